This design comes from an exercise in tuning for small area on the open sky130 flow, not from production work.
RTL that was checked went through simulation tests only; none was proved equivalent to the original.
The runs stand in the order in which they began. Some may have run side by side, so a run need not build on the results above it, and the first need not be the original design.
The series may have gaps, and a smaller design here may also do less where the tests do not look.
No functional check of the RTL was part of run 7.
No driver is modelled on the clock port, so clocking that relies on it looks cheaper here than on a real chip.

<file path="flow/run.sh">
#!/bin/bash
# synth_recipe.tcl (not shown) runs the flow's synth.tcl, then flattens the netlist and writes it again
# the make line also repeats each setting of config.mk as NAME=value (left out here)
make -C /OpenROAD-flow-scripts/flow DESIGN_CONFIG=/design/flow/config.mk WORK_HOME=/design/flow/orfs CLKGATE_MAP_FILE= SYNTH_SCRIPT=/design/flow/synth_recipe.tcl finish
</file>
<file path="flow/config.mk">
export PLATFORM = sky130hd
export DESIGN_NAME = Top_Module
export DESIGN_NICKNAME = Top_Module
export VERILOG_FILES = /design/flow/design.v
export SDC_FILE = /design/flow/constraint.sdc
export NUM_CORES = 4
export LEC_CHECK = 0
export CAP_MARGIN = 20
export CORE_MARGIN = 2
export CORE_UTILIZATION = 40
export PLACE_DENSITY = 0.6
export SLEW_MARGIN = 20
</file>
<file path="flow/constraint.sdc">
create_clock -name core_clock -period 20.0 [get_ports {clk}]
set_input_delay 4.0000 -clock core_clock [delete_from_list [all_inputs] [get_ports {clk}]]
set_output_delay 4.0000 -clock core_clock [all_outputs]
set_load 0.01 [all_outputs]
</file>
<file path="flow/design.v">
`timescale 1ns / 1ps
module D_FF(
    input clk,  
    input rst,  
    input en,  
    input D,  
    output reg Q
    );
    always @(posedge clk)
    begin
    if (rst) Q <= 1'b0;
    else if (en) Q <= D;
    end
endmodule
`timescale 1ns / 1ps
module Slow_Clock(
    input clk_in,
    input reset,
    output slow_clk_en
    );
    reg [7:0] counter;
    always @(posedge clk_in)
    begin
    if (reset)
    counter <= 0;
    else
    counter <= (counter >= 255) ? 8'd0 : counter + 8'd1;
    end
    assign slow_clk_en = (counter == 255) ? 1'b1 : 1'b0;
endmodule
`timescale 1ns / 1ps
module debounce(
    input clk_in,
    input reset,
    input pb,
    output led
    );
    wire clk_out;
    wire Q1, Q2, Q2_bar;
  Slow_Clock u1(clk_in, reset, clk_out);
  D_FF d1(clk_in, reset, clk_out, pb, Q1); 
  D_FF D2(clk_in, reset, clk_out, Q1, Q2); 
  assign Q2_bar = ~Q2;
  assign led = Q2_bar & Q1;
endmodule
`timescale 1ns / 1ps
module Decoder_7_segment(
    input [3:0] in,  
    output reg [6:0] seg  
    );
    always @(*)
    begin
    case (in)
    0: seg=7'b0000001;  
    1: seg=7'b1001111;  
    2: seg=7'b0010010;  
    3: seg=7'b0000110;  
    4: seg=7'b1001100;  
    5: seg=7'b0100100;  
    6: seg=7'b0100000;  
    7: seg=7'b0001111;  
    8: seg=7'b0000000;  
    9: seg=7'b0000100;  
    default: seg=7'b1111111;  
    endcase
    end
endmodule
`timescale 1ns / 1ps
module Sevenseg_driver(
    input clk,
    input rst,
    input clr,
    input [3:0] in1,
    input [3:0] in2,
    input [3:0] in3,
    input [3:0] in4,
    output reg [6:0] seg,
    output reg [3:0] an
    );
    wire [6:0] seg1, seg2, seg3, seg4;
    reg [5:0] segclk;
    localparam LEFT = 2'b00, MIDLEFT = 2'b01, MIDRIGHT = 2'b10, RIGHT = 2'b11;
    reg [1:0] state;
    Decoder_7_segment disp1(in1, seg1);
    Decoder_7_segment disp2(in2, seg2);
    Decoder_7_segment disp3(in3, seg3);
    Decoder_7_segment disp4(in4, seg4);
    always @(posedge clk)
    begin
    if (rst)
    segclk <= 0;
    else if (segclk == 63)
    segclk <= 0;
    else
    segclk <= segclk + 1'b1;
    end
    always @(posedge clk)
    begin
    if (rst || clr)
    begin
    seg <= 7'b1111111;
    an <= 4'b1111;
    state <= LEFT;
    end
    else if (segclk == 63)
    begin
    case (state)
    LEFT:
    begin
    seg <= seg1;
    an <= 4'b0111;
    state <= MIDLEFT;
    end
    MIDLEFT:
    begin
    seg <= seg2;
    an <= 4'b1011;
    state <= MIDRIGHT;
    end
    MIDRIGHT:
    begin
    seg <= seg3;
    an <= 4'b1101;
    state <= RIGHT;
    end
    RIGHT:
    begin
    seg <= seg4;
    an <= 4'b1110;
    state <= LEFT;
    end
    endcase
    end
    end
endmodule
`timescale 1ns / 1ps
module binarytoBCD(
    input [11:0] binary,
    output reg [3:0] thos,
    output reg [3:0] huns,
    output reg [3:0] tens,
    output reg [3:0] ones
    );
    reg [11:0] bcd_data, bcd_data2, bcd_data3;
    always @(*)  
    begin
    bcd_data = binary;  
    thos = bcd_data/1000;  
    bcd_data2 = bcd_data%1000;  
    huns = bcd_data2/100;  
    bcd_data3 = bcd_data2%100;  
    tens = bcd_data3/10;  
    ones = bcd_data3%10;  
    end
endmodule
`timescale 1ns / 1ps
module digital_clock(  
    input clk,
    input en,
    input rst,
    input hrup,
    input minup,
    output [3:0] s1,
    output [3:0] s2,
    output [3:0] m1,
    output [3:0] m2,
    output [3:0] h1,
    output [3:0] h2
    );
   reg [5:0] hour, min, sec;  
   reg [14:0] clkc;
   always @(posedge clk)
   begin 
   if (rst == 1'b1)
   begin
   {hour,min,sec} <= 0;
   clkc <= 0;
   end
   else if (minup == 1'b1)  
   if (min == 6'd59)
   min <=0;
   else 
   min <=min+1'd1;
   else if (hrup == 1'b1)
   if (hour ==23)
   hour <= 0;
   else
   hour <= hour +1;
   else if (en == 1'b1)
   if (clkc == 32_767)
   begin
   clkc <=0;
   if (sec == 6'd59)
   begin
   sec<=0;
   if(min== 6'd59)
   begin 
   min<=0;
   if (hour == 6'd23)
   hour<=0;
   else
   hour<= hour +1'd1;
   end
   else
   min <= min + 1'd1;
   end
   else
   sec<= sec+1'd1;
   end
   else
   clkc<=clkc + 1;
   end
   binarytoBCD secs(.binary(sec), .thos(), .huns(), .tens(s2), .ones(s1));
   binarytoBCD mins(.binary(min), .thos(), .huns(), .tens(m2), .ones(m1));
   binarytoBCD hours(.binary(hour), .thos(), .huns(), .tens(h2), .ones(h1));
endmodule
`timescale 1ns / 1ps
module Top_Module(
    input clk,  
    input rst,  
    input sw,  
    input btnC,  
    input btnU,   
    input btnR,   
    output  [3:0] an, 
    output  [6:0] seg,
    output [7:0] led  
    );
    wire [3:0] s1,s2,m1,m2,h1,h2;
    reg hrup, minup, reset;
    wire btnCclr, btnUclr, btnRclr;
    reg btnCclr_prev, btnUclr_prev, btnRclr_prev;
   debounce dbC(clk, rst, btnC, btnCclr);
   debounce dbU(clk, rst, btnU, btnUclr);
   debounce dbR(clk, rst, btnR, btnRclr);
   Sevenseg_driver seg7(clk, rst, 1'b0, h2, h1, m2, m1, seg, an);  
   digital_clock clock(clk, sw, rst | btnCclr, hrup, minup, s1, s2, m1, m2, h1, h2);
   always @(posedge clk)
   begin
   if (rst == 1'b1)
   begin
   btnUclr_prev <= 1'b0;
   btnRclr_prev <= 1'b0;
   hrup <= 1'b0;
   minup <= 1'b0;
   end
   else
   begin
   btnUclr_prev <= btnUclr; 
   btnRclr_prev <= btnRclr;
   if (btnUclr_prev == 1'b0 &&  btnUclr == 1'b1) hrup <= 1'b1; else hrup <=1'b0;
   if (btnRclr_prev == 1'b0 &&  btnRclr == 1'b1) minup <= 1'b1; else minup <=1'b0;
   end
  end
  assign led[7:0] ={s2,s1};
endmodule
</file>
==> results.sh, run 1 <==
export IMPL_grt_pass1_wl_um=20800
export IMPL_worstMarginPinSlew_ps=919
export IMPL_numCtsBuffers=9
export IMPL_dpl_cell_count=880
export IMPL_rsz0062_at_grt="false"
export IMPL_syn_area_sq_um=5840
export IMPL_cts_tree="built"
export IMPL_min_to="hrup"
export IMPL_reg2reg_depth=18
export IMPL_setup_viol=0
export IMPL_arrival_ps=3380
export IMPL_finalHoldViolCount=0
export IMPL_synth_fp_nets=773
export IMPL_grt_pass1_vias=4468
export IMPL_synth_compound_area_share_pct=18.4
export IMPL_start_kind="register"
export IMPL_final_setup_tns_ps=0
export IMPL_endpoint_kind="output port"
export IMPL_routabilityCongestion=0.863
export IMPL_post_cts_buffers=0
export IMPL_seq_area_frac_synth_pct=29.5
export IMPL_clock_path_buffers=2
export IMPL_cts_hold_buffers=0
export IMPL_diodes=0
export IMPL_ios=25
export IMPL_slew_viol_final=0
export IMPL_drv_cap=0
export IMPL_grt_usage_pct=15.6
export IMPL_whs_path_depth=1
export IMPL_yosysWarnings=10
export IMPL_vias=4818
export IMPL_r2r_end="seg7.seg[2]"
export IMPL_fin_skew_ps=10.3
export IMPL_critPathMaxFanout=12
export IMPL_port_buffer_count=23
export IMPL_async_flop_share_pct=0
export IMPL_finalNetCount=768
export IMPL_use_met1_pct=21.0
export IMPL_drt_iter0_drc=265
export IMPL_n_fill_cell=1419
export IMPL_fin_crit_ps=7380
export IMPL_synth_edf_count=0
export IMPL_grt_overflow_total=0
export IMPL_viasPerCell=5.38
export IMPL_worst_hold_slack_ps=379
export IMPL_busiest_layer="met2"
export IMPL_coreArea_sq_um=14400
export IMPL_grt_met3_usage_pct=2.28
export IMPL_grtUsageMet2_pct=25.4
export IMPL_cts_max_level=3
export IMPL_synth_top_family_by_area="simple AND/OR/NAND/NOR gates"
export IMPL_synth_avg_cell_area_sq_um=8.21
export IMPL_dpl_hpwl_um=8880
export IMPL_wire_per_inst_um=13.5
export IMPL_min_period_over_period_pct=36.9
export IMPL_routed_wl_um=12100
export IMPL_antenna_found_initial=0
export IMPL_rrSetupSlack_ps=15460
export IMPL_drive_gt1_share_pct=6.18
export IMPL_synthAdderAreaFrac_pct=11.9
export IMPL_cts_sinks=86
export IMPL_area_growth_pct=8.67
export IMPL_status="finished clean"
export IMPL_cts_resized=0
export IMPL_fp_dieH_um=125
export IMPL_critical_path_class="register to output port"
export IMPL_synthSimpleGateAreaFrac_pct=22.7
export IMPL_min_path_type="register to register"
export IMPL_clock_root_buffer="clkbuf_16"
export IMPL_fp_dieArea_sq_um=15600
export IMPL_synthFlopType="dfxtp_1"
export IMPL_ys_ff_latch=86
export IMPL_fin_util_pct=44.0
export IMPL_drc=0
export IMPL_muxShareOfSynthArea_pct=2.96
export IMPL_ys_types=82
export IMPL_synth_xor_area_share_pct=8.24
export IMPL_die_x_um=125
export IMPL_reg2reg_from="clock.min[4]"
export IMPL_start_util_pct=40.5
export IMPL_rows=44
export IMPL_clock_latency_ps=340
export IMPL_path_clk_slew_ps=70
export IMPL_grt_max_degree=41
export IMPL_hold_start="btnUclr_prev"
export IMPL_max_freq_ghz=0.135
export IMPL_relSlewSlack_pct=38.6
export IMPL_ant_nets=0
export IMPL_synthCells=712
export IMPL_cp_required_ps=16000
export IMPL_detail_route_first_pass_iterations=5
export IMPL_fin_cells=896
## critical path: stages (launching register included)
cell	delay (ps)
dfxtp_1	420
or2_2	370
ha_1	280
nor2b_1	310
a21oi_1	140
a21oi_1	210
xor2_1	250
nand2_1	70
nand2_1	60
o21ai_1	120
nand2b_1	120
xnor2_1	120
clkdlybuf4s50_1	560
## per-layer routing
metal  up-vias  wire length, um
met5         -                0
met4         0              216
met3        17              380
met2        70             5620
met1      2243             5860
li1       2488                -
## worst max path at each step
stage / startpoint / to / slack [ps] / depth (start not counted)
after floorplan: clock.sec[4] / led[3] / 13610 / 12
after global placement: clock.sec[3] / led[3] / 13130 / 12
after detailed placement: clock.sec[3] / led[3] / 12970 / 12
final: clock.sec[3] / led[3] / 12620 / 12
after global routing: clock.sec[3] / led[3] / 12320 / 12
after CTS: clock.sec[3] / led[3] / 12600 / 12
## sequential cells by signal (all words and copies together), names as in the netlist, 2 cells and up
name / flops
clock.clkc: 15
seg7.state: 2
seg7.an: 4
dbR.u1.counter: 8
dbC.u1.counter: 8
seg7.segclk: 6
dbU.u1.counter: 8
clock.hour: 6
seg7.seg: 7
clock.sec: 6
clock.min: 6
## cells by family (layout without fill, tap and decap cells)
kind of cell | after synthesis | count (layout)
fa+ha+maj | 56 | 56
simple gates | 270 | 270
flops | 86 | 86
other cells | 1 | 1
buf+inv | 75 | 75
mux | 17 | 17
compound gates | 152 | 152
xor+xnor | 55 | 55
## synth_stat cells, types with 4 or more instances
cell / count / area [sq um]
nor2_1: 92 / 345
dfxtp_1: 86 / 1720
ha_1: 55 / 688
nand2_1: 51 / 191
inv_1: 31 / 116
xor2_1: 29 / 254
a21oi_1: 28 / 140
nand3_1: 26 / 130
xnor2_1: 26 / 228
o21ai_0: 22 / 110
a31oi_1: 18 / 113
nor2b_1: 17 / 106
clkbuf_1: 16 / 60.1
mux2i_1: 15 / 150
nand4_1: 14 / 87.6
and2_1: 11 / 68.8
and3_1: 11 / 68.8
nor3_1: 10 / 50.1
buf_2: 9 / 45.0
o21ai_1: 9 / 45.0
or2_2: 8 / 50.1
buf_6: 7 / 78.8
o31ai_1: 6 / 45.0
a211o_1: 5 / 43.8
a21o_1: 5 / 37.5
nor3b_1: 5 / 37.5
a211oi_1: 4 / 30.0
buf_1: 4 / 15.0
buf_4: 4 / 30.0
nor4_1: 4 / 25.0
o211ai_1: 4 / 30.0
o22a_1: 4 / 35.0
## final cells by class
| cell class | instances | area (sq um) | share of cell area (%) |
|---|---|---|---|
| Clock buffer | 11 | 233 | 3.67 |
| Clock inverter | 5 | 35.0 | 0.552 |
| Timing Repair Buffer | 24 | 238 | 3.74 |
| Multi-Input combinational cell | 551 | 3760 | 59.2 |
| Tap cell | 184 | 230 | 3.63 |
| Sequential cell | 86 | 1720 | 27.1 |
| Inverter | 35 | 136 | 2.15 |
## layout by cell type (no fill, tap or decap), types with 5 or more instances in the layout
| master | count |
|---|---|
| nor2_1 | 92 |
| dfxtp_1 | 86 |
| ha_1 | 55 |
| nand2_1 | 51 |
| inv_1 | 31 |
| xor2_1 | 29 |
| a21oi_1 | 28 |
| xnor2_1 | 26 |
| nand3_1 | 26 |
| clkdlybuf4s50_1 | 23 |
| o21ai_0 | 22 |
| a31oi_1 | 18 |
| nor2b_1 | 17 |
| mux2i_1 | 15 |
| nand4_1 | 14 |
| and2_1 | 11 |
| and3_1 | 11 |
| nor3_1 | 10 |
| o21ai_1 | 9 |
| clkbuf_16 | 9 |
| or2_2 | 8 |
| o31ai_1 | 6 |
| a21o_1 | 5 |
| nor3b_1 | 5 |
| a211o_1 | 5 |
## per-stage QoR
stage,area (sq um),worst slack (ps)
2_1_floorplan,5840,13610
3_3_place_gp,6080,13130
3_5_place_dp,6080,12970
4_1_cts,6350,12600
5_1_grt,6350,12320
6_report,6350,12620
Power of run 1 is not shown: the default activity estimate is doubtful for this run.
==> inputs of run 2 (changes only) <==
--- a/flow/design.v
+++ b/flow/design.v
@@ -223,34 +223,124 @@
     input btnU,   
     input btnR,   
-    output  [3:0] an, 
-    output  [6:0] seg,
+    output [3:0] an,
+    output [6:0] seg,
     output [7:0] led  
     );
-    wire [3:0] s1,s2,m1,m2,h1,h2;
-    reg hrup, minup, reset;
-    wire btnCclr, btnUclr, btnRclr;
-    reg btnCclr_prev, btnUclr_prev, btnRclr_prev;
-   debounce dbC(clk, rst, btnC, btnCclr);
-   debounce dbU(clk, rst, btnU, btnUclr);
-   debounce dbR(clk, rst, btnR, btnRclr);
-   Sevenseg_driver seg7(clk, rst, 1'b0, h2, h1, m2, m1, seg, an);  
-   digital_clock clock(clk, sw, rst | btnCclr, hrup, minup, s1, s2, m1, m2, h1, h2);
-   always @(posedge clk)
-   begin
-   if (rst == 1'b1)
-   begin
-   btnUclr_prev <= 1'b0;
-   btnRclr_prev <= 1'b0;
-   hrup <= 1'b0;
-   minup <= 1'b0;
-   end
-   else
-   begin
-   btnUclr_prev <= btnUclr; 
-   btnRclr_prev <= btnRclr;
-   if (btnUclr_prev == 1'b0 &&  btnUclr == 1'b1) hrup <= 1'b1; else hrup <=1'b0;
-   if (btnRclr_prev == 1'b0 &&  btnRclr == 1'b1) minup <= 1'b1; else minup <=1'b0;
-   end
-  end
-  assign led[7:0] ={s2,s1};
+    reg [7:0] cnt;
+    always @(posedge clk)
+        if (rst) cnt <= 8'd0;
+        else cnt <= cnt + 8'd1;
+    wire strobe = &cnt;               
+    wire first  = (cnt == 8'd1);      
+    reg qc1, qc2, qu1, qu2, qr1, qr2;
+    always @(posedge clk)
+        if (rst) {qc1, qc2, qu1, qu2, qr1, qr2} <= 6'd0;
+        else if (strobe) {qc1, qc2, qu1, qu2, qr1, qr2} <= {btnC, qc1, btnU, qu1, btnR, qr1};
+    wire clr   = rst | (qc1 & ~qc2);
+    wire hrup  = first & qu1 & ~qu2;
+    wire minup = first & qr1 & ~qr2;
+    reg [14:0] clkc;
+    reg [3:0] s1, m1, h1;
+    reg [2:0] s2, m2;
+    reg [1:0] h2;
+    wire s1_9 = s1[3] & s1[0];
+    wire s2_5 = s2[2] & s2[0];
+    wire m1_9 = m1[3] & m1[0];
+    wire m2_5 = m2[2] & m2[0];
+    wire h1_9 = h1[3] & h1[0];
+    wire h_23 = h2[1] & h1[1] & h1[0];
+    wire tick = &clkc;
+    always @(posedge clk)
+    begin
+        if (clr)
+        begin
+            clkc <= 15'd0;
+            {s2, s1, m2, m1, h2, h1} <= 0;
+        end
+        else if (minup)
+        begin
+            if (m1_9)
+            begin
+                m1 <= 4'd0;
+                m2 <= m2_5 ? 3'd0 : m2 + 3'd1;
+            end
+            else
+                m1 <= m1 + 4'd1;
+        end
+        else if (hrup || (sw && tick && s1_9 && s2_5 && m1_9 && m2_5))
+        begin
+            if (!hrup)
+            begin
+                clkc <= 15'd0;
+                {s2, s1, m2, m1} <= 0;
+            end
+            if (h_23)
+                {h2, h1} <= 0;
+            else if (h1_9)
+            begin
+                h1 <= 4'd0;
+                h2 <= h2 + 2'd1;
+            end
+            else
+                h1 <= h1 + 4'd1;
+        end
+        else if (sw)
+        begin
+            clkc <= clkc + 15'd1;
+            if (tick)
+            begin
+                if (s1_9)
+                begin
+                    s1 <= 4'd0;
+                    if (s2_5)
+                    begin
+                        s2 <= 3'd0;
+                        if (m1_9)
+                        begin
+                            m1 <= 4'd0;
+                            m2 <= m2 + 3'd1;
+                        end
+                        else
+                            m1 <= m1 + 4'd1;
+                    end
+                    else
+                        s2 <= s2 + 3'd1;
+                end
+                else
+                    s1 <= s1 + 4'd1;
+            end
+        end
+    end
+    reg [3:0] dig;
+    always @(posedge clk)
+        if (rst) dig <= 4'hF;
+        else if (cnt[5:0] == 6'd63)
+            case (cnt[7:6])
+                2'd0: dig <= {2'b00, h2};
+                2'd1: dig <= h1;
+                2'd2: dig <= {1'b0, m2};
+                default: dig <= m1;
+            endcase
+    wire blank = dig[3] & dig[1];     
+    assign an = blank ? 4'b1111 :
+                (cnt[7:6] == 2'd1) ? 4'b0111 :
+                (cnt[7:6] == 2'd2) ? 4'b1011 :
+                (cnt[7:6] == 2'd3) ? 4'b1101 : 4'b1110;
+    reg [6:0] sg;
+    always @(*)
+        if (dig[3])
+            sg = dig[1] ? 7'b1111111 : (dig[0] ? 7'b0000100 : 7'b0000000);
+        else
+            case (dig[2:0])
+                3'd0: sg = 7'b0000001;
+                3'd1: sg = 7'b1001111;
+                3'd2: sg = 7'b0010010;
+                3'd3: sg = 7'b0000110;
+                3'd4: sg = 7'b1001100;
+                3'd5: sg = 7'b0100100;
+                3'd6: sg = 7'b0100000;
+                default: sg = 7'b0001111;
+            endcase
+    assign seg = sg;
+    assign led = {1'b0, s2, s1};
 endmodule
--- a/flow/config.mk
+++ b/flow/config.mk
@@ -8,5 +8,6 @@
 export CAP_MARGIN = 20
 export CORE_MARGIN = 2
-export CORE_UTILIZATION = 40
-export PLACE_DENSITY = 0.6
+export CORE_UTILIZATION = 70
+export CTS_BUF_LIST = sky130_fd_sc_hd__clkbuf_4 sky130_fd_sc_hd__clkbuf_8
+export PLACE_DENSITY = 0.8
 export SLEW_MARGIN = 20
==> run 2 against run 1 <==
  * Still clean on timing, DRC and antenna
  * Cell count decreased by 56%
  * Core utilization increased by 35 points
  * Wire length decreased by 53%
  * Worst setup slack improved by 1200 ps
  * Critical path depth decreased by 6
  * First-iteration DRC count decreased by 53%
  * Via count decreased by 51%
==> results.sh, run 2 <==
export IMPL_drc=0
export IMPL_routed_wl_um=5650
export IMPL_cts_hold_buffers=0
export IMPL_largest_reg_flops=15
export IMPL_drv_cap=0
export IMPL_clock_root_buffer="clkbuf_8"
export IMPL_max_freq_ghz=0.162
export IMPL_critPathMaxFanout=15
export IMPL_routabilityCongestion=0.800
export IMPL_slew_viol_final=0
export IMPL_cp_required_ps=20220
export IMPL_yosys_area_top_type="dfxtp_1"
export IMPL_grt_pass1_wl_um=9230
export IMPL_reg2reg_from="cnt[1]"
export IMPL_numCtsBuffers=5
export IMPL_relSlewSlack_pct=36.2
export IMPL_top_layer="met4"
export IMPL_viasPerCell=5.99
export IMPL_ys_top_cells_by_count="dfxtp_1, nor2_1, nand2_1"
export IMPL_critical_path_cell_count=6
export IMPL_vias=2361
export IMPL_drt_iter0_drc=125
export IMPL_synthCells=333
export IMPL_start_kind="primary input"
export IMPL_yosys_top_cells_area="dfxtp_1, nor2_1, xor2_1"
export IMPL_detail_route_first_pass_iterations=4
export IMPL_diodes=0
export IMPL_rows=23
export IMPL_setup_viol=0
export IMPL_min_path_type="register to register"
export IMPL_wl_met2_um=2600
export IMPL_critPathCapture="h2[1]"
export IMPL_cts_tree="built"
export IMPL_port_buffer_count=23
export IMPL_worstMarginPinSlew_ps=951
export IMPL_async_flop_share_pct=0
export IMPL_endpoint_kind="register"
export IMPL_fp_dieH_um=67.6
export IMPL_critical_path_class="primary input to register"
export IMPL_antenna_found_initial=0
export IMPL_status="finished clean"
export IMPL_path_clk_slew_ps=100
export IMPL_path_cells="clkdlybuf4s50_1, nand3_1, nor4_4, a21oi_2, or4b_1, a32o_1"
export IMPL_wl_met1_um=2770
export IMPL_grt_overflow_total=0
export IMPL_ios=25
export IMPL_start_util_pct=71.9
export IMPL_reg_largest_list="clkc: 15 flops, cnt: 8 flops"
export IMPL_crit_path_top_delay_cell="clkdlybuf4s50_1"
export IMPL_min_period_over_period_pct=30.8
export IMPL_clock_latency_ps=310
export IMPL_r2r_end="clkc[6]"
export IMPL_fp_dieArea_sq_um=4580
export IMPL_slowest_delay_ps=760
export IMPL_cts_resized=0
export IMPL_fin_crit_ps=6160
export IMPL_finalHoldViolCount=0
export IMPL_ant_nets=0
export IMPL_coreArea_sq_um=3940
export IMPL_drive_gt1_share_pct=5.81
export IMPL_cts_max_level=2
export IMPL_crit_family="simple AND/OR/NAND/NOR gates"
export IMPL_rrSetupSlack_ps=17380
export IMPL_layout_commonest_cell="dfxtp_1"
export IMPL_rsz0062_at_grt="false"
export IMPL_grt_pass1_vias=2072
export IMPL_area_growth_pct=10.4
export IMPL_ys_types=55
export IMPL_route_met3_wl_um=176
export IMPL_dpl_hpwl_um=4000
export IMPL_synth_fp_nets=347
export IMPL_finalNetCount=357
export IMPL_whs_path_depth=2
export IMPL_die_x_um=67.6
export IMPL_syn_area_sq_um=2840
export IMPL_cts_sinks=53
export IMPL_clock_path_buffers=2
export IMPL_synth_top_area_share_pct=37.4
export IMPL_ys_ff_latch=53
export IMPL_yosysWarnings=1
export IMPL_grt_usage_pct=26.5
export IMPL_synth_most_common_cell="dfxtp_1"
export IMPL_arrival_ps=6370
export IMPL_grt_max_degree=21
export IMPL_seq_area_frac_synth_pct=37.4
export IMPL_post_cts_buffers=0
export IMPL_reg2reg_depth=7
export IMPL_crit_buf_inv=1
export IMPL_largest_register="clkc"
export IMPL_synthFlopType="dfxtp_1"
export IMPL_fin_skew_ps=10.4
export IMPL_critPathLaunch="sw"
export IMPL_final_cell_mix="dfxtp_1, nor2_1, nand2_1, clkdlybuf4s50_1, o21ai_0"
export IMPL_final_setup_tns_ps=0
export IMPL_synth_edf_count=0
export IMPL_wire_per_inst_um=14.3
export IMPL_synth_avg_cell_area_sq_um=8.51
-- run 2: cell count changes in the layout (fill, tap and decap cells not counted), moves of 12 or more --
cell,before,now
inv_1,31,9
ha_1,55,8
nor2b_1,17,5
a31oi_1,18,0
xor2_1,29,14
nand3_1,26,14
dfxtp_1,86,53
nand2_1,51,30
xnor2_1,26,6
nor2_1,92,38
-- run 2: worst min-delay path by stage --
stage | startpoint | end
global placement | cnt[0] | cnt[0]
finish | clkc[1] | clkc[1]
CTS | clkc[1] | clkc[1]
floorplan | cnt[0] | cnt[0]
global route | cnt[0] | cnt[0]
detailed placement | clkc[1] | clkc[1]
-- run 2: kinds of logic (layout without fill, tap and decap cells) --
group	count (synthesis)	after routing	share of synthesized area, %
muxes	11	11	4.81
other	1	1	0.132
xor gates and xnor gates	20	20	6.18
adders and majority gates	8	8	3.53
and+or+nand+nor	149	149	29.3
DFF	53	53	37.4
AOI/OAI and AO/OA	62	62	14.3
buffers and inverters	29	40	4.32
-- run 2: layout make-up --
cell class | count | area (sq um)
clock buffer | 6 | 76.3
clock inverter | 2 | 15.0
fill | 268 | 812
inverter | 9 | 33.8
multi-input combinational | 251 | 1650
sequential | 53 | 1060
tap | 50 | 62.6
timing repair buffer | 23 | 230
-- run 2: layer usage --
layer,vias up,track usage [%]
li1,1204,-
met1,1101,35.0
met2,45,42.3
met3,11,5.33
met4,0,10.5
met5,-,0
-- run 2: stage by stage --
stage	std cells	util [%]	hold slack, ps	setup slack (ps)	area [sq um]
detailed placement	386	77.1	470	13550	3040
global placement	386	77.1	463	13610	3040
global route	394	79.4	521	13670	3130
CTS	394	79.4	484	13900	3130
finish	394	79.4	486	13840	3130
floorplan	333	-	441	14600	2840
-- run 2: worst register-to-register path, cell delays in order (launching register included) --
cell and delay (ps):
dfxtp_1 380, inv_1 60, ha_1 170, or3b_2 280, a211o_1 480, nand2_1 200
o21ai_1 780, nor2_1 120
Power of run 2 is not shown: the default activity estimate is doubtful for this run.
==> inputs of run 3 (changes only) <==
==> flow/flow/run.sh (new file) <==
#!/bin/bash
# Own layout flow: the standard synthesis, its combinational logic re-mapped
# for area (flip-flops untouched, proven equal), then the standard layout with
# the smallest buffer on each port. Each tool's output goes to its own log here.
set -euo pipefail
W=$(pwd)
R=$W/orfs/results/$FLOW_PLATFORM/Top_Module/base
LIB=$FLOW_HOME/platforms/sky130hd/lib/sky130_fd_sc_hd__tt_025C_1v80.lib

bash standard.sh synth > $W/log_1_synth_standard.log 2>&1
cp $R/1_2_yosys.v $W/netlist_standard.v

sed -e "s#@LIB@#$LIB#g" -e "s#@IN@#$W/netlist_standard.v#" -e "s#@OUT@#$W/netlist_area.v#" \
    -e "s#@ABC@#$W/flow/area.abc#" -e "s#@STAT@#$W/netlist_area_stat.txt#" flow/resynth.ys > $W/resynth_run.ys
sed -e "s#@LIB@#$LIB#g" -e "s#@GOLD@#$W/netlist_standard.v#" -e "s#@GATE@#$W/netlist_area.v#" \
    flow/equiv.ys > $W/equiv_run.ys
if yosys -s $W/resynth_run.ys > $W/log_2_resynth.log 2>&1 && \
   yosys -s $W/equiv_run.ys > $W/log_3_equiv.log 2>&1; then
  echo "using the re-mapped netlist"
  cp $W/netlist_area.v $R/1_2_yosys.v
  rm -f $R/1_synth.odb
  bash standard.sh synth > $W/log_4_synth_odb.log 2>&1
else
  echo "re-mapping failed or not proven; keeping the standard netlist"
fi

CTS_ARGS=$(cat flow/cts_args.txt)
bash standard.sh "BUFFER_PORTS_ARGS=-buffer_cell sky130_fd_sc_hd__buf_1" "CTS_ARGS=$CTS_ARGS" finish > $W/log_5_layout.log 2>&1
==> flow/flow/area.abc (new file) <==
strash
balance -l
resub -K 6 -l
rewrite -l
resub -K 6 -N 2 -l
refactor -l
resub -K 8 -l
balance -l
resub -K 8 -N 2 -l
rewrite -l
resub -K 10 -l
rewrite -z -l
resub -K 10 -N 2 -l
balance -l
resub -K 12 -l
refactor -z -l
resub -K 12 -N 2 -l
rewrite -z -l
balance -l
&get -n
&deepsyn -T 30
&put
&get -n
&dch -f
&nf -a -R 1000
&put
==> flow/flow/cts_args.txt (new file) <==
-sink_clustering_enable -repair_clock_nets -dont_use_dummy_load -buf_list sky130_fd_sc_hd__clkbuf_16 -sink_clustering_size 60 -sink_clustering_max_diameter 500
==> flow/flow/equiv.ys (new file) <==
# Prove the re-mapped netlist equal to the standard one, flip-flop for flip-flop.
read_liberty -ignore_miss_func @LIB@
read_verilog @GOLD@
rename Top_Module gold
read_verilog @GATE@
rename Top_Module gate
flatten gold gate
rename -hide gold/w:* gate/w:* %u gold/w:*.IQ gate/w:*.IQ %u %d
opt_clean gold gate
equiv_make gold gate equiv
hierarchy -top equiv
equiv_simple -seq 1
equiv_status -assert
==> flow/flow/resynth.ys (new file) <==
# Re-map the combinational logic of the standard synthesis netlist for area.
# The flip-flop instances are kept as they are (names, cell types, nets).
read_liberty -ignore_miss_func @LIB@
read_verilog @IN@
hierarchy -top Top_Module
setattr -mod -set keep_hierarchy 1 sky130_fd_sc_hd__df* sky130_fd_sc_hd__edf* sky130_fd_sc_hd__sdf* sky130_fd_sc_hd__sedf* sky130_fd_sc_hd__dl*
flatten
rename -hide w:*.*
opt_clean -purge
abc -liberty @LIB@ -dont_use sky130_fd_sc_hd__probe_p_8 -dont_use sky130_fd_sc_hd__probec_p_8 -dont_use sky130_fd_sc_hd__lpflow_bleeder_1 -dont_use sky130_fd_sc_hd__lpflow_clkbufkapwr_1 -dont_use sky130_fd_sc_hd__lpflow_clkbufkapwr_16 -dont_use sky130_fd_sc_hd__lpflow_clkbufkapwr_2 -dont_use sky130_fd_sc_hd__lpflow_clkbufkapwr_4 -dont_use sky130_fd_sc_hd__lpflow_clkbufkapwr_8 -dont_use sky130_fd_sc_hd__lpflow_clkinvkapwr_1 -dont_use sky130_fd_sc_hd__lpflow_clkinvkapwr_16 -dont_use sky130_fd_sc_hd__lpflow_clkinvkapwr_2 -dont_use sky130_fd_sc_hd__lpflow_clkinvkapwr_4 -dont_use sky130_fd_sc_hd__lpflow_clkinvkapwr_8 -dont_use sky130_fd_sc_hd__lpflow_decapkapwr_12 -dont_use sky130_fd_sc_hd__lpflow_decapkapwr_3 -dont_use sky130_fd_sc_hd__lpflow_decapkapwr_4 -dont_use sky130_fd_sc_hd__lpflow_decapkapwr_6 -dont_use sky130_fd_sc_hd__lpflow_decapkapwr_8 -dont_use sky130_fd_sc_hd__lpflow_inputiso0n_1 -dont_use sky130_fd_sc_hd__lpflow_inputiso0p_1 -dont_use sky130_fd_sc_hd__lpflow_inputiso1n_1 -dont_use sky130_fd_sc_hd__lpflow_inputiso1p_1 -dont_use sky130_fd_sc_hd__lpflow_inputisolatch_1 -dont_use sky130_fd_sc_hd__lpflow_isobufsrc_1 -dont_use sky130_fd_sc_hd__lpflow_isobufsrc_16 -dont_use sky130_fd_sc_hd__lpflow_isobufsrc_2 -dont_use sky130_fd_sc_hd__lpflow_isobufsrc_4 -dont_use sky130_fd_sc_hd__lpflow_isobufsrc_8 -dont_use sky130_fd_sc_hd__lpflow_isobufsrckapwr_16 -dont_use sky130_fd_sc_hd__lpflow_lsbuf_lh_hl_isowell_tap_1 -dont_use sky130_fd_sc_hd__lpflow_lsbuf_lh_hl_isowell_tap_2 -dont_use sky130_fd_sc_hd__lpflow_lsbuf_lh_hl_isowell_tap_4 -dont_use sky130_fd_sc_hd__lpflow_lsbuf_lh_isowell_4 -dont_use sky130_fd_sc_hd__lpflow_lsbuf_lh_isowell_tap_1 -dont_use sky130_fd_sc_hd__lpflow_lsbuf_lh_isowell_tap_2 -dont_use sky130_fd_sc_hd__lpflow_lsbuf_lh_isowell_tap_4  -script @ABC@
opt_clean -purge
hilomap -singleton -hicell sky130_fd_sc_hd__conb_1 HI -locell sky130_fd_sc_hd__conb_1 LO
splitnets
opt_clean -purge
select Top_Module
tee -o @STAT@ stat -liberty @LIB@
write_verilog -noattr -nohex -nodec -selected @OUT@
==> flow/standard.sh (new file) <==
#!/bin/bash
# synth_recipe.tcl (not shown) runs the flow's synth.tcl, then flattens the netlist and writes it again
# the make line also repeats each setting of config.mk as NAME=value (left out here)
make -C /OpenROAD-flow-scripts/flow DESIGN_CONFIG=/design/flow/config.mk WORK_HOME=/design/flow/orfs CLKGATE_MAP_FILE= SYNTH_SCRIPT=/design/flow/synth_recipe.tcl "${@:-finish}"
--- a/flow/config.mk
+++ b/flow/config.mk
@@ -9,5 +9,4 @@
 export CORE_MARGIN = 2
 export CORE_UTILIZATION = 70
-export CTS_BUF_LIST = sky130_fd_sc_hd__clkbuf_4 sky130_fd_sc_hd__clkbuf_8
 export PLACE_DENSITY = 0.8
 export SLEW_MARGIN = 20
removed: flow/run.sh
==> run 3 against run 2 <==
  * Still clean on timing, DRC and antenna
  * Non-clock buffer count is the same
  * Die area down 26%
  * Worst hold slack worse by 16 ps
  * Area after synthesis decreased by 28%
  * Fmax shrank 26%
  * Critical path type unchanged
  * Critical endpoint is now h1[2]
==> results.sh, run 3 <==
export IMPL_arrival_ps=8560
export IMPL_finalHoldViolCount=0
export IMPL_synth_fp_nets=237
export IMPL_drt_iter0_drc=138
export IMPL_start_kind="primary input"
export IMPL_slowest_delay_ps=320
export IMPL_fin_cells=290
export IMPL_status="finished clean"
export IMPL_vias=1696
export IMPL_critical_path_cell_count=22
export IMPL_reg_largest_list="clkc: 15 flops, cnt: 8 flops"
export IMPL_clock_latency_ps=280
export IMPL_whs_path_depth=1
export IMPL_cp_required_ps=20220
export IMPL_post_cts_buffers=0
export IMPL_cts_hold_buffers=0
export IMPL_largest_register="clkc"
export IMPL_die_x_um=58.0
export IMPL_coreArea_sq_um=2760
export IMPL_reg2reg_depth=24
export IMPL_cts_sinks=53
export IMPL_antenna_found_initial=0
export IMPL_crit_path_top_delay_cell="nor2b_1"
export IMPL_endpoint_kind="register"
export IMPL_syn_area_sq_um=2040
export IMPL_cp_common_cell="and3_1"
export IMPL_path_clk_slew_ps=60
export IMPL_grt_overflow_total=0
export IMPL_routed_wl_um=3840
export IMPL_relSlewSlack_pct=35.6
export IMPL_port_buffer_count=23
export IMPL_fin_area_sq_um=2290
export IMPL_min_period_over_period_pct=41.7
export IMPL_grt_max_degree=16
export IMPL_clock_path_buffers=2
export IMPL_rows=19
export IMPL_rsz0062_at_grt="false"
export IMPL_critical_path_class="primary input to register"
export IMPL_start_util_pct=74.0
export IMPL_crit_family="simple AND/OR/NAND/NOR gates"
export IMPL_wire_per_inst_um=13.2
export IMPL_clock_root_buffer="clkbuf_16"
export IMPL_numCtsBuffers=5
export IMPL_area_growth_pct=12.3
export IMPL_grt_pass1_vias=1504
export IMPL_layout_commonest_cell="dfxtp_1"
export IMPL_slew_viol_final=0
export IMPL_fin_crit_ps=8340
export IMPL_synth_avg_cell_area_sq_um=8.83
export IMPL_viasPerCell=5.85
export IMPL_finalNetCount=267
export IMPL_grt_pass1_wl_um=6510
export IMPL_cts_tree="built"
export IMPL_drv_cap=0
export IMPL_min_path_type="register to register"
export IMPL_dpl_hpwl_um=2600
export IMPL_dpl_cell_count=285
export IMPL_yosysWarnings=1
export IMPL_grt_usage_pct=25.9
export IMPL_cts_max_level=2
export IMPL_largest_reg_flops=15
export IMPL_fin_skew_ps=8.45
export IMPL_cts_resized=0
export IMPL_detail_route_first_pass_iterations=4
export IMPL_crit_buf_inv=1
export IMPL_routabilityCongestion=0.802
export IMPL_final_setup_tns_ps=0
export IMPL_ant_nets=0
export IMPL_fp_dieH_um=58.0
export IMPL_placed_cell_area_sq_um=2170
export IMPL_final_cell_mix="dfxtp_1, nor2_1, a21oi_1, buf_1, nand2_1"
export IMPL_drc=0
export IMPL_critPathMaxFanout=6
export IMPL_setup_viol=0
export IMPL_drive_gt1_share_pct=2.70
export IMPL_synthCells=231
export IMPL_diodes=0
export IMPL_ios=25
export IMPL_max_freq_ghz=0.120
export IMPL_fp_dieArea_sq_um=3360
export IMPL_worstMarginPinSlew_ps=965
export IMPL_path_cells="buf_1, nor3b_1, and3_1, and3_1, and3_1, and3_1, and3_1, and3_1, and2_0, and3_1, and2_0, and3_1, a21oi_1, nor2b_1, and3_1, a21oi_1, nor2_1, and2_0, nand2_1, nor4_1, nor2_1, a21oi_1"
==> run 3: final timing paths <==
kind | start | end | slack [ps]
max | sw | h1[2] | 11660
min | clkc[4] | clkc[4] | 470
max reg2reg | cnt[6] | h1[2] | 14480
min reg2reg | clkc[4] | clkc[4] | 470
==> run 3: per-layer routing <==
| layer | up-vias | share of wire (%) | track usage (%) |
|---|---|---|---|
| met1 | 760 | 46 | 32.9 |
| met2 | 38 | 47 | 42.4 |
| li1 | 889 | - | - |
| met4 | 0 | 2.0 | 12.6 |
| met3 | 9 | 4.1 | 4.91 |
| met5 | - | 0 | 0 |
==> run 3: area by class of cell <==
cell class                      instances  area (sq um)
Clock buffer                            5           125
Fill cell                             191           467
Inverter                                2          7.51
Multi-Input combinational cell        176           972
Sequential cell                        53          1060
Tap cell                               31          38.8
Timing Repair Buffer                   23          86.3
==> run 3: stage by stage <==
| stage | utilization, % | hold slack, ps | setup slack (ps) |
|---|---|---|---|
| floorplan | - | 426 | 12020 |
| global placement | 78.5 | 447 | 11690 |
| detailed placement | 78.5 | 460 | 11490 |
| CTS | 83.1 | 470 | 11700 |
| global route | 83.1 | 498 | 11040 |
| finish | 83.1 | 469 | 11660 |
Power of run 3 is not shown: the default activity estimate is doubtful for this run.
==> inputs of run 4 (changes only) <==
==> flow/flow/cts_args.txt (replaced) <==
-sink_clustering_enable -repair_clock_nets -dont_use_dummy_load -buf_list sky130_fd_sc_hd__clkbuf_8
==> run 4 against run 3 <==
  * Critical path depth unchanged
  * Cell area fell by 2.5%
  * Wire length fell by 6.2%
  * Global-route usage decreased by 0.71 points
  * Still clean
  * Via count unchanged
  * Synthesized cell count did not move
  * Worst hold slack gained 7.5 ps
  * Flip-flop and latch count stayed put
  * Fmax rose by 0.63%
  * Area after synthesis stayed put
==> results.sh, run 4 <==
export IMPL_status="finished clean"
export IMPL_critical_path_class="primary input to register"
export IMPL_coreArea_sq_um=2760
export IMPL_reg_largest_list="clkc: 15 flops, cnt: 8 flops"
export IMPL_grt_met3_usage_pct=6.70
export IMPL_slew_viol_final=0
export IMPL_grt_pass1_vias=1467
export IMPL_fp_dieArea_sq_um=3360
export IMPL_grt_usage_pct=25.2
export IMPL_path_clk_slew_ps=90
export IMPL_final_setup_tns_ps=0
export IMPL_cts_hold_buffers=0
export IMPL_endpoint_kind="register"
export IMPL_die_x_um=58.0
export IMPL_final_cell_mix="dfxtp_1, nor2_1, a21oi_1, buf_1, nand2_1"
export IMPL_diodes=0
export IMPL_min_period_over_period_pct=41.5
export IMPL_yosysWarnings=1
export IMPL_max_freq_ghz=0.121
export IMPL_dpl_hpwl_um=2600
export IMPL_busiest_layer="met2"
export IMPL_cp_required_ps=20240
export IMPL_grt_max_degree=16
export IMPL_fin_crit_ps=8290
export IMPL_drc=0
export IMPL_rsz0062_at_grt="false"
export IMPL_detail_route_first_pass_iterations=4
export IMPL_largest_reg_flops=15
export IMPL_start_util_pct=74.0
export IMPL_start_kind="primary input"
export IMPL_arrival_ps=8540
export IMPL_clock_latency_ps=310
export IMPL_fp_dieH_um=58.0
export IMPL_worstMarginPinSlew_ps=920
export IMPL_grtUsageMet2_pct=40.4
export IMPL_placed_cell_area_sq_um=2170
export IMPL_wire_per_inst_um=12.4
export IMPL_viasPerCell=5.85
export IMPL_drive_gt1_share_pct=2.70
export IMPL_ant_nets=0
export IMPL_clock_path_buffers=2
export IMPL_critPathMaxFanout=6
export IMPL_fin_util_pct=81.0
export IMPL_cts_resized=0
export IMPL_vias=1696
export IMPL_syn_area_sq_um=2040
export IMPL_routabilityCongestion=0.802
export IMPL_largest_register="clkc"
export IMPL_ios=25
export IMPL_min_path_type="register to register"
export IMPL_fin_area_sq_um=2230
export IMPL_synth_fp_nets=237
export IMPL_finalNetCount=267
export IMPL_numCtsBuffers=5
export IMPL_use_met1_pct=32.1
export IMPL_layout_commonest_cell="dfxtp_1"
export IMPL_drv_cap=0
export IMPL_area_growth_pct=9.50
export IMPL_grt_pass1_wl_um=6300
export IMPL_post_cts_buffers=0
export IMPL_finalHoldViolCount=0
export IMPL_setup_viol=0
export IMPL_port_buffer_count=23
export IMPL_cts_tree="built"
export IMPL_synthCells=231
export IMPL_routed_wl_um=3600
export IMPL_cts_max_level=2
export IMPL_grt_overflow_total=0
export IMPL_antenna_found_initial=0
export IMPL_drt_iter0_drc=115
export IMPL_fin_skew_ps=14.3
export IMPL_clock_root_buffer="clkbuf_8"
export IMPL_cts_sinks=53
export IMPL_rows=19
export IMPL_synth_avg_cell_area_sq_um=8.83
export IMPL_relSlewSlack_pct=38.7
-- run 4: cell types whose count changed in the layout (fill, tap and decap cells not counted) --
cell and delta:
clkbuf_8 +5, clkbuf_16 -5
-- run 4: final timing paths --
check	startpoint	endpoint	slack, ps	cells past startpoint
min reg2reg	clkc[4]	clkc[4]	480	1
min	clkc[4]	clkc[4]	480	1
max	sw	h1[2]	11710	22
max reg2reg	cnt[6]	h1[2]	14510	24
-- run 4: layout make-up --
| type | count | area (sq um) |
|---|---|---|
| Tap cell | 31 | 38.8 |
| Sequential cell | 53 | 1060 |
| Multi-Input combinational cell | 176 | 972 |
| Timing Repair Buffer | 23 | 86.3 |
| Clock buffer | 5 | 68.8 |
| Fill cell | 199 | 523 |
| Inverter | 2 | 7.51 |
-- run 4: critical path, stage by stage --
cell	delay [ps]
buf_1	60
nor3b_1	240
and3_1	240
and3_1	230
and3_1	240
and3_1	220
and3_1	240
and3_1	210
and2_0	240
and3_1	220
and2_0	290
and3_1	290
a21oi_1	100
nor2b_1	320
and3_1	310
a21oi_1	100
nor2_1	130
and2_0	250
nand2_1	120
nor4_1	260
nor2_1	70
a21oi_1	110
-- run 4: routing by layer --
| metal | up-vias | part of all wire (%) |
|---|---|---|
| met5 | - | 0 |
| met4 | 0 | 2.1 |
| met3 | 9 | 5.0 |
| met2 | 39 | 48 |
| met1 | 766 | 45 |
| li1 | 882 | - |
-- run 4: stage by stage --
step / hold WS, ps / setup WS, ps / std cells
final: 477 / 11710 / 290
after global routing: 501 / 11120 / 290
after CTS: 473 / 11750 / 290
after detailed placement: 460 / 11490 / 285
after global placement: 447 / 11690 / 285
after floorplan: 426 / 12020 / 231
Power of run 4 is not shown: the default activity estimate is doubtful for this run.
==> inputs of run 5 (changes only) <==
--- a/flow/flow/run.sh
+++ b/flow/flow/run.sh
@@ -25,4 +25,6 @@
 fi
 
-CTS_ARGS=$(cat flow/cts_args.txt)
-bash standard.sh "BUFFER_PORTS_ARGS=-buffer_cell sky130_fd_sc_hd__buf_1" "CTS_ARGS=$CTS_ARGS" finish > $W/log_5_layout.log 2>&1
+bash standard.sh "BUFFER_PORTS_ARGS=-buffer_cell sky130_fd_sc_hd__buf_1" place > $W/log_5_place.log 2>&1
+RESULTS=$R CLK_GROUPS=3 CLK_BUF=sky130_fd_sc_hd__clkbuf_8 \
+  openroad -no_init -exit flow/cts_manual.tcl > $W/log_6_cts_manual.log 2>&1
+bash standard.sh finish > $W/log_7_route_finish.log 2>&1
==> flow/flow/cts_manual.tcl (new file) <==
# Clock buffering in place of TritonCTS: the clock port drives CLK_GROUPS
# buffers directly, each driving the clock pins of one cluster of flip-flops
# (k-means on their placed locations), all at the same depth.
set platform $::env(FLOW_HOME)/platforms/sky130hd
read_lef $platform/lef/sky130_fd_sc_hd.tlef
read_lef $platform/lef/sky130_fd_sc_hd_merged.lef
read_liberty $platform/lib/sky130_fd_sc_hd__tt_025C_1v80.lib
set R $::env(RESULTS)
read_db $R/3_place.odb
read_sdc $R/3_place.sdc
source $platform/setRC.tcl

set k $::env(CLK_GROUPS)
set buf $::env(CLK_BUF)
set block [ord::get_db_block]
set net [$block findNet clk]
set sinks {}
foreach it [$net getITerms] {
  set inst [$it getInst]
  set loc [$inst getLocation]
  lappend sinks [list [lindex $loc 0] [lindex $loc 1] "[$inst getName]/[[$it getMTerm] getName]"]
}
set sinks [lsort -integer -index 0 $sinks]
set n [llength $sinks]
# initial centres: split the x-sorted sinks into k runs
set centres {}
for {set g 0} {$g < $k} {incr g} {
  set grp [lrange $sinks [expr {$g * $n / $k}] [expr {($g + 1) * $n / $k - 1}]]
  set sx 0.0; set sy 0.0
  foreach s $grp { set sx [expr {$sx + [lindex $s 0]}]; set sy [expr {$sy + [lindex $s 1]}] }
  lappend centres [list [expr {$sx / [llength $grp]}] [expr {$sy / [llength $grp]}]]
}
for {set iter 0} {$iter < 20} {incr iter} {
  for {set g 0} {$g < $k} {incr g} { set mem($g) {} }
  foreach s $sinks {
    set best 0; set bd 1e30
    for {set g 0} {$g < $k} {incr g} {
      set c [lindex $centres $g]
      set d [expr {abs([lindex $s 0] - [lindex $c 0]) + abs([lindex $s 1] - [lindex $c 1])}]
      if {$d < $bd} { set bd $d; set best $g }
    }
    lappend mem($best) $s
  }
  set centres {}
  for {set g 0} {$g < $k} {incr g} {
    set sx 0.0; set sy 0.0
    foreach s $mem($g) { set sx [expr {$sx + [lindex $s 0]}]; set sy [expr {$sy + [lindex $s 1]}] }
    set m [expr {max(1, [llength $mem($g)])}]
    lappend centres [list [expr {$sx / $m}] [expr {$sy / $m}]]
  }
}
for {set g 0} {$g < $k} {incr g} {
  if {[llength $mem($g)] == 0} continue
  set pins {}
  foreach s $mem($g) { lappend pins [get_pins [lindex $s 2]] }
  set c [lindex $centres $g]
  set dbu [$block getDbUnitsPerMicron]
  puts "clock group $g: [llength $mem($g)] sinks"
  insert_buffer -buffer_cell $buf -net clk -load_pins $pins \
    -location [list [expr {[lindex $c 0] / $dbu}] [expr {[lindex $c 1] / $dbu}]] \
    -buffer_name clkbuf_leaf_$g -net_name clknet_leaf_$g
}
foreach g [$block getNets] {
  if {[string match clknet_leaf_* [$g getName]] || [$g getName] == "clk"} { $g setSigType CLOCK }
}
set_propagated_clock [all_clocks]
detailed_placement
check_placement -verbose
estimate_parasitics -placement
report_clock_skew
set mx 0
foreach p [get_pins -hierarchical */CLK] { set s [get_property $p slew_max]; if {$s > $mx} {set mx $s} }
puts "largest clock pin slew (placement estimate): $mx"
puts "clock net pins: [llength [$net getITerms]]"
write_db $R/4_1_cts.odb
write_sdc -no_timestamp $R/4_cts.sdc
--- a/flow/config.mk
+++ b/flow/config.mk
@@ -8,5 +8,5 @@
 export CAP_MARGIN = 20
 export CORE_MARGIN = 2
-export CORE_UTILIZATION = 70
-export PLACE_DENSITY = 0.8
+export CORE_UTILIZATION = 45
+export PLACE_DENSITY = 0.7
 export SLEW_MARGIN = 20
removed: flow/flow/cts_args.txt
==> run 5 against run 4 <==
  * Worst setup slack worse by 45 ps
  * Cell area hardly changed
  * Still clean on timing, DRC and antenna
  * Register-to-register slack improved by 100 ps
==> results.sh, run 5 <==
export IMPL_diodes=0
export IMPL_fp_dieH_um=71.3
export IMPL_dpl_cell_count=306
export IMPL_finalHoldViolCount=0
export IMPL_largest_reg_flops=15
export IMPL_final_setup_tns_ps=0
export IMPL_cp_required_ps=20090
export IMPL_n_fill_cell=408
export IMPL_fin_cells=309
export IMPL_relSlewSlack_pct=31.1
export IMPL_slew_viol_final=0
export IMPL_cp_common_cell="and3_1"
export IMPL_critical_path_class="primary input to register"
export IMPL_arrival_ps=8430
export IMPL_min_path_type="register to register"
export IMPL_grt_usage_pct=14.3
export IMPL_drt_iter0_drc=87
export IMPL_routed_wl_um=3510
export IMPL_start_util_pct=46.9
export IMPL_wire_per_inst_um=11.4
export IMPL_grt_pass1_wl_um=6340
export IMPL_fin_crit_ps=8340
export IMPL_status="finished clean"
export IMPL_detail_route_first_pass_iterations=4
export IMPL_critPathMaxFanout=6
export IMPL_grt_overflow_total=0
export IMPL_yosysWarnings=1
export IMPL_area_growth_pct=9.44
export IMPL_max_freq_ghz=0.120
export IMPL_largest_register="clkc"
export IMPL_start_kind="primary input"
export IMPL_antenna_found_initial=0
export IMPL_synthCells=231
export IMPL_setup_viol=0
export IMPL_path_cells="buf_1, nor3b_1, and3_1, and3_1, and3_1, and3_1, and3_1, and3_1, and2_0, and3_1, and2_0, and3_1, a21oi_1, nor2b_1, and3_1, a21oi_1, nor2_1, and2_0, nand2_1, nor4_1, nor2_1, a21oi_1"
export IMPL_syn_area_sq_um=2040
export IMPL_endpoint_kind="register"
export IMPL_fin_skew_ps=38.6
export IMPL_coreArea_sq_um=4350
export IMPL_fp_dieArea_sq_um=5090
export IMPL_clock_latency_ps=170
export IMPL_min_period_over_period_pct=41.7
export IMPL_worstMarginPinSlew_ps=1030
export IMPL_placed_cell_area_sq_um=2190
export IMPL_drive_gt1_share_pct=1.95
export IMPL_slowest_delay_ps=310
export IMPL_grt_max_degree=25
export IMPL_register_area_sq_um=1060
export IMPL_synth_avg_cell_area_sq_um=8.83
export IMPL_final_cell_mix="dfxtp_1, nor2_1, a21oi_1, buf_1, nand2_1"
export IMPL_synth_fp_nets=237
export IMPL_routabilityCongestion=0.728
export IMPL_crit_path_top_delay_cell="and3_1"
export IMPL_vias=1663
export IMPL_port_buffer_count=23
export IMPL_layout_commonest_cell="dfxtp_1"
export IMPL_fin_util_pct=51.3
export IMPL_ant_nets=0
export IMPL_die_x_um=71.3
export IMPL_dpl_hpwl_um=2630
export IMPL_reg_largest_list="clkc: 15 flops, cnt: 8 flops"
export IMPL_rows=24
export IMPL_viasPerCell=5.38
export IMPL_grt_pass1_vias=1498
export IMPL_ios=25
export IMPL_drv_cap=0
export IMPL_multi_input_area_sq_um=972
export IMPL_rsz0062_at_grt="false"
export IMPL_drc=0
export IMPL_fin_area_sq_um=2230
export IMPL_finalNetCount=265
export IMPL_path_clk_slew_ps=90
[run 5: cell types whose count changed in the layout (fill, tap and decap cells not counted)]
cell / before / now
clkbuf_8: 5 / 3
[run 5: critical path: cells and delay by family]
kind | cells | cell delay, ps
compound gates | 3 | 310
buf+inv | 1 | 60
simple gates | 18 | 4030
[run 5: stage by stage]
stage	hold WS [ps]	worst slack, ps
3_5_place_dp	450	11490
6_report	473	11660
2_1_floorplan	426	12020
3_3_place_gp	449	11640
5_1_grt	492	10990
[run 5: layout make-up]
| type | count | area share [%] |
|---|---|---|
| repair buffers | 23 | 3.87 |
| inverters | 2 | 0.336 |
| well taps | 52 | 2.91 |
| multi-input cells | 176 | 43.5 |
| clock buffers | 3 | 1.85 |
| flip-flops and latches | 53 | 47.5 |
[run 5: path summary, 6_finish.rpt]
kind / startpoint / endpoint / slack, ps / depth (start not counted)
worst min-delay path: clkc[10] / clkc[10] / 470 / 1
worst min register to register: clkc[10] / clkc[10] / 470 / 1
worst max-delay path: sw / h1[2] / 11660 / 22
worst max register to register: cnt[7] / h1[2] / 14610 / 24
[run 5: per-layer routing]
metal	part of all wire (%)	track usage [%]	wire length [um]
met1	47	19.0	1660
met2	44	25.3	1560
met3	6.1	1.55	216
met4	2.0	2.73	72
met5	0	0	0
Power of run 5 is not shown: the default activity estimate is doubtful for this run.
==> inputs of run 6 (changes only) <==
--- a/flow/design.v
+++ b/flow/design.v
@@ -238,6 +238,6 @@
         else if (strobe) {qc1, qc2, qu1, qu2, qr1, qr2} <= {btnC, qc1, btnU, qu1, btnR, qr1};
     wire clr   = rst | (qc1 & ~qc2);
-    wire hrup  = first & qu1 & ~qu2;
     wire minup = first & qr1 & ~qr2;
+    wire hrup  = first & qu1 & ~qu2 & ~minup;
     reg [14:0] clkc;
     reg [3:0] s1, m1, h1;
@@ -250,65 +250,34 @@
     wire h1_9 = h1[3] & h1[0];
     wire h_23 = h2[1] & h1[1] & h1[0];
-    wire tick = &clkc;
+    wire run    = sw & ~minup & ~hrup;           
+    wire sec_up = run & (&clkc);                 
+    wire s2_up  = sec_up & s1_9;
+    wire min_c  = s2_up & s2_5;                  
+    wire min_up = minup | min_c;
+    wire m2_up  = min_up & m1_9;
+    wire hr_up  = hrup | (min_c & m1_9 & m2_5);
+    wire h2_up  = hr_up & (h1_9 | h_23);
+    function [3:0] inc9(input [3:0] q);
+        inc9 = {(q[3] & ~q[0]) | (q[2] & q[1] & q[0]), q[2] ^ (q[1] & q[0]), (q[1] ^ q[0]) & ~q[3], ~q[0]};
+    endfunction
+    function [2:0] inc5(input [2:0] q);
+        inc5 = {(q[2] & ~q[0]) | (q[1] & q[0]), (q[1] ^ q[0]) & ~q[2], ~q[0]};
+    endfunction
     always @(posedge clk)
     begin
-        if (clr)
-        begin
-            clkc <= 15'd0;
-            {s2, s1, m2, m1, h2, h1} <= 0;
-        end
-        else if (minup)
-        begin
-            if (m1_9)
-            begin
-                m1 <= 4'd0;
-                m2 <= m2_5 ? 3'd0 : m2 + 3'd1;
-            end
-            else
-                m1 <= m1 + 4'd1;
-        end
-        else if (hrup || (sw && tick && s1_9 && s2_5 && m1_9 && m2_5))
-        begin
-            if (!hrup)
-            begin
-                clkc <= 15'd0;
-                {s2, s1, m2, m1} <= 0;
-            end
-            if (h_23)
-                {h2, h1} <= 0;
-            else if (h1_9)
-            begin
-                h1 <= 4'd0;
-                h2 <= h2 + 2'd1;
-            end
-            else
-                h1 <= h1 + 4'd1;
-        end
-        else if (sw)
-        begin
-            clkc <= clkc + 15'd1;
-            if (tick)
-            begin
-                if (s1_9)
-                begin
-                    s1 <= 4'd0;
-                    if (s2_5)
-                    begin
-                        s2 <= 3'd0;
-                        if (m1_9)
-                        begin
-                            m1 <= 4'd0;
-                            m2 <= m2 + 3'd1;
-                        end
-                        else
-                            m1 <= m1 + 4'd1;
-                    end
-                    else
-                        s2 <= s2 + 3'd1;
-                end
-                else
-                    s1 <= s1 + 4'd1;
-            end
-        end
+        if (clr) clkc <= 15'd0;
+        else if (run) clkc <= clkc + 15'd1;
+        if (clr) s1 <= 4'd0;
+        else if (sec_up) s1 <= inc9(s1);
+        if (clr) s2 <= 3'd0;
+        else if (s2_up) s2 <= inc5(s2);
+        if (clr) m1 <= 4'd0;
+        else if (min_up) m1 <= inc9(m1);
+        if (clr) m2 <= 3'd0;
+        else if (m2_up) m2 <= inc5(m2);
+        if (clr) h1 <= 4'd0;
+        else if (hr_up) h1 <= h_23 ? 4'd0 : inc9(h1);
+        if (clr) h2 <= 2'd0;
+        else if (h2_up) h2 <= h_23 ? 2'd0 : {h2[0], ~h2[0]};
     end
     reg [3:0] dig;
@@ -322,25 +291,17 @@
                 default: dig <= m1;
             endcase
-    wire blank = dig[3] & dig[1];     
+    wire blank = dig[3] & dig[2];     
     assign an = blank ? 4'b1111 :
                 (cnt[7:6] == 2'd1) ? 4'b0111 :
                 (cnt[7:6] == 2'd2) ? 4'b1011 :
                 (cnt[7:6] == 2'd3) ? 4'b1101 : 4'b1110;
-    reg [6:0] sg;
-    always @(*)
-        if (dig[3])
-            sg = dig[1] ? 7'b1111111 : (dig[0] ? 7'b0000100 : 7'b0000000);
-        else
-            case (dig[2:0])
-                3'd0: sg = 7'b0000001;
-                3'd1: sg = 7'b1001111;
-                3'd2: sg = 7'b0010010;
-                3'd3: sg = 7'b0000110;
-                3'd4: sg = 7'b1001100;
-                3'd5: sg = 7'b0100100;
-                3'd6: sg = 7'b0100000;
-                default: sg = 7'b0001111;
-            endcase
-    assign seg = sg;
+    wire [3:0] d = dig;
+    assign seg[6] = (~d[3] & ~d[2] & ~d[1] & d[0]) | (d[3] & d[2]) | (d[2] & ~d[1] & ~d[0]);
+    assign seg[5] = ~((~d[3] & d[1] & d[0]) | ~d[2] | (~d[1] & ~d[0]));
+    assign seg[4] = (d[3] & d[2]) | (~d[2] & d[1] & ~d[0]);
+    assign seg[3] = (~d[3] & ~d[2] & ~d[1] & d[0]) | (d[2] & ~d[1] & ~d[0]) | (d[2] & d[1] & d[0]);
+    assign seg[2] = (d[2] & ~d[1]) | d[0];
+    assign seg[1] = (~d[3] & ~d[2] & d[0]) | (~d[2] & d[1]) | (d[1] & d[0]);
+    assign seg[0] = (~d[3] & ~d[2] & ~d[1]) | (d[2] & d[1] & d[0]);
     assign led = {1'b0, s2, s1};
 endmodule
==> flow/flow/run.sh (replaced) <==
#!/bin/bash
# Own layout flow: the standard synthesis, its combinational logic re-mapped
# for area (flip-flops untouched; several ABC runs with different seeds, each
# proven equal to the standard netlist, the smallest kept), then the standard
# floorplan and placement with the smallest buffer on each port, a flat
# clock buffering (cts_manual.tcl) and the standard routing and finish.
# Each tool's output goes to its own log in this folder.
set -euo pipefail
W=$(pwd)
R=$W/orfs/results/$FLOW_PLATFORM/Top_Module/base
LIB=$FLOW_HOME/platforms/sky130hd/lib/sky130_fd_sc_hd__tt_025C_1v80.lib

bash standard.sh synth > $W/log_1_synth_standard.log 2>&1
cp $R/1_2_yosys.v $W/netlist_standard.v

remap() {
  local s=$1
  sed -e "s#@SEED@#$s#" flow/area.abc > $W/area_$s.abc
  sed -e "s#@LIB@#$LIB#g" -e "s#@IN@#$W/netlist_standard.v#" -e "s#@OUT@#$W/netlist_area_$s.v#" \
      -e "s#@ABC@#$W/area_$s.abc#" -e "s#@STAT@#$W/netlist_area_stat_$s.txt#" flow/resynth.ys > $W/resynth_$s.ys
  sed -e "s#@LIB@#$LIB#g" -e "s#@GOLD@#$W/netlist_standard.v#" -e "s#@GATE@#$W/netlist_area_$s.v#" \
      flow/equiv.ys > $W/equiv_$s.ys
  if yosys -s $W/resynth_$s.ys > $W/log_2_resynth_$s.log 2>&1 && \
     yosys -s $W/equiv_$s.ys > $W/log_3_equiv_$s.log 2>&1; then
    grep "Chip area" $W/netlist_area_stat_$s.txt | awk '{print $NF}' > $W/area_ok_$s.txt
  fi
}
for s in 1 2 3 4; do remap $s & done
wait

best=""; best_area=""
for s in 1 2 3 4; do
  if [[ -s $W/area_ok_$s.txt ]]; then
    a=$(cat $W/area_ok_$s.txt)
    echo "seed $s: area $a (proven equal)"
    if [[ -z $best ]] || awk -v a=$a -v b=$best_area 'BEGIN{exit !(a < b)}'; then best=$s; best_area=$a; fi
  else
    echo "seed $s: failed or not proven"
  fi
done
if [[ -n $best ]]; then
  echo "using the re-mapped netlist of seed $best ($best_area um2)"
  cp $W/netlist_area_$best.v $R/1_2_yosys.v
  rm -f $R/1_synth.odb
  bash standard.sh synth > $W/log_4_synth_odb.log 2>&1
else
  echo "keeping the standard netlist"
fi

bash standard.sh "BUFFER_PORTS_ARGS=-buffer_cell sky130_fd_sc_hd__buf_1" place > $W/log_5_place.log 2>&1
RESULTS=$R CLK_GROUPS=3 CLK_BUF=sky130_fd_sc_hd__clkbuf_8 \
  openroad -no_init -exit flow/cts_manual.tcl > $W/log_6_cts_manual.log 2>&1
bash standard.sh finish > $W/log_7_route_finish.log 2>&1
--- a/flow/flow/area.abc
+++ b/flow/flow/area.abc
@@ -19,5 +19,5 @@
 balance -l
 &get -n
-&deepsyn -T 30
+&deepsyn -T 60 -S @SEED@
 &put
 &get -n
@@ -25,2 +25,7 @@
 &nf -a -R 1000
 &put
+strash
+&get -n
+&dch -f
+&nf -a -R 1000
+&put
--- a/flow/config.mk
+++ b/flow/config.mk
@@ -7,6 +7,6 @@
 export LEC_CHECK = 0
 export CAP_MARGIN = 20
-export CORE_MARGIN = 2
-export CORE_UTILIZATION = 45
-export PLACE_DENSITY = 0.7
+export CORE_AREA = 2.3 2.72 59.8 59.84
+export DIE_AREA = 0 0 62 62
+export PLACE_DENSITY = 0.8
 export SLEW_MARGIN = 20
==> run 6 against run 5 <==
  * Still clean
  * Register-to-register slack got worse by 550 ps
  * Count of clock-buffer cells in the layout unchanged
  * Global-route usage increased by 4.1 points
  * First-iteration DRC count decreased by 15%
  * Critical endpoint unchanged
==> results.sh, run 6 <==
export IMPL_r2r_end="h2[1]"
export IMPL_fp_dieH_um=62
export IMPL_wire_per_inst_um=11.9
export IMPL_largest_reg_flops=15
export IMPL_ant_nets=0
export IMPL_rsz0062_at_grt="false"
export IMPL_cp_common_cell="and3_1"
export IMPL_drt_iter0_drc=74
export IMPL_critical_path_class="primary input to register"
export IMPL_path_cells="buf_1, and3_1, and3_1, and3_1, and3_1, and2_0, and3_1, and2_0, and3_1, and2_0, and3_1, and2_0, and3_1, a32o_1, and2_0, and3_1, nand2_1, a21boi_0, and2_0, nand2_1, nor3_1, nor2_1, a21oi_1"
export IMPL_n_fill_cell=295
export IMPL_syn_area_sq_um=2030
export IMPL_fin_ws_ps=11190
export IMPL_finalHoldViolCount=0
export IMPL_largest_register="clkc"
export IMPL_yosysWarnings=1
export IMPL_worstMarginPinSlew_ps=712
export IMPL_min_period_over_period_pct=44.1
export IMPL_register_area_sq_um=1060
export IMPL_crit_path_top_delay_cell="and2_0"
export IMPL_grt_pass1_wl_um=5530
export IMPL_path_clk_slew_ps=100
export IMPL_grt_pass1_vias=1287
export IMPL_coreArea_sq_um=3280
export IMPL_relSlewSlack_pct=52.5
export IMPL_whs_path_depth=1
export IMPL_reg2reg_depth=26
export IMPL_status="finished clean"
export IMPL_slew_viol_final=0
export IMPL_ios=25
export IMPL_port_buffer_count=23
export IMPL_diodes=0
export IMPL_min_path_type="register to register"
export IMPL_grt_usage_pct=18.4
export IMPL_setup_viol=0
export IMPL_synth_fp_nets=237
export IMPL_finalNetCount=265
export IMPL_start_util_pct=61.7
export IMPL_reg2reg_from="cnt[6]"
export IMPL_min_to="clkc[13]"
export IMPL_fin_crit_ps=8810
export IMPL_grt_overflow_total=0
export IMPL_max_freq_ghz=0.113
export IMPL_fin_util_pct=67.3
export IMPL_arrival_ps=8910
export IMPL_critPathMaxFanout=9
export IMPL_area_growth_pct=9.14
export IMPL_vias=1672
export IMPL_dpl_hpwl_um=2650
export IMPL_fin_skew_ps=16.4
export IMPL_cp_required_ps=20100
export IMPL_grt_max_degree=23
export IMPL_hold_start="clkc[13]"
export IMPL_viasPerCell=5.52
export IMPL_synthCells=231
export IMPL_rrSetupSlack_ps=14060
export IMPL_synth_avg_cell_area_sq_um=8.77
export IMPL_drc=0
export IMPL_slowest_delay_ps=360
export IMPL_clock_latency_ps=160
export IMPL_routabilityCongestion=0.739
export IMPL_multi_input_area_sq_um=953
export IMPL_final_setup_tns_ps=0
export IMPL_final_cell_mix="dfxtp_1, a21oi_1, nor2_1, buf_1, nand2_1"
export IMPL_die_x_um=62
export IMPL_drv_cap=0
export IMPL_drive_gt1_share_pct=1.17
export IMPL_place_ws_ps=11050
export IMPL_antenna_found_initial=0
export IMPL_endpoint_kind="register"
export IMPL_reg_largest_list="clkc: 15 flops, cnt: 8 flops"
export IMPL_layout_commonest_cell="dfxtp_1"
export IMPL_rows=21
export IMPL_fp_dieArea_sq_um=3840
export IMPL_start_kind="primary input"
export IMPL_detail_route_first_pass_iterations=4
export IMPL_routed_wl_um=3620
## run 6: worst max path at each step
stage               startpoint     to  slack [ps]
floorplan                   sw  h1[2]       11650
global placement            sw  h1[2]       11250
detailed placement          sw  h1[2]       11050
global route                sw  h1[2]       10730
finish                      sw  h1[2]       11190
## run 6: layout make-up
class / count / area share [%]
clock buffer: 3 / 1.87
inverter: 3 / 0.509
multi-input combinational: 175 / 43.1
sequential: 53 / 48.0
tap: 46 / 2.60
timing repair buffer: 23 / 3.90
## run 6: critical path: cells and delay by family
kind,cells,cell delay [ps]
AO/OA/AOI/OAI,3,570
AND/OR/NAND/NOR,19,4290
buffers and inverters,1,60
## run 6: per-stage QoR
stage          instances  area [sq um]  hold slack [ps]
2_1_floorplan        231          2030              430
3_3_place_gp         300          2170              450
3_5_place_dp         300          2170              455
5_1_grt              303          2210              489
6_report             303          2210              469
## run 6: routing by layer
metal  vias up  part of all wire, %  routed length [um]  GRT usage (%)
li1        894                    -                   -              -
met2        27                   47                1710           34.1
met1       745                   47                1710           23.6
met5         -                    0                   0              0
met4         0                  1.3                  46           2.13
met3         6                  3.9                 142           1.86
Power of run 6 is not shown: the default activity estimate is doubtful for this run.
==> inputs of run 7 (changes only) <==
--- a/flow/design.v
+++ b/flow/design.v
@@ -227,10 +227,15 @@
     output [7:0] led  
     );
-    reg [7:0] cnt;
+    reg [5:0] lo;
+    reg [1:0] hi;
+    wire lo_end = (lo == 6'd0);       
     always @(posedge clk)
-        if (rst) cnt <= 8'd0;
-        else cnt <= cnt + 8'd1;
-    wire strobe = &cnt;               
-    wire first  = (cnt == 8'd1);      
+        if (rst) lo <= 6'd1;
+        else lo <= {lo[4:0], lo[5] ^ lo[4] ^ (lo[4:0] == 5'd0)};
+    always @(posedge clk)
+        if (rst) hi <= 2'd0;
+        else if (lo_end) hi <= hi + 2'd1;
+    wire strobe = lo_end & (&hi);                     
+    wire first  = (lo == 6'b000010) & (hi == 2'd0);   
     reg qc1, qc2, qu1, qu2, qr1, qr2;
     always @(posedge clk)
@@ -240,5 +245,5 @@
     wire minup = first & qr1 & ~qr2;
     wire hrup  = first & qu1 & ~qu2 & ~minup;
-    reg [14:0] clkc;
+    reg [14:0] clkc;                  
     reg [3:0] s1, m1, h1;
     reg [2:0] s2, m2;
@@ -251,5 +256,6 @@
     wire h_23 = h2[1] & h1[1] & h1[0];
     wire run    = sw & ~minup & ~hrup;           
-    wire sec_up = run & (&clkc);                 
+    wire clkc_z = (clkc[13:0] == 14'd0);
+    wire sec_up = run & clkc_z & ~clkc[14];      
     wire s2_up  = sec_up & s1_9;
     wire min_c  = s2_up & s2_5;                  
@@ -266,6 +272,6 @@
     always @(posedge clk)
     begin
-        if (clr) clkc <= 15'd0;
-        else if (run) clkc <= clkc + 15'd1;
+        if (clr) clkc <= 15'd1;
+        else if (run) clkc <= {clkc[13:0], clkc[14] ^ clkc[13] ^ clkc_z};
         if (clr) s1 <= 4'd0;
         else if (sec_up) s1 <= inc9(s1);
@@ -284,6 +290,6 @@
     always @(posedge clk)
         if (rst) dig <= 4'hF;
-        else if (cnt[5:0] == 6'd63)
-            case (cnt[7:6])
+        else if (lo_end)
+            case (hi)
                 2'd0: dig <= {2'b00, h2};
                 2'd1: dig <= h1;
@@ -293,7 +299,7 @@
     wire blank = dig[3] & dig[2];     
     assign an = blank ? 4'b1111 :
-                (cnt[7:6] == 2'd1) ? 4'b0111 :
-                (cnt[7:6] == 2'd2) ? 4'b1011 :
-                (cnt[7:6] == 2'd3) ? 4'b1101 : 4'b1110;
+                (hi == 2'd1) ? 4'b0111 :
+                (hi == 2'd2) ? 4'b1011 :
+                (hi == 2'd3) ? 4'b1101 : 4'b1110;
     wire [3:0] d = dig;
     assign seg[6] = (~d[3] & ~d[2] & ~d[1] & d[0]) | (d[3] & d[2]) | (d[2] & ~d[1] & ~d[0]);
--- a/flow/flow/run.sh
+++ b/flow/flow/run.sh
@@ -1,5 +1,5 @@
 #!/bin/bash
 # Own layout flow: the standard synthesis, its combinational logic re-mapped
-# for area (flip-flops untouched; several ABC runs with different seeds, each
+# for area (flip-flops untouched; eight ABC runs with different seeds and mapping settings, each
 # proven equal to the standard netlist, the smallest kept), then the standard
 # floorplan and placement with the smallest buffer on each port, a flat
@@ -16,5 +16,8 @@
 remap() {
   local s=$1
-  sed -e "s#@SEED@#$s#" flow/area.abc > $W/area_$s.abc
+  local seed=$(( (s - 1) % 4 + 1 ))
+  local nf="-a -R 1000"
+  if (( s > 4 )); then nf="-a -R 1000 -C 32 -F 8 -A 8 -p"; fi
+  sed -e "s#@SEED@#$seed#" -e "s#@NF@#$nf#g" flow/area.abc > $W/area_$s.abc
   sed -e "s#@LIB@#$LIB#g" -e "s#@IN@#$W/netlist_standard.v#" -e "s#@OUT@#$W/netlist_area_$s.v#" \
       -e "s#@ABC@#$W/area_$s.abc#" -e "s#@STAT@#$W/netlist_area_stat_$s.txt#" flow/resynth.ys > $W/resynth_$s.ys
@@ -28,7 +31,9 @@
 for s in 1 2 3 4; do remap $s & done
 wait
+for s in 5 6 7 8; do remap $s & done
+wait
 
 best=""; best_area=""
-for s in 1 2 3 4; do
+for s in 1 2 3 4 5 6 7 8; do
   if [[ -s $W/area_ok_$s.txt ]]; then
     a=$(cat $W/area_ok_$s.txt)
--- a/flow/flow/area.abc
+++ b/flow/flow/area.abc
@@ -23,9 +23,9 @@
 &get -n
 &dch -f
-&nf -a -R 1000
+&nf @NF@
 &put
 strash
 &get -n
 &dch -f
-&nf -a -R 1000
+&nf @NF@
 &put
==> run 7 against run 6 <==
  * Still clean
  * Global-route usage grew 1.3 points
  * Worst hold slack lost 41 ps
  * Critical path depth shrank 9
  * Fmax grew 34%
  * Core utilization is the same
==> results.sh, run 7 <==
export IMPL_status="finished clean"
export IMPL_routabilityCongestion=0.767
export IMPL_layout_commonest_cell="dfxtp_1"
export IMPL_largest_reg_flops=15
export IMPL_arrival_ps=6640
export IMPL_port_buffer_count=23
export IMPL_path_clk_slew_ps=120
export IMPL_grt_usage_pct=19.6
export IMPL_die_x_um=62
export IMPL_path_cells="buf_1, nand3_1, nor4_1, and3_1, and2_0, nand2_1, nand2_1, and2_0, and3_1, nand2_1, a21oi_1, a21oi_1, nor2_1, nor2_1"
export IMPL_r2r_end="h2[0]"
export IMPL_diodes=0
export IMPL_cp_common_cell="nand2_1"
export IMPL_area_growth_pct=9.48
export IMPL_drive_gt1_share_pct=1.59
export IMPL_crit_family="simple AND/OR/NAND/NOR gates"
export IMPL_yosysWarnings=1
export IMPL_wl_met2_um=1810
export IMPL_vias=1693
export IMPL_crit_path_top_delay_cell="a21oi_1"
export IMPL_detail_route_first_pass_iterations=4
export IMPL_final_setup_tns_ps=0
export IMPL_relSlewSlack_pct=38.5
export IMPL_finalHoldViolCount=0
export IMPL_wl_met1_um=1860
export IMPL_reg_largest_list="clkc: 15 flops, lo: 6 flops"
export IMPL_finalNetCount=259
export IMPL_drc=0
export IMPL_reg2reg_from="hi[0]"
export IMPL_crit_buf_inv=1
export IMPL_grt_overflow_total=0
export IMPL_dpl_hpwl_um=2770
export IMPL_fin_crit_ps=6580
export IMPL_grt_pass1_vias=1420
export IMPL_ant_nets=0
export IMPL_coreArea_sq_um=3280
export IMPL_rows=21
export IMPL_wire_per_inst_um=12.9
export IMPL_cp_required_ps=20060
export IMPL_clock_latency_ps=170
export IMPL_min_path_type="register to register"
export IMPL_rsz0062_at_grt="false"
export IMPL_drt_iter0_drc=66
export IMPL_reg2reg_depth=17
export IMPL_min_period_over_period_pct=32.9
export IMPL_grt_max_degree=24
export IMPL_viasPerCell=5.70
export IMPL_rrSetupSlack_ps=16400
export IMPL_synthCells=225
export IMPL_critPathMaxFanout=7
export IMPL_worstMarginPinSlew_ps=919
export IMPL_slowest_delay_ps=400
export IMPL_fin_skew_ps=36.9
export IMPL_routed_wl_um=3820
export IMPL_setup_viol=0
export IMPL_synth_avg_cell_area_sq_um=8.98
export IMPL_slew_viol_final=0
export IMPL_syn_area_sq_um=2020
export IMPL_whs_path_depth=2
export IMPL_drv_cap=0
export IMPL_top_layer="met4"
export IMPL_largest_register="clkc"
export IMPL_synth_fp_nets=231
export IMPL_final_cell_mix="dfxtp_1, nor2_1, nand2_1, buf_1, a22o_1"
export IMPL_route_met3_wl_um=120
export IMPL_start_kind="primary input"
export IMPL_critical_path_class="primary input to register"
export IMPL_fp_dieH_um=62
export IMPL_grt_pass1_wl_um=5980
export IMPL_hold_start="s2[1]"
export IMPL_start_util_pct=61.5
export IMPL_max_freq_ghz=0.152
export IMPL_antenna_found_initial=0
export IMPL_fp_dieArea_sq_um=3840
export IMPL_ios=25
export IMPL_n_fill_cell=283
export IMPL_endpoint_kind="register"
## run 7: worst max path at each step
stage / startpoint / endpoint / depth (start not counted)
after floorplan: sw / h2[0] / 13
after global placement: sw / h2[1] / 14
after global routing: sw / h2[1] / 14
final: sw / h2[0] / 14
after detailed placement: sw / h2[0] / 14
## run 7: cell type report
class                      instances  area (sq um)  share of cell area, %
clock buffer                       3          41.3                   1.87
inverter                           6          22.5                   1.02
multi-input combinational        166           942                   42.6
sequential                        53          1060                   48.0
timing repair buffer              23          86.3                   3.90
tap                               46          57.6                   2.60
## run 7: worst register-to-register path: cells and delay by family (launching register included)
kind             cells  cell delay [ps]
AND/OR/NAND/NOR     15             2500
AO/OA/AOI/OAI        2              590
flip-flops           1              420
## run 7: stage by stage
step           util, %  hold slack, ps  cells  area (sq um)  setup WS (ps)
6_report          67.3             428    297          2210          13420
5_1_grt           67.3             441    297          2210          13080
3_5_place_dp      65.9             461    294          2160          13350
3_3_place_gp      65.9             457    294          2160          13430
2_1_floorplan        -             441    225          2020          13750
## run 7: metal layers
metal / track usage (%) / up-vias
li1: - / 868
met1: 26.6 / 789
met2: 34.7 / 34
met3: 1.66 / 2
met4: 3.34 / 0
met5: 0 / -
Power of run 7 is not shown: the default activity estimate is doubtful for this run.
==> inputs of run 8 (changes only) <==
--- a/flow/design.v
+++ b/flow/design.v
@@ -246,13 +246,13 @@
     wire hrup  = first & qu1 & ~qu2 & ~minup;
     reg [14:0] clkc;                  
-    reg [3:0] s1, m1, h1;
-    reg [2:0] s2, m2;
-    reg [1:0] h2;
+    reg [3:0] s1, m1, h1;             
+    reg [2:0] s2, m2;                 
+    reg [1:0] h2;                     
     wire s1_9 = s1[3] & s1[0];
     wire s2_5 = s2[2] & s2[0];
-    wire m1_9 = m1[3] & m1[0];
-    wire m2_5 = m2[2] & m2[0];
-    wire h1_9 = h1[3] & h1[0];
-    wire h_23 = h2[1] & h1[1] & h1[0];
+    wire m1_9 = m1[3] & m1[2];
+    wire m2_5 = m2[2] & ~m2[1];
+    wire h1_9 = h1[3] & h1[2];
+    wire h_23 = h2[1] & h1[2] & h1[0];
     wire run    = sw & ~minup & ~hrup;           
     wire clkc_z = (clkc[13:0] == 14'd0);
@@ -270,4 +270,14 @@
         inc5 = {(q[2] & ~q[0]) | (q[1] & q[0]), (q[1] ^ q[0]) & ~q[2], ~q[0]};
     endfunction
+    function [3:0] cinc9(input [3:0] q);
+        cinc9 = {(~q[3] & q[2] & ~q[1]) | (q[3] & ~q[2]), q[1], q[0],
+                 (~q[3] & ~q[2]) | (~q[2] & ~q[1] & ~q[0])};
+    endfunction
+    function [2:0] cinc5(input [2:0] q);
+        cinc5 = {q[1], q[0], ~q[2]};
+    endfunction
+    function [1:0] cinc2(input [1:0] q);
+        cinc2 = {~q[1] & q[0], ~q[1]};
+    endfunction
     always @(posedge clk)
     begin
@@ -279,15 +289,15 @@
         else if (s2_up) s2 <= inc5(s2);
         if (clr) m1 <= 4'd0;
-        else if (min_up) m1 <= inc9(m1);
+        else if (min_up) m1 <= cinc9(m1);
         if (clr) m2 <= 3'd0;
-        else if (m2_up) m2 <= inc5(m2);
+        else if (m2_up) m2 <= cinc5(m2);
         if (clr) h1 <= 4'd0;
-        else if (hr_up) h1 <= h_23 ? 4'd0 : inc9(h1);
+        else if (hr_up) h1 <= h_23 ? 4'd0 : cinc9(h1);
         if (clr) h2 <= 2'd0;
-        else if (h2_up) h2 <= h_23 ? 2'd0 : {h2[0], ~h2[0]};
+        else if (h2_up) h2 <= h_23 ? 2'd0 : cinc2(h2);
     end
     reg [3:0] dig;
     always @(posedge clk)
-        if (rst) dig <= 4'hF;
+        if (rst) dig <= 4'b0101;
         else if (lo_end)
             case (hi)
@@ -297,5 +307,5 @@
                 default: dig <= m1;
             endcase
-    wire blank = dig[3] & dig[2];     
+    wire blank = dig[2] & ~dig[1] & dig[0];      
     assign an = blank ? 4'b1111 :
                 (hi == 2'd1) ? 4'b0111 :
@@ -303,11 +313,11 @@
                 (hi == 2'd3) ? 4'b1101 : 4'b1110;
     wire [3:0] d = dig;
-    assign seg[6] = (~d[3] & ~d[2] & ~d[1] & d[0]) | (d[3] & d[2]) | (d[2] & ~d[1] & ~d[0]);
-    assign seg[5] = ~((~d[3] & d[1] & d[0]) | ~d[2] | (~d[1] & ~d[0]));
-    assign seg[4] = (d[3] & d[2]) | (~d[2] & d[1] & ~d[0]);
-    assign seg[3] = (~d[3] & ~d[2] & ~d[1] & d[0]) | (d[2] & ~d[1] & ~d[0]) | (d[2] & d[1] & d[0]);
-    assign seg[2] = (d[2] & ~d[1]) | d[0];
-    assign seg[1] = (~d[3] & ~d[2] & d[0]) | (~d[2] & d[1]) | (d[1] & d[0]);
-    assign seg[0] = (~d[3] & ~d[2] & ~d[1]) | (d[2] & d[1] & d[0]);
+    assign seg[6] = (~d[3] & ~d[1] & d[0]) | (~d[3] & d[1] & ~d[0]);
+    assign seg[5] = (~d[3] & d[2] & ~d[1]) | (d[3] & ~d[2] & ~d[1] & ~d[0]);
+    assign seg[4] = (~d[3] & ~d[2] & d[1]) | (d[2] & ~d[1] & d[0]);
+    assign seg[3] = (~d[3] & d[1] & ~d[0]) | (~d[1] & d[0]);
+    assign seg[2] = d[2] | (~d[1] & d[0]);
+    assign seg[1] = d[0];
+    assign seg[0] = (~d[3] & ~d[2] & ~d[1]) | (~d[1] & d[0]);
     assign led = {1'b0, s2, s1};
 endmodule
--- a/flow/flow/cts_manual.tcl
+++ b/flow/flow/cts_manual.tcl
@@ -1,5 +1,5 @@
 # Clock buffering in place of TritonCTS: the clock port drives CLK_GROUPS
 # buffers directly, each driving the clock pins of one cluster of flip-flops
-# (k-means on their placed locations), all at the same depth.
+# (balanced k-means on their placed locations), all at the same depth.
 set platform $::env(FLOW_HOME)/platforms/sky130hd
 read_lef $platform/lef/sky130_fd_sc_hd.tlef
@@ -31,14 +31,23 @@
   lappend centres [list [expr {$sx / [llength $grp]}] [expr {$sy / [llength $grp]}]]
 }
+# balanced k-means: each cluster takes at most ceil(n/k) sinks, assigned
+# greedily in order of distance to the cluster centres
+set cap [expr {($n + $k - 1) / $k}]
 for {set iter 0} {$iter < 20} {incr iter} {
-  for {set g 0} {$g < $k} {incr g} { set mem($g) {} }
-  foreach s $sinks {
-    set best 0; set bd 1e30
+  set pairs {}
+  for {set i 0} {$i < $n} {incr i} {
+    set s [lindex $sinks $i]
     for {set g 0} {$g < $k} {incr g} {
       set c [lindex $centres $g]
-      set d [expr {abs([lindex $s 0] - [lindex $c 0]) + abs([lindex $s 1] - [lindex $c 1])}]
-      if {$d < $bd} { set bd $d; set best $g }
+      lappend pairs [list [expr {abs([lindex $s 0] - [lindex $c 0]) + abs([lindex $s 1] - [lindex $c 1])}] $i $g]
     }
-    lappend mem($best) $s
+  }
+  set pairs [lsort -real -index 0 $pairs]
+  for {set g 0} {$g < $k} {incr g} { set mem($g) {}; set size($g) 0 }
+  array unset done
+  foreach pr $pairs {
+    lassign $pr d i g
+    if {[info exists done($i)] || $size($g) >= $cap} continue
+    set done($i) 1; incr size($g); lappend mem($g) [lindex $sinks $i]
   }
   set centres {}
==> run 8 against run 7 <==
  * Core utilization fell by 0.30 points
  * Wire length decreased by 8.8%
  * Non-clock buffer count stayed put
  * Die area stayed put
  * First-iteration DRC count is 7.6% higher
  * Synthesized cell count shrank 5.8%
  * Clock skew down 34 ps
  * Via count decreased by 4.7%
  * Count of clock-buffer cells in the layout did not move
==> results.sh, run 8 <==
export IMPL_path_cells="buf_1, nand3_1, nor3_1, and3_1, nand2_1, nand2_1, nand2_1, nor4b_1, a22o_1"
export IMPL_routabilityCongestion=0.767
export IMPL_vias=1613
export IMPL_fin_cells=284
export IMPL_clock_latency_ps=160
export IMPL_fin_ws_ps=14200
export IMPL_yosysWarnings=1
export IMPL_synth_avg_cell_area_sq_um=9.48
export IMPL_syn_area_sq_um=2010
export IMPL_cp_common_cell="nand2_1"
export IMPL_drt_iter0_drc=71
export IMPL_area_growth_pct=9.53
export IMPL_setup_viol=0
export IMPL_viasPerCell=5.68
export IMPL_grt_max_degree=19
export IMPL_ios=25
export IMPL_final_setup_tns_ps=0
export IMPL_max_freq_ghz=0.173
export IMPL_relSlewSlack_pct=39.0
export IMPL_n_fill_cell=300
export IMPL_fin_skew_ps=3.14
export IMPL_port_buffer_count=23
export IMPL_antenna_found_initial=0
export IMPL_status="finished clean"
export IMPL_ant_nets=0
export IMPL_critPathMaxFanout=9
export IMPL_layout_commonest_cell="dfxtp_1"
export IMPL_worstMarginPinSlew_ps=911
export IMPL_drc=0
export IMPL_endpoint_kind="register"
export IMPL_min_path_type="register to register"
export IMPL_reg_largest_list="clkc: 15 flops, lo: 6 flops"
export IMPL_detail_route_first_pass_iterations=4
export IMPL_finalHoldViolCount=0
export IMPL_coreArea_sq_um=3280
export IMPL_grt_pass1_wl_um=5640
export IMPL_start_kind="primary input"
export IMPL_rows=21
export IMPL_routed_wl_um=3480
export IMPL_slew_viol_final=0
export IMPL_critical_path_class="primary input to register"
export IMPL_synthCells=212
export IMPL_min_period_over_period_pct=29.0
export IMPL_dpl_cell_count=281
export IMPL_arrival_ps=5900
export IMPL_slowest_delay_ps=390
export IMPL_drive_gt1_share_pct=1.68
export IMPL_start_util_pct=61.2
export IMPL_die_x_um=62
export IMPL_final_cell_mix="dfxtp_1, a22o_1, nor2_1, buf_1, nand2_1"
export IMPL_path_clk_slew_ps=100
export IMPL_finalNetCount=246
export IMPL_place_ws_ps=14080
export IMPL_fin_crit_ps=5800
export IMPL_crit_path_top_delay_cell="nor4b_1"
export IMPL_diodes=0
export IMPL_grt_usage_pct=18.5
export IMPL_worst_hold_slack_ps=484
export IMPL_grt_overflow_total=0
export IMPL_largest_reg_flops=15
export IMPL_grt_pass1_vias=1290
export IMPL_wire_per_inst_um=12.3
export IMPL_synth_fp_nets=218
export IMPL_fp_dieArea_sq_um=3840
export IMPL_fp_dieH_um=62
export IMPL_dpl_hpwl_um=2580
export IMPL_largest_register="clkc"
export IMPL_rsz0062_at_grt="false"
export IMPL_drv_cap=0
export IMPL_cp_required_ps=20110
run 8: cell count changes in the layout (fill, tap and decap cells not counted), moves of 3 or more:
cell	before	now
o21ai_0	14	7
a21oi_1	15	9
a22oi_1	8	2
a22o_1	21	26
nand2_1	25	20
nor2b_1	6	10
and2_0	5	2
nand3_1	5	8
run 8: layout make-up:
cell class                      count  area [sq um]  area share, %
Sequential cell                    53          1060           48.2
Tap cell                           46          57.6           2.62
Inverter                            4          15.0          0.682
Timing Repair Buffer               23          86.3           3.92
Multi-Input combinational cell    155           940           42.7
Clock buffer                        3          41.3           1.88
run 8: metal layers:
layer  GRT usage [%]  part of all wire (%)  routed length (um)
met1            30.5                    54                1890
met2            27.5                    42                1460
met3            1.24                   3.2                 111
met4            1.52                  0.55                  19
met5               0                     0                   0
run 8: path summary, 6_finish.rpt:
path | depth (start not counted) | slack, ps | to | from
max | 9 | 14200 | h2[1] | sw
min | 2 | 480 | m2[0] | m2[0]
max reg2reg | 11 | 17020 | h2[1] | hi[0]
min reg2reg | 2 | 480 | m2[0] | m2[0]
run 8: metrics by stage:
step	area [sq um]	util [%]
2_1_floorplan	2010	-
3_3_place_gp	2150	65.6
3_5_place_dp	2150	65.6
5_1_grt	2200	67.0
6_report	2200	67.0
run 8: critical path, delay by kind of cell:
family	cells	cell delay (ps)
buf+inv	1	130
compound gates	1	180
simple gates	7	1600
Power of run 8 is not shown: the default activity estimate is doubtful for this run.
==> inputs of run 9 (changes only) <==
--- a/flow/flow/run.sh
+++ b/flow/flow/run.sh
@@ -1,5 +1,5 @@
 #!/bin/bash
 # Own layout flow: the standard synthesis, its combinational logic re-mapped
-# for area (flip-flops untouched; eight ABC runs with different seeds and mapping settings, each
+# for area (flip-flops untouched; twelve ABC runs with different seeds and mapping settings, each
 # proven equal to the standard netlist, the smallest kept), then the standard
 # floorplan and placement with the smallest buffer on each port, a flat
@@ -16,7 +16,7 @@
 remap() {
   local s=$1
-  local seed=$(( (s - 1) % 4 + 1 ))
+  local seed=$s
   local nf="-a -R 1000"
-  if (( s > 4 )); then nf="-a -R 1000 -C 32 -F 8 -A 8 -p"; fi
+  if (( s % 2 == 0 )); then nf="-a -R 1000 -C 32 -F 8 -A 8 -p"; fi
   sed -e "s#@SEED@#$seed#" -e "s#@NF@#$nf#g" flow/area.abc > $W/area_$s.abc
   sed -e "s#@LIB@#$LIB#g" -e "s#@IN@#$W/netlist_standard.v#" -e "s#@OUT@#$W/netlist_area_$s.v#" \
@@ -29,11 +29,12 @@
   fi
 }
-for s in 1 2 3 4; do remap $s & done
-wait
-for s in 5 6 7 8; do remap $s & done
-wait
+CANDIDATES="1 2 3 4 5 6 7 8 9 10 11 12"
+for batch in "1 2 3 4" "5 6 7 8" "9 10 11 12"; do
+  for s in $batch; do remap $s & done
+  wait
+done
 
 best=""; best_area=""
-for s in 1 2 3 4 5 6 7 8; do
+for s in $CANDIDATES; do
   if [[ -s $W/area_ok_$s.txt ]]; then
     a=$(cat $W/area_ok_$s.txt)
--- a/flow/flow/area.abc
+++ b/flow/flow/area.abc
@@ -19,5 +19,5 @@
 balance -l
 &get -n
-&deepsyn -T 60 -S @SEED@
+&deepsyn -T 90 -S @SEED@
 &put
 &get -n
--- a/flow/config.mk
+++ b/flow/config.mk
@@ -6,7 +6,7 @@
 export NUM_CORES = 4
 export LEC_CHECK = 0
-export CAP_MARGIN = 20
+export CAP_MARGIN = 0
 export CORE_AREA = 2.3 2.72 59.8 59.84
 export DIE_AREA = 0 0 62 62
 export PLACE_DENSITY = 0.8
-export SLEW_MARGIN = 20
+export SLEW_MARGIN = 0
==> run 9 against run 8 <==
  * Fmax fell by 13%
  * Worst hold slack got worse by 1.4 ps
  * Via count fell by 0.74%
  * Worst setup slack got worse by 870 ps
  * Flip-flop and latch count did not move
  * Count of clock-buffer cells in the layout did not move
  * Largest cell class unchanged
  * Highest routed layer unchanged
==> results.sh, run 9 <==
export IMPL_area_growth_pct=9.21
export IMPL_rrSetupSlack_ps=16190
export IMPL_relSlewSlack_pct=16.1
export IMPL_synth_fp_nets=214
export IMPL_routabilityCongestion=0.804
export IMPL_critPathMaxFanout=6
export IMPL_reg2reg_from="hi[0]"
export IMPL_rows=21
export IMPL_status="finished clean"
export IMPL_layout_commonest_cell="dfxtp_1"
export IMPL_clock_latency_ps=160
export IMPL_critical_path_class="primary input to register"
export IMPL_wire_per_inst_um=13.3
export IMPL_largest_reg_flops=15
export IMPL_grt_pass1_vias=1306
export IMPL_grt_usage_pct=19.1
export IMPL_grt_max_degree=19
export IMPL_min_to="dig[3]"
export IMPL_drive_gt1_share_pct=1.28
export IMPL_synth_avg_cell_area_sq_um=9.67
export IMPL_final_cell_mix="dfxtp_1, a22o_1, buf_1, nor2_1, nand2_1"
export IMPL_largest_register="clkc"
export IMPL_worstMarginPinSlew_ps=1250
export IMPL_rsz0062_at_grt="false"
export IMPL_grt_pass1_wl_um=5790
export IMPL_max_freq_ghz=0.150
export IMPL_drv_cap=0
export IMPL_detail_route_first_pass_iterations=4
export IMPL_grtUsageMet2_pct=33.5
export IMPL_die_x_um=62
export IMPL_viasPerCell=5.72
export IMPL_r2r_end="h2[1]"
export IMPL_fp_dieH_um=62
export IMPL_min_period_over_period_pct=33.3
export IMPL_antenna_found_initial=0
export IMPL_fin_crit_ps=6660
export IMPL_slew_viol_final=0
export IMPL_ios=25
export IMPL_use_met1_pct=26.2
export IMPL_cp_required_ps=20060
export IMPL_whs_path_depth=2
export IMPL_drt_iter0_drc=69
export IMPL_reg2reg_depth=12
export IMPL_path_clk_slew_ps=100
export IMPL_busiest_layer="met2"
export IMPL_port_buffer_count=23
export IMPL_grt_overflow_total=0
export IMPL_setup_viol=0
export IMPL_fp_dieArea_sq_um=3840
export IMPL_arrival_ps=6730
export IMPL_reg_largest_list="clkc: 15 flops, lo: 6 flops"
export IMPL_endpoint_kind="register"
export IMPL_syn_area_sq_um=2010
export IMPL_final_setup_tns_ps=0
export IMPL_fin_skew_ps=6.07
export IMPL_vias=1601
export IMPL_synthCells=208
export IMPL_hold_start="m1[3]"
export IMPL_routed_wl_um=3730
export IMPL_min_path_type="register to register"
export IMPL_coreArea_sq_um=3280
export IMPL_grt_met3_usage_pct=1.45
export IMPL_yosysWarnings=1
export IMPL_start_kind="primary input"
export IMPL_ant_nets=0
export IMPL_dpl_hpwl_um=2620
export IMPL_diodes=0
export IMPL_drc=0
export IMPL_finalNetCount=242
export IMPL_finalHoldViolCount=0
export IMPL_start_util_pct=61.2
-- run 9: changes by cell type in the layout (fill, tap and decap cells not counted), moves of 2 or more --
cell      change
nor2_1        -6
a21oi_1       -5
nor2b_1       +3
nor3b_1       +3
a211oi_1      +2
clkinv_1      +2
nand4_1       +2
o21ai_0       -2
-- run 9: per-stage QoR --
step / cell area, sq um / cells / setup WS [ps] / hold slack [ps] / util (%)
after floorplan: 2010 / 208 / 13690 / 440 / -
after global placement: 2150 / 277 / 13350 / 459 / 65.6
after detailed placement: 2150 / 277 / 13200 / 461 / 65.6
after global routing: 2200 / 280 / 13060 / 512 / 66.9
final: 2200 / 280 / 13340 / 483 / 66.9
-- run 9: worst max-delay path, cell delays in order --
cell	delay, ps
buf_1	100
nand3_1	120
nor3_1	400
and3_1	270
nand2_1	90
o41ai_1	870
and2_0	370
a31o_1	210
a21oi_1	70
a22o_1	240
-- run 9: worst max path at each step --
stage | start | end | slack (ps) | cells past startpoint
finish | sw | h2[1] | 13340 | 10
global route | sw | h2[1] | 13060 | 10
detailed placement | sw | h2[1] | 13200 | 10
global placement | sw | h2[1] | 13350 | 10
floorplan | sw | h2[1] | 13690 | 9
-- run 9: area by class of cell --
class	count	area (sq um)
inverters	6	22.5
clock buffers	3	41.3
well taps	46	57.6
fillers	293	1090
multi-input cells	149	927
repair buffers	23	86.3
flip-flops and latches	53	1060
-- run 9: per-layer routing --
layer / routed length, um / up-vias
met3: 121 / 4
met2: 1710 / 34
li1: - / 825
met1: 1850 / 738
met5: 0 / -
met4: 46 / 0
Power of run 9 is not shown: the default activity estimate is doubtful for this run.
==> inputs of run 10 (changes only) <==
--- a/flow/design.v
+++ b/flow/design.v
@@ -251,8 +251,8 @@
     wire s1_9 = s1[3] & s1[0];
     wire s2_5 = s2[2] & s2[0];
-    wire m1_9 = m1[3] & m1[2];
-    wire m2_5 = m2[2] & ~m2[1];
-    wire h1_9 = h1[3] & h1[2];
-    wire h_23 = h2[1] & h1[2] & h1[0];
+    wire m1_9 = (m1[3] & m1[2]);
+    wire m2_5 = (m2[2] & m2[0]);
+    wire h1_9 = (h1[3] & h1[2]);
+    wire h_23 = (~h2[0]) & ((h1[2] & h1[1]));
     wire run    = sw & ~minup & ~hrup;           
     wire clkc_z = (clkc[13:0] == 14'd0);
@@ -271,12 +271,12 @@
     endfunction
     function [3:0] cinc9(input [3:0] q);
-        cinc9 = {(~q[3] & q[2] & ~q[1]) | (q[3] & ~q[2]), q[1], q[0],
-                 (~q[3] & ~q[2]) | (~q[2] & ~q[1] & ~q[0])};
+        cinc9 = {(~q[3] & q[2] & q[0]) | (q[3] & ~q[2]),
+                 ~q[0], (~q[3] & ~q[2]) | (~q[2] & ~q[1] & q[0]), ~q[1]};
     endfunction
     function [2:0] cinc5(input [2:0] q);
-        cinc5 = {q[1], q[0], ~q[2]};
+        cinc5 = {~q[0], ~q[2], ~q[1]};
     endfunction
     function [1:0] cinc2(input [1:0] q);
-        cinc2 = {~q[1] & q[0], ~q[1]};
+        cinc2 = {q[0], ~q[1] | ~q[0]};
     endfunction
     always @(posedge clk)
@@ -288,16 +288,16 @@
         if (clr) s2 <= 3'd0;
         else if (s2_up) s2 <= inc5(s2);
-        if (clr) m1 <= 4'd0;
+        if (clr) m1 <= 4'b0001;
         else if (min_up) m1 <= cinc9(m1);
-        if (clr) m2 <= 3'd0;
+        if (clr) m2 <= 3'b001;
         else if (m2_up) m2 <= cinc5(m2);
-        if (clr) h1 <= 4'd0;
-        else if (hr_up) h1 <= h_23 ? 4'd0 : cinc9(h1);
-        if (clr) h2 <= 2'd0;
-        else if (h2_up) h2 <= h_23 ? 2'd0 : cinc2(h2);
+        if (clr) h1 <= 4'b0001;
+        else if (hr_up) h1 <= h_23 ? 4'b0001 : cinc9(h1);
+        if (clr) h2 <= 2'b01;
+        else if (h2_up) h2 <= h_23 ? 2'b01 : cinc2(h2);
     end
     reg [3:0] dig;
     always @(posedge clk)
-        if (rst) dig <= 4'b0101;
+        if (rst) dig <= 4'b0111;
         else if (lo_end)
             case (hi)
@@ -307,5 +307,5 @@
                 default: dig <= m1;
             endcase
-    wire blank = dig[2] & ~dig[1] & dig[0];      
+    wire blank = (dig[2] & dig[1] & dig[0]);      
     assign an = blank ? 4'b1111 :
                 (hi == 2'd1) ? 4'b0111 :
@@ -313,11 +313,11 @@
                 (hi == 2'd3) ? 4'b1101 : 4'b1110;
     wire [3:0] d = dig;
-    assign seg[6] = (~d[3] & ~d[1] & d[0]) | (~d[3] & d[1] & ~d[0]);
-    assign seg[5] = (~d[3] & d[2] & ~d[1]) | (d[3] & ~d[2] & ~d[1] & ~d[0]);
-    assign seg[4] = (~d[3] & ~d[2] & d[1]) | (d[2] & ~d[1] & d[0]);
-    assign seg[3] = (~d[3] & d[1] & ~d[0]) | (~d[1] & d[0]);
-    assign seg[2] = d[2] | (~d[1] & d[0]);
-    assign seg[1] = d[0];
-    assign seg[0] = (~d[3] & ~d[2] & ~d[1]) | (~d[1] & d[0]);
+    assign seg[6] = (~d[3] & ~d[1] & ~d[0]) | (~d[3] & d[1] & d[0]);
+    assign seg[5] = (~d[3] & d[2] & d[0]) | (d[3] & ~d[2] & ~d[1] & d[0]);
+    assign seg[4] = (~d[3] & ~d[2] & ~d[0]) | (d[2] & d[1] & d[0]);
+    assign seg[3] = (~d[3] & ~d[1] & ~d[0]) | (d[1] & d[0]);
+    assign seg[2] = d[2] | (d[1] & d[0]);
+    assign seg[1] = d[1];
+    assign seg[0] = (~d[3] & ~d[2] & ~d[1]) | (d[1] & d[0]);
     assign led = {1'b0, s2, s1};
 endmodule
==> run 10 against run 9 <==
  * Highest routed layer unchanged
  * Critical path type unchanged
  * Core utilization is 0.50 points lower
  * Global-route usage is 0.45 points lower
  * First-iteration DRC count is 67% higher
  * Synthesized cell count is 2.4% higher
  * Largest cell class unchanged
  * Wire length is 1.4% lower
  * Via count is 1.0% higher
  * Clock skew is 1.1 ps higher
  * Critical endpoint unchanged
==> results.sh, run 10 <==
export IMPL_drc=0
export IMPL_synth_fp_nets=219
export IMPL_yosysWarnings=1
export IMPL_diodes=0
export IMPL_max_freq_ghz=0.139
export IMPL_reg2reg_depth=18
export IMPL_viasPerCell=5.67
export IMPL_min_to="s1[2]"
export IMPL_drt_iter0_drc=115
export IMPL_grt_pass1_wl_um=5670
export IMPL_r2r_end="h2[1]"
export IMPL_die_x_um=62
export IMPL_start_kind="primary input"
export IMPL_n_fill_cell=270
export IMPL_endpoint_kind="register"
export IMPL_critPathMaxFanout=8
export IMPL_drv_cap=0
export IMPL_rsz0062_at_grt="false"
export IMPL_whs_path_depth=1
export IMPL_fp_dieArea_sq_um=3840
export IMPL_rows=21
export IMPL_setup_viol=0
export IMPL_clock_latency_ps=160
export IMPL_wire_per_inst_um=12.9
export IMPL_finalNetCount=247
export IMPL_relSlewSlack_pct=23.0
export IMPL_ios=25
export IMPL_min_period_over_period_pct=36.0
export IMPL_detail_route_first_pass_iterations=4
export IMPL_register_area_sq_um=1060
export IMPL_busiest_layer="met2"
export IMPL_worstMarginPinSlew_ps=1150
export IMPL_port_buffer_count=23
export IMPL_cp_required_ps=20060
export IMPL_grt_usage_pct=18.6
export IMPL_multi_input_area_sq_um=915
export IMPL_grt_pass1_vias=1307
export IMPL_reg2reg_from="hi[0]"
export IMPL_grt_max_degree=19
export IMPL_coreArea_sq_um=3280
export IMPL_area_growth_pct=9.28
export IMPL_rrSetupSlack_ps=15660
export IMPL_grtUsageMet2_pct=31.1
export IMPL_arrival_ps=7270
export IMPL_largest_reg_flops=15
export IMPL_drive_gt1_share_pct=1.26
export IMPL_min_path_type="register to register"
export IMPL_largest_register="clkc"
export IMPL_fin_crit_ps=7200
export IMPL_antenna_found_initial=0
export IMPL_dpl_hpwl_um=2670
export IMPL_fin_skew_ps=7.14
export IMPL_synth_avg_cell_area_sq_um=9.36
export IMPL_routed_wl_um=3680
export IMPL_fp_dieH_um=62
export IMPL_final_setup_tns_ps=0
export IMPL_layout_commonest_cell="dfxtp_1"
export IMPL_routabilityCongestion=0.774
export IMPL_hold_start="s1[2]"
export IMPL_reg_largest_list="clkc: 15 flops, lo: 6 flops"
export IMPL_slew_viol_final=0
export IMPL_synthCells=213
export IMPL_syn_area_sq_um=1990
export IMPL_path_clk_slew_ps=100
export IMPL_start_util_pct=60.7
export IMPL_critical_path_class="primary input to register"
export IMPL_final_cell_mix="dfxtp_1, buf_1, nor2_1, nand2_1, a22o_1"
export IMPL_grt_overflow_total=0
export IMPL_grt_met3_usage_pct=1.24
export IMPL_finalHoldViolCount=0
export IMPL_ant_nets=0
export IMPL_use_met1_pct=27.5
export IMPL_worst_hold_slack_ps=483
export IMPL_vias=1617
export IMPL_status="finished clean"
[run 10: worst max path at each step]
stage	startpoint	end	depth (start not counted)
2_1_floorplan	sw	h2[1]	14
3_3_place_gp	sw	h2[1]	15
3_5_place_dp	sw	h2[1]	15
5_1_grt	sw	h2[1]	15
6_report	sw	h2[1]	15
[run 10: area by class of cell]
| type | count | share of cell area [%] |
|---|---|---|
| multi-input combinational | 155 | 42.0 |
| timing repair buffer | 23 | 3.96 |
| sequential | 53 | 48.7 |
| tap | 46 | 2.64 |
| clock buffer | 3 | 1.89 |
| inverter | 5 | 0.861 |
[run 10: stage by stage]
stage	cell area [sq um]	setup slack [ps]	std cells	util (%)
2_1_floorplan	1990	13230	213	-
3_3_place_gp	2140	12850	282	65.1
3_5_place_dp	2140	12660	282	65.1
5_1_grt	2180	12530	285	66.4
6_report	2180	12800	285	66.4
[run 10: critical path, stage by stage]
cell	delay, ps
buf_1	100
nand3_1	120
nor4_1	390
and2_0	290
and3_1	280
nand2_1	80
nand2_1	150
and3_1	280
nand3_1	90
a21boi_0	680
a31oi_1	250
a21oi_1	290
nor2_1	80
nor2_1	140
nor2_1	60
[run 10: layer usage]
| metal | vias up | wire length [um] |
|---|---|---|
| met2 | 43 | 1620 |
| met4 | 0 | 24 |
| met3 | 3 | 170 |
| met1 | 726 | 1860 |
| li1 | 845 | - |
| met5 | - | 0 |
Power of run 10 is not shown: the default activity estimate is doubtful for this run.
==> inputs of run 11 (changes only) <==
--- a/flow/design.v
+++ b/flow/design.v
@@ -256,6 +256,5 @@
     wire h_23 = (~h2[0]) & ((h1[2] & h1[1]));
     wire run    = sw & ~minup & ~hrup;           
-    wire clkc_z = (clkc[13:0] == 14'd0);
-    wire sec_up = run & clkc_z & ~clkc[14];      
+    wire sec_up = run & (&clkc);                 
     wire s2_up  = sec_up & s1_9;
     wire min_c  = s2_up & s2_5;                  
@@ -282,6 +281,6 @@
     always @(posedge clk)
     begin
-        if (clr) clkc <= 15'd1;
-        else if (run) clkc <= {clkc[13:0], clkc[14] ^ clkc[13] ^ clkc_z};
+        if (clr) clkc <= 15'd0;
+        else if (run) clkc <= clkc + 15'd1;
         if (clr) s1 <= 4'd0;
         else if (sec_up) s1 <= inc9(s1);
==> run 11 against run 10 <==
  * Area after synthesis rose by 0.19%
  * Worst hold slack worse by 13 ps
  * Still clean
  * Critical path type unchanged
  * Critical path depth up 4
  * Count of clock-buffer cells in the layout did not move
==> results.sh, run 11 <==
export IMPL_worstMarginPinSlew_ps=912
export IMPL_area_growth_pct=9.64
export IMPL_placed_cell_area_sq_um=2150
export IMPL_critPathMaxFanout=8
export IMPL_synthCells=224
export IMPL_min_period_over_period_pct=40.9
export IMPL_fin_crit_ps=8190
export IMPL_relSlewSlack_pct=38.6
export IMPL_routabilityCongestion=0.825
export IMPL_die_x_um=62
export IMPL_drv_cap=0
export IMPL_fin_area_sq_um=2190
export IMPL_layout_commonest_cell="dfxtp_1"
export IMPL_slowest_delay_ps=590
export IMPL_drive_gt1_share_pct=1.59
export IMPL_wire_per_inst_um=12.3
export IMPL_grt_pass1_wl_um=5750
export IMPL_start_util_pct=60.8
export IMPL_grt_max_degree=19
export IMPL_ant_nets=0
export IMPL_coreArea_sq_um=3280
export IMPL_ios=25
export IMPL_diodes=0
export IMPL_critical_path_class="primary input to register"
export IMPL_fp_dieArea_sq_um=3840
export IMPL_finalHoldViolCount=0
export IMPL_fin_skew_ps=10.3
export IMPL_dpl_hpwl_um=2650
export IMPL_top_layer="met4"
export IMPL_fin_util_pct=66.7
export IMPL_detail_route_first_pass_iterations=4
export IMPL_port_buffer_count=23
export IMPL_largest_register="clkc"
export IMPL_grt_usage_pct=19.0
export IMPL_vias=1669
export IMPL_synth_fp_nets=230
export IMPL_drc=0
export IMPL_antenna_found_initial=0
export IMPL_register_area_sq_um=1060
export IMPL_rows=21
export IMPL_clock_latency_ps=160
export IMPL_crit_path_top_delay_cell="o21ai_0"
export IMPL_reg_largest_list="clkc: 15 flops, lo: 6 flops"
export IMPL_path_clk_slew_ps=110
export IMPL_status="finished clean"
export IMPL_finalNetCount=259
export IMPL_wl_met2_um=1770
export IMPL_arrival_ps=8240
export IMPL_route_met3_wl_um=116
export IMPL_setup_viol=0
export IMPL_dpl_cell_count=294
export IMPL_grt_overflow_total=0
export IMPL_min_path_type="register to register"
export IMPL_rrSetupSlack_ps=14670
export IMPL_slew_viol_final=0
export IMPL_drt_iter0_drc=89
export IMPL_grt_pass1_vias=1392
export IMPL_start_kind="primary input"
export IMPL_yosysWarnings=1
export IMPL_max_freq_ghz=0.122
export IMPL_multi_input_area_sq_um=915
export IMPL_crit_family="simple AND/OR/NAND/NOR gates"
export IMPL_fin_cells=297
export IMPL_routed_wl_um=3650
export IMPL_final_cell_mix="dfxtp_1, a21oi_1, buf_1, o21ai_0, nand2_1"
export IMPL_wl_met1_um=1710
export IMPL_crit_buf_inv=1
export IMPL_synth_avg_cell_area_sq_um=8.92
export IMPL_rsz0062_at_grt="false"
export IMPL_syn_area_sq_um=2000
export IMPL_cp_required_ps=20050
export IMPL_endpoint_kind="register"
export IMPL_viasPerCell=5.62
export IMPL_fp_dieH_um=62
export IMPL_n_fill_cell=282
export IMPL_largest_reg_flops=15
export IMPL_final_setup_tns_ps=0
export IMPL_path_cells="buf_1, and4_1, and2_0, and3_1, and3_1, and2_0, and3_1, and2_0, and3_1, and2_0, and3_1, and2_0, nand4_1, o21ai_0, nand2_1, o21ai_0, o21ai_0, a31oi_1, a21oi_1"
==> run 11: per-layer routing <==
metal	GRT usage, %	vias up
met5	0	-
met4	3.04	0
met3	1.45	6
met2	36.8	27
met1	23.2	754
li1	-	882
==> run 11: stage by stage <==
step / hold WS [ps] / worst slack, ps
detailed placement: 457 / 11640
floorplan: 432 / 12260
global route: 487 / 11220
finish: 470 / 11810
global placement: 450 / 11840
==> run 11: worst paths after layout <==
kind                            start    end  depth (start not counted)
worst min register to register  lo[1]  lo[2]                          1
worst min-delay path            lo[1]  lo[2]                          1
worst max register to register  lo[2]  h1[3]                         22
worst max-delay path               sw  h1[3]                         19
==> run 11: layout make-up <==
class | instances | share of cell area, %
well taps | 46 | 2.63
multi-input cells | 165 | 41.7
repair buffers | 24 | 4.28
clock buffers | 3 | 1.88
flip-flops and latches | 53 | 48.4
inverters | 6 | 1.03
Power of run 11 is not shown: the default activity estimate is doubtful for this run.
==> inputs of run 12 (changes only) <==
--- a/flow/design.v
+++ b/flow/design.v
@@ -252,9 +252,10 @@
     wire s2_5 = s2[2] & s2[0];
     wire m1_9 = (m1[3] & m1[2]);
-    wire m2_5 = (m2[2] & m2[0]);
+    wire m2_5 = (m2[2] & m2[1]);
     wire h1_9 = (h1[3] & h1[2]);
-    wire h_23 = (~h2[0]) & ((h1[2] & h1[1]));
+    wire h_23 = (~h2[1]) & ((h1[2] & ~h1[0]));
     wire run    = sw & ~minup & ~hrup;           
-    wire sec_up = run & (&clkc);                 
+    wire clkc_z = (clkc[13:0] == 14'd0);
+    wire sec_up = run & clkc_z & ~clkc[14];      
     wire s2_up  = sec_up & s1_9;
     wire min_c  = s2_up & s2_5;                  
@@ -270,33 +271,33 @@
     endfunction
     function [3:0] cinc9(input [3:0] q);
-        cinc9 = {(~q[3] & q[2] & q[0]) | (q[3] & ~q[2]),
-                 ~q[0], (~q[3] & ~q[2]) | (~q[2] & ~q[1] & q[0]), ~q[1]};
+        cinc9 = {(~q[3] & q[2] & q[1]) | (q[3] & ~q[2]),
+                 ~q[1], q[0], (q[3] & ~q[1]) | (q[3] & ~q[0]) | q[2]};
     endfunction
     function [2:0] cinc5(input [2:0] q);
-        cinc5 = {~q[0], ~q[2], ~q[1]};
+        cinc5 = {~q[1], q[0], q[2]};
     endfunction
     function [1:0] cinc2(input [1:0] q);
-        cinc2 = {q[0], ~q[1] | ~q[0]};
+        cinc2 = {~q[1] | q[0], ~q[1]};
     endfunction
     always @(posedge clk)
     begin
-        if (clr) clkc <= 15'd0;
-        else if (run) clkc <= clkc + 15'd1;
+        if (clr) clkc <= 15'd1;
+        else if (run) clkc <= {clkc[13:0], clkc[14] ^ clkc[13] ^ clkc_z};
         if (clr) s1 <= 4'd0;
         else if (sec_up) s1 <= inc9(s1);
         if (clr) s2 <= 3'd0;
         else if (s2_up) s2 <= inc5(s2);
-        if (clr) m1 <= 4'b0001;
+        if (clr) m1 <= 4'b0011;
         else if (min_up) m1 <= cinc9(m1);
-        if (clr) m2 <= 3'b001;
+        if (clr) m2 <= 3'b011;
         else if (m2_up) m2 <= cinc5(m2);
-        if (clr) h1 <= 4'b0001;
-        else if (hr_up) h1 <= h_23 ? 4'b0001 : cinc9(h1);
-        if (clr) h2 <= 2'b01;
-        else if (h2_up) h2 <= h_23 ? 2'b01 : cinc2(h2);
+        if (clr) h1 <= 4'b0011;
+        else if (hr_up) h1 <= h_23 ? 4'b0011 : cinc9(h1);
+        if (clr) h2 <= 2'b11;
+        else if (h2_up) h2 <= h_23 ? 2'b11 : cinc2(h2);
     end
     reg [3:0] dig;
     always @(posedge clk)
-        if (rst) dig <= 4'b0111;
+        if (rst) dig <= 4'b0110;
         else if (lo_end)
             case (hi)
@@ -306,5 +307,5 @@
                 default: dig <= m1;
             endcase
-    wire blank = (dig[2] & dig[1] & dig[0]);      
+    wire blank = (dig[2] & dig[1] & ~dig[0]);      
     assign an = blank ? 4'b1111 :
                 (hi == 2'd1) ? 4'b0111 :
@@ -312,11 +313,11 @@
                 (hi == 2'd3) ? 4'b1101 : 4'b1110;
     wire [3:0] d = dig;
-    assign seg[6] = (~d[3] & ~d[1] & ~d[0]) | (~d[3] & d[1] & d[0]);
-    assign seg[5] = (~d[3] & d[2] & d[0]) | (d[3] & ~d[2] & ~d[1] & d[0]);
-    assign seg[4] = (~d[3] & ~d[2] & ~d[0]) | (d[2] & d[1] & d[0]);
-    assign seg[3] = (~d[3] & ~d[1] & ~d[0]) | (d[1] & d[0]);
-    assign seg[2] = d[2] | (d[1] & d[0]);
-    assign seg[1] = d[1];
-    assign seg[0] = (~d[3] & ~d[2] & ~d[1]) | (d[1] & d[0]);
+    assign seg[6] = (~d[3] & ~d[1] & d[0]) | (~d[3] & d[1] & ~d[0]);
+    assign seg[5] = (~d[3] & d[2] & d[1]) | (d[3] & ~d[2] & d[1] & d[0]);
+    assign seg[4] = (~d[3] & ~d[2] & ~d[1]) | (d[2] & d[1] & ~d[0]);
+    assign seg[3] = (~d[3] & ~d[1] & d[0]) | (d[1] & ~d[0]);
+    assign seg[2] = d[2] | (d[1] & ~d[0]);
+    assign seg[1] = ~d[0];
+    assign seg[0] = (~d[3] & ~d[2] & d[1]) | (d[1] & ~d[0]);
     assign led = {1'b0, s2, s1};
 endmodule
==> run 12 against run 11 <==
  * Critical path type unchanged
  * Via count decreased by 5.6%
  * Flip-flop and latch count unchanged
  * Critical path depth decreased by 4
  * Cell area decreased by 0.69%
  * Synthesized cell count decreased by 5.8%
  * Global-route usage increased by 0.12 points
  * Worst hold slack improved by 8.8 ps
  * Highest routed layer unchanged
==> results.sh, run 12 <==
export IMPL_status="finished clean"
export IMPL_fp_dieArea_sq_um=3840
export IMPL_arrival_ps=7050
export IMPL_die_x_um=62
export IMPL_fp_dieH_um=62
export IMPL_drc=0
export IMPL_drv_cap=0
export IMPL_max_freq_ghz=0.144
export IMPL_rows=21
export IMPL_endpoint_kind="register"
export IMPL_start_kind="primary input"
export IMPL_antenna_found_initial=0
export IMPL_grt_max_degree=19
export IMPL_synth_avg_cell_area_sq_um=9.40
export IMPL_vias=1575
export IMPL_fin_cells=284
export IMPL_worstMarginPinSlew_ps=1140
export IMPL_finalNetCount=246
export IMPL_ant_nets=0
export IMPL_relSlewSlack_pct=23.4
export IMPL_dpl_hpwl_um=2680
export IMPL_synth_fp_nets=217
export IMPL_synthCells=211
export IMPL_clock_latency_ps=160
export IMPL_grt_pass1_wl_um=5750
export IMPL_start_util_pct=60.4
export IMPL_drt_iter0_drc=79
export IMPL_largest_register="clkc"
export IMPL_reg_largest_list="clkc: 15 flops, lo: 6 flops"
export IMPL_fin_crit_ps=6940
export IMPL_min_path_type="register to register"
export IMPL_min_period_over_period_pct=34.7
export IMPL_final_setup_tns_ps=0
export IMPL_grt_pass1_vias=1327
export IMPL_detail_route_first_pass_iterations=4
export IMPL_finalHoldViolCount=0
export IMPL_area_growth_pct=9.72
export IMPL_final_cell_mix="dfxtp_1, nand2_1, buf_1, a22o_1, nor2_1"
export IMPL_syn_area_sq_um=1980
export IMPL_path_clk_slew_ps=100
export IMPL_critPathMaxFanout=8
export IMPL_coreArea_sq_um=3280
export IMPL_setup_viol=0
export IMPL_grt_overflow_total=0
export IMPL_wire_per_inst_um=13.0
export IMPL_yosysWarnings=1
export IMPL_grt_usage_pct=19.2
export IMPL_slew_viol_final=0
export IMPL_dpl_cell_count=281
export IMPL_diodes=0
export IMPL_layout_commonest_cell="dfxtp_1"
export IMPL_cp_required_ps=20120
export IMPL_fin_skew_ps=6.28
export IMPL_ios=25
export IMPL_drive_gt1_share_pct=1.68
export IMPL_viasPerCell=5.55
export IMPL_port_buffer_count=23
export IMPL_largest_reg_flops=15
export IMPL_routabilityCongestion=0.809
export IMPL_n_fill_cell=282
export IMPL_rsz0062_at_grt="false"
export IMPL_critical_path_class="primary input to register"
export IMPL_routed_wl_um=3680
==> run 12: cell types whose count changed in the layout (fill, tap and decap cells not counted), sizes merged, moves of 4 or more <==
cell    delta
a22o      +15
nand2b     +4
and2       -5
o21ai     -13
a21oi     -13
and3       -6
nand2      +5
==> run 12: layout make-up <==
type	count	area, sq um	area share, %
tap	46	57.6	2.65
timing repair buffer	24	93.8	4.31
multi-input combinational	152	900	41.3
sequential	53	1060	48.8
clock buffer	3	41.3	1.90
inverter	6	22.5	1.04
==> run 12: stage by stage <==
stage	instance area, sq um	worst slack (ps)	util (%)	hold slack [ps]
3_3_place_gp	2130	13040	65.0	452
5_1_grt	2180	12670	66.2	500
2_1_floorplan	1980	13460	-	432
6_report	2180	13060	66.2	478
3_5_place_dp	2130	12900	65.0	458
==> run 12: path summary, 6_finish.rpt <==
path / startpoint / end / slack (ps) / cells past startpoint
max: sw / h2[0] / 13060 / 15
min: h2[0] / h2[0] / 480 / 2
max reg2reg: lo[1] / h2[0] / 15930 / 19
min reg2reg: h2[0] / h2[0] / 480 / 2
==> run 12: critical path, cell delays in order <==
cell and delay (ps):
buf_1 110, nand3_1 90, nor3_1 450, and3_1 270, and2_0 280, nand2_1 110
nand2_1 110, and3_1 200, nand3_1 80, a21boi_0 660, a31oi_1 240, a21oi_1 190
nand2b_1 140, nand2b_1 80, nand2_1 50
==> run 12: routing by layer <==
metal | vias to the layer above | part of all wire [%] | track usage, %
li1 | 831 | - | -
met1 | 710 | 49 | 26.4
met2 | 28 | 46 | 33.2
met3 | 6 | 3.7 | 1.86
met4 | 0 | 1.2 | 3.04
met5 | - | 0 | 0
Power of run 12 is not shown: the default activity estimate is doubtful for this run.

## static timing again, ports no longer ideal
No port has a modelled driver above. Below, the same layouts with a new extraction and two added sets of constraints. Step 1 sets driving cells, clkbuf_16 on the clock port and buf_2 on the other inputs (assumed; they add their load-dependent delay and slew). Step 2 times the ports against the registers' clock, not the clock port: input delays grow and output delays shrink by t, the midpoint of the rising clock arrivals with the driver on. a / b / c = ideal ports / drivers / drivers and shift; a / b = the first two.
| run | t (ns) | setup WS [ns] | hold slack, ns | worst setup path at the end |
|---|---|---|---|---|
| run 1 | 0.376 | 12.617 / 12.578 / 12.954 | 0.379 / 0.379 / 0.379 | register to output |
| run 2 | 0.336 | 13.844 / 13.846 / 13.511 | 0.486 / 0.486 / 0.486 | input to register |
| run 3 | 0.310 | 11.656 / 11.662 / 11.352 | 0.469 / 0.469 / 0.469 | input to register |
| run 4 | 0.322 | 11.708 / 11.709 / 11.387 | 0.477 / 0.477 / 0.477 | input to register |
| run 5 | 0.199 | 11.663 / 11.685 / 11.486 | 0.473 / 0.473 / 0.473 | input to register |
| run 6 | 0.197 | 11.188 / 11.210 / 11.014 | 0.469 / 0.469 / 0.469 | input to register |
| run 7 | 0.196 | 13.424 / 13.443 / 13.248 | 0.428 / 0.428 / 0.428 | input to register |
| run 8 | 0.196 | 14.204 / 14.220 / 14.025 | 0.484 / 0.484 / 0.484 | input to register |
| run 9 | 0.198 | 13.337 / 13.357 / 13.159 | 0.483 / 0.483 / 0.483 | input to register |
| run 10 | 0.197 | 12.797 / 12.817 / 12.620 | 0.483 / 0.483 / 0.483 | input to register |
| run 11 | 0.198 | 11.811 / 11.830 / 11.632 | 0.470 / 0.470 / 0.470 | input to register |
| run 12 | 0.199 | 13.063 / 13.083 / 12.884 | 0.478 / 0.478 / 0.478 | input to register |
After both steps every run listed still meets setup and hold. The setup slack of run 2, which loses most, moves by +0.002 ns with the drivers and by -0.333 ns with both steps.
